This is an optimization exercise on Yosys and OpenROAD, whose aim is small area, not a production implementation. Where RTL was checked, it was by simulation tests only, not by an equivalence proof against the original. Runs are listed by start time; runs that overlapped did not see each other's results, and the first one shown may already differ from the original design. Some runs may be left out. An edit can pass the tests and still lose a function that they never use. Function not checked in runs 7 and 8: the RTL went through the layout flow alone. The clock cells of runs 10 to 13 come from the design's own scripts or RTL, not from TritonCTS. The clock port is modelled as an ideal driver, which makes a skipped or thinned clock tree look cheaper than it is; a real chip needs a root buffer or a tree.

==> design.v <==
`timescale 1ns / 1ps
module HC_SR04_module (
    input  clk,
    input  reset,
    input  start_trigger,   
    input  data,            
    output start_tick,
    output[15:0] o_data,
    output done
);
    wire w_tick;   
    HC_SR04_cu U_senor_cu (
        .clk(clk),
        .reset(reset),
        .tick(w_tick),
        .start_trigger(start_trigger),
        .data(data),
        .start_tick(start_tick),
        .o_data(o_data),
        .done(done)
    );
    tick_gen_1us U_tick_gen_1us (
        .clk  (clk),
        .reset(reset),
        .tick (w_tick)
    );
endmodule
module HC_SR04_cu (
    input clk,
    input reset,
    input tick,   
    input start_trigger,   
    input data,   
    output start_tick,   
    output [15:0] o_data,   
    output reg done
);
    parameter IDLE = 0, START = 1, WAIT = 2, DATA = 3;
    parameter MAX_DISTANCE = 400;   
    reg [3:0] state, next;
    reg [5:0] tick_count, tick_count_next;
    reg [15:0] data_reg, data_next;
    reg start_tick_reg, start_tick_next;
    reg done_next;
    assign o_data = data_reg / 58;
    assign start_tick = start_tick_reg;
    always @(posedge clk, posedge reset) begin
        if (reset) begin
            state <= 0;
            tick_count <= 0;
            data_reg <= 0;
            start_tick_reg <= 0;
            done <= 0;
        end else begin
            state <= next;
            tick_count <= tick_count_next;
            data_reg <= data_next;
            start_tick_reg <= start_tick_next;
            done <= done_next;
        end
    end
    always @(*) begin
        next = state;
        data_next = data_reg;
        tick_count_next = tick_count;
        start_tick_next = start_tick_reg;
        done_next = 0;
        case (state)
            IDLE:
            if (start_trigger == 1) begin
                next = START;   
            end
            START:
            if (tick == 1) begin
                data_next = 0;   
                start_tick_next = 1;   
                tick_count_next = tick_count + 1;
                if (tick_count_next == 10) begin     
                    next = WAIT;
                    start_tick_next = 0;
                    tick_count_next = 0;
                end
            end
            WAIT:
            if (data == 1) begin
                next = DATA;      
            end else begin
                next = state;
            end
            DATA:
            if (data == 1) begin
                if (tick == 1) begin
                    data_next = data_reg + 1;
                    if (data_next == MAX_DISTANCE * 58) begin
                        next = IDLE;   
                    end
                end
            end else if (data == 0) begin
                done_next = 1;
                next = IDLE;
            end
        endcase
    end
endmodule
module tick_gen_1us (
    input  clk,
    input  reset,
    output tick
);
    localparam BAUD_COUNT = 100;
    reg [$clog2(BAUD_COUNT)-1:0] count_reg, count_next;
    reg tick_reg, tick_next;
    assign tick = tick_reg;
    always @(posedge clk, posedge reset) begin
        if (reset == 1) begin
            count_reg <= 0;
            tick_reg  <= 0;
        end else begin
            count_reg <= count_next;
            tick_reg  <= tick_next;
        end
    end
    always @(*) begin
        count_next = count_reg;
        tick_next  = tick_reg;
        if (count_reg == BAUD_COUNT - 1) begin
            count_next = 0;
            tick_next  = 1;   
        end else begin
            count_next = count_reg + 1;
            tick_next  = 0;
        end
    end
endmodule
==> run.sh <==
#!/bin/bash
# synth_recipe.tcl (not shown) runs the flow's synth.tcl, then flattens the netlist and writes it again
# the make line also repeats each setting of config.mk as NAME=value (left out here)
make -C /OpenROAD-flow-scripts/flow DESIGN_CONFIG=/design/flow/config.mk WORK_HOME=/design/flow/orfs CLKGATE_MAP_FILE= SYNTH_SCRIPT=/design/flow/synth_recipe.tcl finish
==> config.mk <==
export PLATFORM = sky130hd
export DESIGN_NAME = HC_SR04_module
export DESIGN_NICKNAME = HC_SR04_module
export VERILOG_FILES = /design/flow/design.v
export SDC_FILE = /design/flow/constraint.sdc
export NUM_CORES = 4
export LEC_CHECK = 0
export CAP_MARGIN = 20
export CORE_MARGIN = 2
export CORE_UTILIZATION = 40
export SLEW_MARGIN = 20
==> constraint.sdc <==
create_clock -name core_clock -period 12.0 [get_ports {clk}]
set_input_delay 2.4000 -clock core_clock [delete_from_list [all_inputs] [get_ports {clk}]]
set_output_delay 2.4000 -clock core_clock [all_outputs]
set_load 0.01 [all_outputs]
==> results of run 1 <==
worst max-delay path, stage by stage, from the launching register on:
cell,delay [ns]
dfrtp_1,0.63
o211ai_2,0.34
inv_1,0.12
ha_1,0.29
nand2b_1,0.26
o21ai_1,0.18
a221oi_1,0.55
or3_1,0.18
a21oi_1,0.11
o22ai_4,0.31
o2111ai_2,0.20
a211o_1,0.36
o2111a_1,0.31
o311ai_2,0.41
a211o_1,0.17
and3_1,0.40
o31a_1,0.40
o211a_1,0.23
o31a_1,0.49
clkinv_8,0.19
nor2_1,0.29
a2111oi_4,0.12
o31a_4,0.40
o211a_2,0.16
o211ai_1,0.26
o31a_1,0.19
o221a_1,0.17
clkdlybuf4s50_1,0.54
cells by family after synthesis:
logic type                 synth area share
AOI/OAI and AO/OA                     0.356
DFF                                   0.193
xor gates and xnor gates             0.0590
buffers and inverters                0.0811
muxes                                0.0354
and+or+nand+nor                       0.241
adders and majority gates            0.0337
other                              0.000850
per-layer routing:
metal  vias up  GRT usage  part of all wire
met5         -          0                 0
met4         0     0.0458             0.012
met3        17     0.0269             0.046
met2       121      0.322              0.47
met1      2099      0.285              0.47
li1       2153          -                 -
worst max path at each step:
stage,to,slack (ns),start
floorplan,o_data[0],3.13,U_senor_cu.data_reg[11]
global route,o_data[0],0.47,U_senor_cu.data_reg[12]
global placement,o_data[0],1.77,U_senor_cu.data_reg[12]
finish,o_data[0],1.02,U_senor_cu.data_reg[12]
CTS,o_data[0],1.16,U_senor_cu.data_reg[12]
detailed placement,o_data[0],1.51,U_senor_cu.data_reg[12]
area by class of cell:
cell class                      instances  area (µm²)  area share
Multi-Input combinational cell        479        3230       0.688
Sequential cell                        34         851       0.182
Timing Repair Buffer                   19         183      0.0390
Tap cell                              140         175      0.0374
Inverter                               27         114      0.0243
Clock buffer                            5        68.8      0.0147
Clock inverter                          3        68.8      0.0147
layout by cell type, fill, tap and decap left out, types with 12 or more instances in the layout:
cell type and n:
a21oi_1 33, and3_1 13, clkdlybuf4s50_1 16, dfrtp_1 34, inv_1 24, nand2_1 55, nand3_1 24, nor2_1 41
nor3_1 20, o211ai_1 12, o21ai_0 54, xnor2_1 21
Yosys cell counts, types with 9 or more instances:
library cell / n
nor3_1: 20
nor4_1: 9
o21ai_0: 54
inv_1: 24
nor2_1: 41
a21oi_1: 33
ha_1: 11
and2_1: 9
xnor2_1: 21
clkbuf_1: 15
nand4_1: 11
dfrtp_1: 34
a31oi_1: 10
nand2_1: 55
nand3_1: 24
o211ai_1: 12
buf_2: 12
o31ai_1: 9
and3_1: 13
through the flow:
step           instances  utilization
5_1_grt              707        0.434
3_5_place_dp         699        0.421
6_report             707        0.434
4_1_cts              707        0.434
3_3_place_gp         699        0.421
2_1_floorplan        582            -
==> results.cfg, run 1 <==
[run_status]
status = no timing/DRC/antenna violations

[final_layout]
largest_reg_flops = 16
fin_nets = 581
finalInstanceArea_mm2 = 0.00469
drive_gt1_frac = 0.0864
diodes = 0
syn_to_final_growth_pct = 6.18
fillers = 1073

[die]
row_count = 38
io_pins = 22
fp.dieW_um = 109
start_util = 0.409
core-area_mm2 = 0.0108
die_area_mm2 = 0.0119
die_y_um = 109

[clocking]
cts_resized = 0
root_buffer = clkbuf_8
clockBufferDepth = 2
cts-htree-levels = 2
ctsHoldBuffers = 0
cts.clk_slew.worst_paths_ns = 0.08
cts.sinks = 34
cts_setup_buffers = 0
clkLatencyLatePin_ns = 0.30
cts_buffers = 5
tritoncts = done

[job]
maxCapViolations = 0

[timing]
fin_tns_setup_ns = 0
finalSetupViolCount = 0
whs_ns = 0.495
slew_violations = 0
period_minus_slack_ns = 10.98
layout_setup_ws_ns = 1.02
tightestPinTransition_ns = 0.783
finalHoldViolations = 0
finClkSkew_ns = 0.0130
fmax_mhz = 91.1
min_period_over_period = 0.915
slew_headroom = 0.478
rsz0062_at_grt = false

[detailed_routing]
firstDrtPassIters = 7
drtIter0Drc = 289
wl_per_cell_um = 16.2
vias = 4390
vias_per_cell = 6.21
ant_nets = 0
drcViolationCount = 0
routed_wl_um = 11500

[synth]
yosys.area.top_type = dfrtp_1
ys_top_cells_by_area = dfrtp_1, o21ai_0, nand2_1, xnor2_1, a21oi_1
synth.distinct_cells = 92
yosys_warnings = 2
yosysTopAreaCellShare = 0.193
synth-async-reset-ratio = 1.00
synth_seq_cells = 34
seq_area_frac_synth = 0.193
synth_area_mm2 = 0.00441
syn_inst = 578
yosys_most_used_dff = dfrtp_1
synth-edff-count = 0
synth_area_per_cell_um2 = 7.63

[global_route]
antenna_found_initial = 0
grt_max_degree = 35
track_usage = 0.200
grt_pass1_wl_um = 19600
grt_pass1_vias = 3985
grt-ovfl-total = 0

[worst_hold_path]
worst_hold_startpoint = U_tick_gen_1us.count_reg[0]
holdPathEnd = U_tick_gen_1us.count_reg[0]
min_path_cells = 1
hold_class = flop to flop

[place]
gp_congestion = 0.897
dpl_cell_area_mm2 = 0.00454
dp_hpwl_um = 8340
dp_slack_ns = 1.51
portBuffers = 16

[setup_path]
critPathKind = flop to output pin
reg2reg_slack_ns = 8.74
worstReg2RegEnd = U_senor_cu.state[1]
r2r_start = U_senor_cu.data_reg[6]
ff2ff_path_depth = 9
crit_path_max_fanout = 20
crit_arrival_ns = 8.58
crit_required_ns = 9.60
cp-end-kind = output pin
start_kind = flop
Power of run 1 is not shown: the default activity estimate is doubtful for this run.
==> inputs of run 2 (changes only) <==
==> design.v (replaced) <==
`timescale 1ns / 1ps
module HC_SR04_module (
    input  clk,
    input  reset,
    input  start_trigger,
    input  data,
    output start_tick,
    output [15:0] o_data,
    output done
);
    localparam IDLE = 2'd0, START = 2'd1, WAIT = 2'd2, DATA = 2'd3;
    reg [6:0] div;
    wire tick = div[6] & div[5] & div[2];
    reg [1:0] state;
    reg [8:0] q;
    reg [5:0] r;
    reg done_reg;
    wire in_start = (state == START);
    wire in_data  = (state == DATA);
    wire r_last   = r[5] & r[4] & r[3] & r[0];          
    wire r_ninth  = r[3] & r[0];                        
    wire q_last   = q[8] & q[7] & q[3] & q[2] & q[1] & q[0];  
    wire count    = in_data & data & tick;
    assign start_tick = in_start & (r != 6'd0);
    assign o_data = {7'd0, q};
    assign done = done_reg;
    always @(posedge clk, posedge reset) begin
        if (reset) begin
            div <= 7'd0;
        end else begin
            div <= tick ? 7'd1 : div + 7'd1;
        end
    end
    always @(posedge clk, posedge reset) begin
        if (reset) begin
            state <= IDLE;
            q <= 9'd0;
            done_reg <= 1'b0;
        end else begin
            done_reg <= in_data & ~data;
            case (state)
                IDLE:  if (start_trigger) state <= START;
                START: if (tick) begin
                    q <= 9'd0;
                    if (r_ninth) state <= WAIT;
                end
                WAIT:  if (data) state <= DATA;
                DATA:  if (!data) state <= IDLE;
                       else if (tick && r_last) begin
                           q <= q + 9'd1;
                           if (q_last) state <= IDLE;
                       end
            endcase
        end
    end
    always @(posedge clk) begin
        if (!state[0])
            r <= 6'd0;
        else if (tick && (in_start || data))
            r <= r_last ? 6'd0 : r + 6'd1;
    end
endmodule
--- a/config.mk
+++ b/config.mk
@@ -5,7 +5,9 @@
 export SDC_FILE = /design/flow/constraint.sdc
 export NUM_CORES = 4
 export LEC_CHECK = 0
+export ABC_AREA = 1
 export CAP_MARGIN = 20
 export CORE_MARGIN = 2
-export CORE_UTILIZATION = 40
+export CORE_UTILIZATION = 70
+export CTS_BUF_LIST = sky130_fd_sc_hd__clkbuf_8
 export SLEW_MARGIN = 20
==> run 2 against run 1 <==
Count of clock-buffer cells in the layout is 2 lower. Die area fell by 77%. Maximum frequency increased to 2.6 times the previous value. Via count is 69% lower. Highest routed layer unchanged. Clock skew is 0.0092 ns lower. Still clean on timing, DRC and antenna. Design area is 62% lower. Critical path type unchanged. Non-clock buffer count is 5 lower. Critical endpoint is now start_tick.
==> results.cfg, run 2 <==
[place]
dp_hpwl_um = 2290
gp_congestion = 0.867
portBuffers = 14

[clocking]
cts-htree-levels = 1
root_buffer = clkbuf_8
cts_buffers = 3
cts_resized = 0
cts.sinks = 25
tritoncts = done
clkLatencyLatePin_ns = 0.28
cts.clk_slew.worst_paths_ns = 0.09
cts_setup_buffers = 0
clockBufferDepth = 2
ctsHoldBuffers = 0

[timing]
whs_ns = 0.507
fmax_mhz = 238
finClkSkew_ns = 0.00377
rsz0062_at_grt = false
tightestPinTransition_ns = 0.717
slew_headroom = 0.522
finalSetupViolCount = 0
period_minus_slack_ns = 4.20
min_period_over_period = 0.350
slew_violations = 0
fin_tns_setup_ns = 0
finalHoldViolations = 0

[synth]
synth-async-reset-ratio = 0.760
yosysTopAreaCellShare = 0.297
syn_inst = 214
synth_seq_cells = 25
synth_most_common_cell = nand2_1
yosys_warnings = 1
seq_area_frac_synth = 0.372
synth_area_per_cell_um2 = 7.49
synth-edff-count = 0
synth_area_mm2 = 0.00160
ys_top_cells_by_area = dfrtp_1, nand2_1, dfxtp_1, inv_1, nand3_1
yosys.area.top_type = dfrtp_1
synth_common_cells = nand2_1, inv_1, nand3_1, dfrtp_1, nor2_1
synth.distinct_cells = 25
yosys_most_used_dff = dfrtp_1

[run_status]
status = no timing/DRC/antenna violations

[setup_path]
r2r_start = state[0]
crit_path_max_fanout = 5
slowest_delay_ns = 0.52
critPathKind = flop to output pin
reg2reg_slack_ns = 10.09
cpLargestDelayFamily = buffers and inverters
cp-end-kind = output pin
worstReg2RegEnd = q[3]
ff2ff_path_depth = 6
cp_slowest_cell = clkdlybuf4s50_1
path_cells = inv_1 > ha_1 > o31ai_1 > inv_1 > clkdlybuf4s50_1
critical_path_buf_inv_count = 3
crit_arrival_ns = 1.80
crit_required_ns = 9.60
crit_top_cell = inv_1
start_kind = flop

[die]
die_area_mm2 = 0.00269
fp.dieW_um = 51.9
core-area_mm2 = 0.00219
io_pins = 22
row_count = 17
die_y_um = 51.9
start_util = 0.732

[final_layout]
syn_to_final_growth_pct = 10.5
drive_gt1_frac = 0.118
final_cell_mix = nand2_1, inv_1, nand3_1
fin_nets = 243
layout_commonest_cell = nand2_1
diodes = 0
largest_reg_flops = 9

[global_route]
antenna_found_initial = 0
grtUsageMet1 = 0.296
grt_pass1_vias = 1234
grt_util_met3 = 0.0345
track_usage = 0.262
grt-ovfl-total = 0
grt_max_degree = 20
grt_pass1_wl_um = 5180
grtUsageMet2 = 0.477
grt-busiest-layer = met2

[worst_hold_path]
hold_class = flop to flop
holdPathEnd = div[0]
min_path_cells = 1
worst_hold_startpoint = div[0]

[detailed_routing]
drtIter0Drc = 29
firstDrtPassIters = 4
routed_wl_um = 2990
vias_per_cell = 5.30
drcViolationCount = 0
vias = 1361
wl_per_cell_um = 11.6
ant_nets = 0

[job]
maxCapViolations = 0
[run 2: routing by layer]
metal / vias to the layer above / part of all wire / wire [µm]
met4: 0 / 0.022 / 66
met1: 617 / 0.42 / 1260
li1: 693 / - / -
met2: 44 / 0.51 / 1530
met3: 7 / 0.046 / 137
met5: - / 0 / 0
[run 2: area by class of cell]
cell class	count	area [µm²]
clock inverters	1	5.00
well taps	28	35.0
repair buffers	14	140
inverters	33	124
flip-flops and latches	25	596
clock buffers	3	41.3
multi-input cells	153	831
fillers	149	419
[run 2: cell families (layout without fill, tap and decap cells)]
kind of cell	count (synthesis)	count (layout)	share of synthesized area
and+or+nand+nor	110	110	0.327
buffers and inverters	42	51	0.124
AOI/OAI and AO/OA	26	26	0.0991
DFF	25	25	0.372
adders and majority gates	9	9	0.0703
other	1	7	0.00234
xor gates and xnor gates	1	1	0.00547
[run 2: worst max path at each step]
stage,end,cells past startpoint,from
2_1_floorplan,start_tick,4,state[1]
3_3_place_gp,start_tick,5,state[1]
3_5_place_dp,start_tick,5,state[1]
4_1_cts,start_tick,5,state[1]
5_1_grt,start_tick,5,state[1]
6_report,start_tick,5,state[1]
[run 2: per-stage QoR]
stage / cell area, µm² / util / instances / worst slack [ns]
final: 1770 / 0.809 / 257 / 7.80
after global routing: 1770 / 0.809 / 257 / 7.68
after CTS: 1770 / 0.809 / 257 / 7.79
after detailed placement: 1730 / 0.788 / 253 / 8.10
after global placement: 1730 / 0.788 / 253 / 8.15
after floorplan: 1630 / - / 220 / 8.70
Power of run 2 is not shown: the default activity estimate is doubtful for this run.
==> inputs of run 3 (changes only) <==
--- a/config.mk
+++ b/config.mk
@@ -8,6 +8,6 @@
 export ABC_AREA = 1
 export CAP_MARGIN = 20
 export CORE_MARGIN = 2
-export CORE_UTILIZATION = 70
+export CORE_UTILIZATION = 40
 export CTS_BUF_LIST = sky130_fd_sc_hd__clkbuf_8
 export SLEW_MARGIN = 20
==> run 3 against run 2 <==
Critical endpoint unchanged. Via count is 5.4% lower. Synthesized cell count stayed put. Worst setup slack worse by 0.0025 ns. Critical path type unchanged. Design area is 1.6% higher. Count of clock-buffer cells in the layout stayed put. Routed wire length is 7.7% lower. Clock skew hardly changed. Core utilization is 35 points lower. Register-to-register slack hardly changed. Still clean. Hold slack worse by 0.010 ns. Highest routed layer unchanged. Flip-flop and latch count stayed put.
==> results.cfg, run 3 <==
[synth]
yosys_most_used_dff = dfrtp_1
synth_most_common_cell = nand2_1
ys_top_cells_by_area = dfrtp_1, nand2_1, dfxtp_1, inv_1, nand3_1
synth_seq_cells = 25
yosysTopAreaCellShare = 0.297
synth.distinct_cells = 25
syn_inst = 214
yosys.area.top_type = dfrtp_1
synth_area_per_cell_um2 = 7.49
synth_area_mm2 = 0.00160
seq_area_frac_synth = 0.372
synth_common_cells = nand2_1, inv_1, nand3_1, dfrtp_1, nor2_1
yosys_warnings = 1
synth-async-reset-ratio = 0.760
synth-edff-count = 0

[setup_path]
slowest_delay_ns = 0.52
crit_start = state[1]
start_kind = flop
path_cells = inv_1 > ha_1 > o31ai_1 > inv_1 > clkdlybuf4s50_1
crit_path_max_fanout = 5
r2r_start = state[0]
cp_slowest_cell = clkdlybuf4s50_1
crit_arrival_ns = 1.80
crit_top_cell = inv_1
crit_required_ns = 9.60
cp-end-kind = output pin
critPathKind = flop to output pin

[clocking]
ctsHoldBuffers = 0
cts_resized = 0
cts-htree-levels = 1
root_buffer = clkbuf_8
cts.clk_slew.worst_paths_ns = 0.09
cts.sinks = 25
tritoncts = done
cts_setup_buffers = 0
clockBufferDepth = 2
clkLatencyLatePin_ns = 0.28
cts_buffers = 3

[detailed_routing]
drcViolationCount = 0
firstDrtPassIters = 4
routed_wl_um = 2760
vias_per_cell = 4.62
drtIter0Drc = 40
vias = 1288
wl_per_cell_um = 9.90
ant_nets = 0

[timing]
slew_headroom = 0.513
slew_violations = 0
period_minus_slack_ns = 4.20
layout_setup_ws_ns = 7.80
fin_tns_setup_ns = 0
finalHoldViolations = 0
tightestPinTransition_ns = 0.729
finalSetupViolCount = 0
min_period_over_period = 0.350
rsz0062_at_grt = false
finClkSkew_ns = 0.00328
fmax_mhz = 238

[place]
gp_congestion = 0.857
dp_slack_ns = 8.09
portBuffers = 14
dp_hpwl_um = 2130

[die]
die_y_um = 67.3
core-area_mm2 = 0.00391
die_area_mm2 = 0.00453
row_count = 23
io_pins = 22
fp.dieW_um = 67.3
start_util = 0.410

[final_layout]
syn_to_final_growth_pct = 12.3
final_cell_mix = nand2_1, inv_1, nand3_1
drive_gt1_frac = 0.118
fin_nets = 243
fillers = 426
diodes = 0
layout_commonest_cell = nand2_1
largest_reg_flops = 9

[worst_hold_path]
worst_hold_startpoint = div[0]
hold_class = flop to flop

[global_route]
track_usage = 0.148
antenna_found_initial = 0
grt_pass1_vias = 1181
grt_max_degree = 20
grt_pass1_wl_um = 5090
grt-ovfl-total = 0

[run_status]
status = no timing/DRC/antenna violations

[job]
maxCapViolations = 0
[run 3: routing by layer]
layer | track usage | part of all wire | vias up
li1 | - | - | 698
met5 | 0 | 0 | -
met2 | 0.229 | 0.42 | 15
met3 | 0.0250 | 0.027 | 5
met1 | 0.203 | 0.53 | 570
met4 | 0.0663 | 0.020 | 0
[run 3: final timing paths]
check                           slack (ns)  cells after the start         end
worst min register to register        0.50                      1      div[0]
max in group asynchronous             9.00                      2        q[7]
worst max-delay path                  7.80                      5  start_tick
worst max register to register       10.10                      5        q[6]
min in group asynchronous             2.54                      2      div[5]
worst min-delay path                  0.50                      1      div[0]
[run 3: kinds of logic (layout without fill, tap and decap cells)]
group | after synthesis | count (layout) | share of synthesized area
compound gates | 26 | 26 | 0.0991
xor+xnor | 1 | 1 | 0.00547
fa+ha+maj | 9 | 9 | 0.0703
buf+inv | 42 | 51 | 0.124
flops | 25 | 25 | 0.372
other cells | 1 | 7 | 0.00234
simple gates | 110 | 110 | 0.327
[run 3: layout make-up]
cell class / instances / area, µm² / area share
multi-input cells: 153 / 831 / 0.462
well taps: 50 / 62.6 / 0.0348
clock buffers: 3 / 41.3 / 0.0229
flip-flops and latches: 25 / 596 / 0.331
inverters: 33 / 124 / 0.0688
repair buffers: 14 / 140 / 0.0779
clock inverters: 1 / 5.00 / 0.00278
[run 3: critical path, delay by kind of cell, from the launching register on]
kind                       cells  cell delay [ns]
DFF                            1             0.42
adders and majority gates      1             0.29
AOI/OAI and AO/OA              1             0.11
buffers and inverters          3             0.70
[run 3: per-stage QoR]
step / instances / hold slack (ns) / instance area [µm²] / util
2_1_floorplan: 220 / 0.458 / 1630 / -
5_1_grt: 279 / 0.513 / 1800 / 0.460
6_report: 279 / 0.497 / 1800 / 0.460
3_3_place_gp: 275 / 0.485 / 1750 / 0.448
4_1_cts: 279 / 0.503 / 1800 / 0.460
3_5_place_dp: 275 / 0.488 / 1750 / 0.448
Power of run 3 is not shown: the default activity estimate is doubtful for this run.
==> inputs of run 4 (changes only) <==
--- a/config.mk
+++ b/config.mk
@@ -6,8 +6,9 @@
 export NUM_CORES = 4
 export LEC_CHECK = 0
 export ABC_AREA = 1
+export ABC_CLOCK_PERIOD_IN_PS = 100000
 export CAP_MARGIN = 20
 export CORE_MARGIN = 2
-export CORE_UTILIZATION = 40
+export CORE_UTILIZATION = 70
 export CTS_BUF_LIST = sky130_fd_sc_hd__clkbuf_8
 export SLEW_MARGIN = 20
==> run 4 against run 3 <==
Still clean on timing, DRC and antenna. Synthesized area is the same. Flip-flop and latch count is the same. Synthesized cell count is the same. Hold slack gained 0.010 ns. Register-to-register slack is essentially flat. Critical path depth is the same. Non-clock buffer count is the same. Global-route usage grew 11 points. Sequential share of layout area grew 0.51 points. Core utilization grew 35 points. Critical endpoint unchanged. Highest routed layer unchanged.
==> results.cfg, run 4 <==
[run_status]
status = no timing/DRC/antenna violations

[die]
fp.dieW_um = 51.9
die_area_mm2 = 0.00269
io_pins = 22
start_util = 0.732
row_count = 17
core-area_mm2 = 0.00219
die_y_um = 51.9

[final_layout]
largest_reg_flops = 9
final_cell_mix = nand2_1, inv_1, nand3_1
fin_nets = 243
drive_gt1_frac = 0.118
layout_commonest_cell = nand2_1
diodes = 0
syn_to_final_growth_pct = 10.5

[synth]
synthMuxAreaShare = 0
synth_compound_area_frac = 0.0991
yosys_most_used_dff = dfrtp_1
yosys.area.top_type = dfrtp_1
yosys.area_share.xor_xnor = 0.00546
synth_common_cells = nand2_1, inv_1, nand3_1, dfrtp_1, nor2_1
yosys_warnings = 1
yosysTopAreaCellShare = 0.297
synth-async-reset-ratio = 0.760
synth_seq_cells = 25
synth-adder-area-share = 0.0703
synth_top_family_by_area = simple AND/OR/NAND/NOR gates
synth_area_per_cell_um2 = 7.49
synth-simple-area-share = 0.327
synth.distinct_cells = 25
ys_top_cells_by_area = dfrtp_1, nand2_1, dfxtp_1, inv_1, nand3_1
synth-edff-count = 0
synth_most_common_cell = nand2_1
seq_area_frac_synth = 0.372
syn_inst = 214
synth_area_mm2 = 0.00160

[timing]
finalSetupViolCount = 0
finalHoldViolations = 0
fin_tns_setup_ns = 0
rsz0062_at_grt = false
finClkSkew_ns = 0.00377
period_minus_slack_ns = 4.20
min_period_over_period = 0.350
slew_violations = 0
slew_headroom = 0.522
tightestPinTransition_ns = 0.717
fmax_mhz = 238

[clocking]
ctsHoldBuffers = 0
cts-htree-levels = 1
tritoncts = done
cts_setup_buffers = 0
cts.clk_slew.worst_paths_ns = 0.09
cts.sinks = 25
clkLatencyLatePin_ns = 0.28
clockBufferDepth = 2
cts_resized = 0
cts_buffers = 3
root_buffer = clkbuf_8

[setup_path]
cpLargestDelayFamily = buffers and inverters
critPathKind = flop to output pin
slowest_delay_ns = 0.52
cp_slowest_cell = clkdlybuf4s50_1
crit_path_max_fanout = 5
start_kind = flop
path_cells = inv_1 > ha_1 > o31ai_1 > inv_1 > clkdlybuf4s50_1
crit_arrival_ns = 1.80
critical_path_buf_inv_count = 3
cp-end-kind = output pin
crit_required_ns = 9.60
crit_top_cell = inv_1

[detailed_routing]
vias_per_cell = 5.30
vias = 1361
drcViolationCount = 0
wl_per_cell_um = 11.6
ant_nets = 0
routed_wl_um = 2990
drtIter0Drc = 29
firstDrtPassIters = 4

[global_route]
grt-ovfl-total = 0
grt_pass1_vias = 1234
grt_pass1_wl_um = 5180
track_usage = 0.262
antenna_found_initial = 0
grt_max_degree = 20

[place]
dp_hpwl_um = 2290
portBuffers = 14
gp_congestion = 0.867

[job]
maxCapViolations = 0

[worst_hold_path]
hold_class = flop to flop
run 4: cells by family after synthesis:
kind of cell,after synthesis
buf+inv,42
other cells,1
flops,25
simple gates,110
compound gates,26
fa+ha+maj,9
xor+xnor,1
run 4: area by class of cell:
class	instances	area, µm²
Clock buffer	3	41.3
Clock inverter	1	5.00
Fill cell	149	419
Inverter	33	124
Multi-Input combinational cell	153	831
Sequential cell	25	596
Tap cell	28	35.0
Timing Repair Buffer	14	140
run 4: per-stage QoR:
step / cell area [µm²] / util / std cells / hold WS [ns] / worst slack [ns]
floorplan: 1630 / - / 220 / 0.458 / 8.70
global placement: 1730 / 0.788 / 253 / 0.474 / 8.15
detailed placement: 1730 / 0.788 / 253 / 0.492 / 8.10
CTS: 1770 / 0.809 / 257 / 0.508 / 7.79
global route: 1770 / 0.809 / 257 / 0.529 / 7.68
finish: 1770 / 0.809 / 257 / 0.507 / 7.80
run 4: worst paths after layout:
| path | slack [ns] | depth (start not counted) | endpoint | startpoint |
|---|---|---|---|---|
| setup reg to reg | 10.09 | 6 | q[3] | state[0] |
| hold / removal | 0.51 | 1 | div[0] | div[0] |
| max in group asynchronous | 8.98 | 2 | q[8] | reset |
| setup / recovery | 7.80 | 5 | start_tick | state[1] |
| min in group asynchronous | 2.57 | 2 | q[5] | reset |
| hold reg to reg | 0.51 | 1 | div[0] | div[0] |
run 4: per-layer routing:
| layer | routed length (µm) | global-route usage | share of wire |
|---|---|---|---|
| met1 | 1260 | 0.296 | 0.42 |
| met2 | 1530 | 0.477 | 0.51 |
| met3 | 137 | 0.0345 | 0.046 |
| met4 | 66 | 0.127 | 0.022 |
| met5 | 0 | 0 | 0 |
Power of run 4 is not shown: the default activity estimate is doubtful for this run.
==> inputs of run 5 (changes only) <==
--- a/config.mk
+++ b/config.mk
@@ -5,7 +5,7 @@
 export SDC_FILE = /design/flow/constraint.sdc
 export NUM_CORES = 4
 export LEC_CHECK = 0
-export ABC_AREA = 1
+export ABC_AREA = 0
 export ABC_CLOCK_PERIOD_IN_PS = 100000
 export CAP_MARGIN = 20
 export CORE_MARGIN = 2
==> run 5 against run 4 <==
Design area is 9.8% lower. Count of clock-buffer cells in the layout stayed put. Global-route usage is 0.14 points lower. Final cell count is 25% lower. Critical path depth is 1 lower. Via count is 13% lower. Core utilization is 0.57 points higher. Sequential share of layout area is 3.7 points higher. Largest cell class unchanged. Routed wire length is 3.5% lower. Highest routed layer unchanged.
==> results.cfg, run 5 <==
[run_status]
status = no timing/DRC/antenna violations

[synth]
yosys_most_used_dff = dfrtp_1
synth-edff-count = 0
synth_most_common_cell = dfrtp_1
ys_top_cells_by_area = dfrtp_1, dfxtp_1, ha_1, buf_4, o31ai_1
synth_seq_cells = 25
synth_area_mm2 = 0.00145
yosysTopAreaCellShare = 0.328
synth_common_cells = dfrtp_1, nand2_1, buf_4
yosys.area.top_type = dfrtp_1
seq_area_frac_synth = 0.411
yosys_warnings = 1
synth_area_per_cell_um2 = 9.35
synth.distinct_cells = 37
syn_inst = 155
synth-async-reset-ratio = 0.760

[timing]
fmax_mhz = 236
layout_setup_ws_ns = 7.76
finalHoldViolations = 0
tightestPinTransition_ns = 0.707
slew_violations = 0
slew_headroom = 0.528
min_period_over_period = 0.353
finalSetupViolCount = 0
period_minus_slack_ns = 4.24
fin_tns_setup_ns = 0
rsz0062_at_grt = false
finClkSkew_ns = 0.00283

[die]
row_count = 16
die_y_um = 49.5
start_util = 0.739
fp.dieW_um = 49.5
die_area_mm2 = 0.00245
core-area_mm2 = 0.00196
io_pins = 22

[worst_hold_path]
hold_class = flop to flop
holdPathEnd = div[0]
worst_hold_startpoint = div[0]
min_path_cells = 1

[detailed_routing]
vias = 1184
drtIter0Drc = 51
vias_per_cell = 6.17
firstDrtPassIters = 4
wl_met3_um = 202
route.met2.wl_um = 1400
ant_nets = 0
wl_per_cell_um = 15.0
drcViolationCount = 0
routed_wl_um = 2890
top_layer = met4
met1Wirelength_um = 1250

[final_layout]
drive_gt1_frac = 0.0545
largest_reg_flops = 9
fin_util = 0.814
layout_commonest_cell = dfrtp_1
fin_nets = 179
syn_to_final_growth_pct = 10.3
diodes = 0
finalInstanceArea_mm2 = 0.00160
fillers = 144
final_cell_mix = dfrtp_1, clkdlybuf4s50_1, nand2_1

[setup_path]
critPathKind = flop to output pin
crit_required_ns = 9.60
cp_slowest_cell = clkdlybuf4s50_1
crit_path_max_fanout = 6
reg2reg_slack_ns = 10.04
r2r_start = state[1]
crit_arrival_ns = 1.84
slowest_delay_ns = 0.56
ff2ff_path_depth = 6
start_kind = flop
path_cells = inv_1 > ha_1 > a21boi_0 > clkdlybuf4s50_1
worstReg2RegEnd = q[7]
cp-end-kind = output pin

[clocking]
cts_buffers = 3
cts.sinks = 25
root_buffer = clkbuf_8
clkLatencyLatePin_ns = 0.26
cts-htree-levels = 1
ctsHoldBuffers = 0
cts.clk_slew.worst_paths_ns = 0.08
tritoncts = done
cts_setup_buffers = 0
cts_resized = 0
clockBufferDepth = 2

[place]
gp_congestion = 0.835
dpl_cell_area_mm2 = 0.00155
dp_hpwl_um = 2090
dp_slack_ns = 7.90
portBuffers = 14

[global_route]
grt_max_degree = 20
grt-ovfl-total = 0
track_usage = 0.260
antenna_found_initial = 0
grt_pass1_wl_um = 5000
grt_pass1_vias = 1105

[job]
maxCapViolations = 0
==> run 5: final cells by class <==
class,instances,area (µm²),share of cell area
Timing Repair Buffer,14,140,0.0877
Tap cell,27,33.8,0.0211
Clock inverter,1,5.00,0.00313
Clock buffer,3,41.3,0.0258
Inverter,9,33.8,0.0211
Sequential cell,25,596,0.373
Multi-Input combinational cell,113,748,0.468
==> run 5: through the flow <==
step / hold slack, ns / instances
global route: 0.521 / 192
CTS: 0.498 / 192
detailed placement: 0.487 / 188
floorplan: 0.456 / 161
global placement: 0.474 / 188
finish: 0.496 / 192
==> run 5: worst max path at each step <==
stage / from / to / cells past startpoint
2_1_floorplan: state[1] / start_tick / 3
6_report: state[1] / start_tick / 4
3_5_place_dp: data / state[1] / 5
4_1_cts: state[1] / start_tick / 4
5_1_grt: state[1] / start_tick / 4
3_3_place_gp: data / state[1] / 5
==> run 5: logic make-up (layout without fill, tap and decap cells) <==
logic type / count (synthesis) / after routing / share of synthesized area
XOR/XNOR: 7 / 7 / 0.0423
buffers and inverters: 23 / 27 / 0.0881
AND/OR/NAND/NOR: 56 / 56 / 0.213
other: 1 / 7 / 0.00259
AO/OA/AOI/OAI: 32 / 32 / 0.150
flip-flops: 25 / 25 / 0.411
adder cells (fa/ha/maj): 9 / 9 / 0.0777
multiplexers: 2 / 2 / 0.0147
==> run 5: layer usage <==
metal | GRT usage | vias up
met2 | 0.428 | 56
met5 | 0 | -
met4 | 0.0926 | 0
met3 | 0.0364 | 5
met1 | 0.353 | 557
li1 | - | 566
==> run 5: critical path, delay by kind of cell, from the launching register on <==
kind | cells | cell delay [ns]
adder cells (fa/ha/maj) | 1 | 0.26
flip-flops | 1 | 0.43
buffers and inverters | 2 | 0.67
AO/OA/AOI/OAI | 1 | 0.22
Power of run 5 is not shown: the default activity estimate is doubtful for this run.
==> inputs of run 6 (changes only) <==
==> flow/run.sh (new file) <==
#!/bin/bash
# Own layout flow: standard synthesis, then an area re-mapping of its combinational logic
# (registers untouched), then the standard ORFS layout with small port buffers.
set -euo pipefail
W=$PWD
R=$W/orfs/results/$FLOW_PLATFORM/HC_SR04_module/base
F=$W/flow
bash standard.sh synth > $W/log_1_standard_synth.txt 2>&1
cp $R/1_2_yosys.v $W/std_1_2_yosys.v
LIB=$FLOW_HOME/platforms/sky130hd/lib/sky130_fd_sc_hd__tt_025C_1v80.lib \
DONT="sky130_fd_sc_hd__probe_p_8 sky130_fd_sc_hd__probec_p_8 sky130_fd_sc_hd__lpflow_*" \
IN=$W/std_1_2_yosys.v OUT=$W/resyn.v TOP=$FLOW_TOP ABC_SCRIPT=$F/area.abc \
  yosys -c $F/resyn.tcl > $W/log_2_resyn.txt 2>&1
cp $W/resyn.v $R/1_2_yosys.v
rm -f $R/1_synth.odb $R/1_synth.sdc
bash standard.sh BUFFER_PORTS_ARGS="-buffer_cell sky130_fd_sc_hd__buf_1" SKIP_REPAIR_TIE_FANOUT=1 finish > $W/log_3_layout.txt 2>&1
==> flow/area.abc (new file) <==
strash
&get -n
&deepsyn -T 20
&put
dch -f
&get -n
&nf -a
&put
==> flow/resyn.tcl (new file) <==
# Re-map the combinational logic of the standard synthesis netlist for area.
# Flip-flops (and tie cells) are kept as the very same instances, names and cell types.
yosys -import
set lib $::env(LIB)
read_liberty -ignore_miss_func $lib
read_verilog $::env(IN)
hierarchy -top $::env(TOP)
set keep {}
foreach c [split [tee -q -s result.string select -list t:sky130_fd_sc_hd__df* t:sky130_fd_sc_hd__conb_*] "\n"] {}
foreach t [lsort -unique [regexp -all -inline {sky130_fd_sc_hd__(?:df|conb_)\w+} [tee -q -s result.string ls]]] {}
set used [lsort -unique [regexp -all -inline {sky130_fd_sc_hd__\w+} [read [open $::env(IN)]]]]
foreach t $used {
  if {[regexp {^sky130_fd_sc_hd__(df|conb_)} $t]} {
    setattr -mod -set keep_hierarchy 1 $t
    lappend keep $t
  }
}
flatten
hierarchy -top $::env(TOP)
foreach t $keep { blackbox $t }
opt_clean -purge
set dont {}
foreach c $::env(DONT) { lappend dont -dont_use $c }
abc -liberty $lib {*}$dont -script $::env(ABC_SCRIPT)
opt_clean -purge
stat -liberty $lib
write_verilog -noattr -nohex -nodec $::env(OUT)
==> standard.sh (new file) <==
#!/bin/bash
# synth_recipe.tcl (not shown) runs the flow's synth.tcl, then flattens the netlist and writes it again
# the make line also repeats each setting of config.mk as NAME=value (left out here)
make -C /OpenROAD-flow-scripts/flow DESIGN_CONFIG=/design/flow/config.mk WORK_HOME=/design/flow/orfs CLKGATE_MAP_FILE= SYNTH_SCRIPT=/design/flow/synth_recipe.tcl "${@:-finish}"
removed: run.sh
==> run 6 against run 5 <==
Highest routed layer unchanged. Via count is 28% lower. Synthesized area is 29% lower. Worst setup slack better by 0.26 ns. First-iteration DRC count is 67% lower. Still clean.
==> results.cfg, run 6 <==
[place]
gp_congestion = 0.795
dp_hpwl_um = 1420
portBuffers = 14

[die]
die_area_mm2 = 0.00179
core-area_mm2 = 0.00133
row_count = 13
start_util = 0.771
die_y_um = 42.3
fp.dieW_um = 42.3
io_pins = 22

[global_route]
grt_max_degree = 20
antenna_found_initial = 0
grt-ovfl-total = 0
track_usage = 0.260
grt_pass1_vias = 772
grt_pass1_wl_um = 3480

[clocking]
root_buffer = clkbuf_8
ctsHoldBuffers = 0
tritoncts = done
cts_setup_buffers = 0
clkLatencyLatePin_ns = 0.27
cts.sinks = 25
cts_resized = 0
clockBufferDepth = 2
cts.clk_slew.worst_paths_ns = 0.09
cts_buffers = 3
cts-htree-levels = 1

[detailed_routing]
vias = 857
drcViolationCount = 0
firstDrtPassIters = 5
wl_per_cell_um = 15.0
drtIter0Drc = 17
vias_per_cell = 6.21
ant_nets = 0
routed_wl_um = 2070

[timing]
period_minus_slack_ns = 3.98
rsz0062_at_grt = false
slew_violations = 0
slew_headroom = 0.560
fin_tns_setup_ns = 0
fmax_mhz = 251
finClkSkew_ns = 0.00724
tightestPinTransition_ns = 0.656
finalSetupViolCount = 0
finalHoldViolations = 0
min_period_over_period = 0.332

[worst_hold_path]
worst_hold_startpoint = div[0]
hold_class = flop to flop

[setup_path]
crit_top_cell = and4_1
crit_required_ns = 12.20
slowest_delay_ns = 0.57
crit_arrival_ns = 4.18
cpLargestDelayFamily = simple AND/OR/NAND/NOR gates
ff2ff_path_depth = 6
reg2reg_slack_ns = 9.73
critPathKind = input port to flop
start_kind = input port
cp-end-kind = flop
crit_start = data
crit_end = q[8]
cp.depth = 7
cp_slowest_cell = nor4_1
path_cells = buf_1 > clkinv_1 > nor4_1 > and4_1 > and4_1 > and3_1 > a2bb2oi_1
worstReg2RegEnd = q[8]
crit_path_max_fanout = 5
r2r_start = div[5]
critical_path_buf_inv_count = 2

[final_layout]
drive_gt1_frac = 0.0325
syn_to_final_growth_pct = 11.4
largest_reg_flops = 9
fin_nets = 128
final_cell_mix = dfrtp_1, nor2_1, a21oi_1, buf_1, nor3_1
diodes = 0
layout_commonest_cell = dfrtp_1

[synth]
synth_area_per_cell_um2 = 9.80
syn_inst = 105
synth_area_mm2 = 0.00103
yosys_warnings = 1

[run_status]
status = no timing/DRC/antenna violations

[job]
maxCapViolations = 0
## run 6: final cells by class
cell class / count / area, µm²
Clock buffer: 3 / 41.3
Clock inverter: 1 / 5.00
Fill cell: 73 / 188
Inverter: 3 / 11.3
Multi-Input combinational cell: 77 / 422
Sequential cell: 25 / 596
Tap cell: 15 / 18.8
Timing Repair Buffer: 14 / 52.6
## run 6: worst min path at each step
stage                     cells past startpoint      to  slack (ns)
after floorplan                               1  div[0]        0.46
after global placement                        2    r[5]        0.48
after detailed placement                      2    r[5]        0.49
after CTS                                     2    r[5]        0.50
after global routing                          2    r[5]        0.53
final                                         1  div[0]        0.50
## run 6: worst register-to-register path, delay by kind of cell (launching register included)
kind / cells / cell delay [ns]
DFF: 1 / 0.40
AOI/OAI and AO/OA: 1 / 0.15
and+or+nand+nor: 5 / 1.65
## run 6: per-stage QoR
step	cell area, µm²	hold WS, ns	instances	util	setup WS [ns]
detailed placement	1100	0.485	134	0.825	7.89
global route	1150	0.527	138	0.859	7.92
floorplan	1030	0.460	105	-	8.23
CTS	1150	0.504	138	0.859	8.07
finish	1150	0.503	138	0.859	8.02
global placement	1100	0.484	134	0.825	8.00
## run 6: routing by layer
layer / wire (µm) / track usage / vias up
met5: 0 / 0 / -
met4: 57 / 0.125 / 0
li1: - / - / 412
met3: 92 / 0.0259 / 8
met1: 910 / 0.354 / 403
met2: 1000 / 0.415 / 34
Power of run 6 is not shown: the default activity estimate is doubtful for this run.
==> inputs of run 7 (changes only) <==
--- a/design.v
+++ b/design.v
@@ -10,7 +10,7 @@
 );
     localparam IDLE = 2'd0, START = 2'd1, WAIT = 2'd2, DATA = 2'd3;
     reg [6:0] div;
-    wire tick = div[6] & div[5] & div[2];
+    wire tick = div[6] & div[5] & ~div[4] & ~div[2] & div[1] & div[0];
     reg [1:0] state;
     reg [8:0] q;
     reg [5:0] r;
@@ -26,9 +26,9 @@
     assign done = done_reg;
     always @(posedge clk, posedge reset) begin
         if (reset) begin
-            div <= 7'd0;
+            div <= 7'h23;
         end else begin
-            div <= tick ? 7'd1 : div + 7'd1;
+            div <= {div[5:0], div[6] ^ div[0] ^ tick};
         end
     end
     always @(posedge clk, posedge reset) begin
--- a/flow/resyn.tcl
+++ b/flow/resyn.tcl
@@ -6,8 +6,6 @@
 read_verilog $::env(IN)
 hierarchy -top $::env(TOP)
 set keep {}
-foreach c [split [tee -q -s result.string select -list t:sky130_fd_sc_hd__df* t:sky130_fd_sc_hd__conb_*] "\n"] {}
-foreach t [lsort -unique [regexp -all -inline {sky130_fd_sc_hd__(?:df|conb_)\w+} [tee -q -s result.string ls]]] {}
 set used [lsort -unique [regexp -all -inline {sky130_fd_sc_hd__\w+} [read [open $::env(IN)]]]]
 foreach t $used {
   if {[regexp {^sky130_fd_sc_hd__(df|conb_)} $t]} {
--- a/config.mk
+++ b/config.mk
@@ -11,4 +11,5 @@
 export CORE_MARGIN = 2
 export CORE_UTILIZATION = 70
 export CTS_BUF_LIST = sky130_fd_sc_hd__clkbuf_8
+export CTS_CLUSTER_SIZE = 30
 export SLEW_MARGIN = 20
==> run 7 against run 6 <==
Routed wire length grew 9.1%. Flip-flop and latch count is the same. Worst setup slack better by 0.066 ns. Highest routed layer unchanged. Critical endpoint unchanged.
==> results.cfg, run 7 <==
[final_layout]
layout_commonest_cell = dfrtp_1
syn_to_final_growth_pct = 12.7
fin_nets = 119
final_cell_mix = dfrtp_1, buf_1, nor2_1, nor3_1
largest_reg_flops = 9
fillers = 70
diodes = 0
drive_gt1_frac = 0.0702

[worst_hold_path]
min_path_cells = 0
worst_hold_startpoint = div[3]
holdPathEnd = div[4]
hold_class = flop to flop

[place]
dp_hpwl_um = 1490
portBuffers = 14
gp_congestion = 0.766
dp_slack_ns = 7.86

[global_route]
antenna_found_initial = 0
grt_pass1_vias = 791
track_usage = 0.296
grt_max_degree = 20
grt_pass1_wl_um = 3760
grt-ovfl-total = 0

[die]
start_util = 0.758
die_area_mm2 = 0.00172
die_y_um = 41.5
io_pins = 22
row_count = 13
fp.dieW_um = 41.5
core-area_mm2 = 0.00130

[detailed_routing]
firstDrtPassIters = 4
vias = 826
vias_per_cell = 6.40
route.met2.wl_um = 1070
drtIter0Drc = 35
routed_wl_um = 2250
top_layer = met4
ant_nets = 0
drcViolationCount = 0
wl_met3_um = 134
wl_per_cell_um = 17.5
met1Wirelength_um = 943

[clocking]
ctsHoldBuffers = 0
clkLatencyLatePin_ns = 0.27
root_buffer = clkbuf_8
cts_buffers = 3
tritoncts = done
cts.clk_slew.worst_paths_ns = 0.09
cts_resized = 0
clockBufferDepth = 2
cts-htree-levels = 1
cts_setup_buffers = 0
cts.sinks = 25

[timing]
slew_violations = 0
min_period_over_period = 0.326
finalHoldViolations = 0
layout_setup_ws_ns = 8.09
slew_headroom = 0.561
rsz0062_at_grt = false
fmax_mhz = 256
period_minus_slack_ns = 3.91
finClkSkew_ns = 0.00526
finalSetupViolCount = 0
fin_tns_setup_ns = 0
tightestPinTransition_ns = 0.655

[run_status]
status = no timing/DRC/antenna violations

[setup_path]
ff2ff_path_depth = 6
crit_path_max_fanout = 5
worstReg2RegEnd = q[8]
reg2reg_slack_ns = 9.42
r2r_start = div[1]
crit_arrival_ns = 4.11
start_kind = input port
critPathKind = input port to flop
cp-end-kind = flop
crit_required_ns = 12.20

[synth]
yosys_warnings = 1
synth_area_um2 = 986
synth_area_per_cell_um2 = 10.3
syn_inst = 96

[job]
maxCapViolations = 0
==> run 7: layout make-up <==
cell class                      instances  area [µm²]  area share
Clock inverter                          1        7.51     0.00676
Multi-Input combinational cell         69         384       0.346
Clock buffer                            3        41.3      0.0372
Timing Repair Buffer                   14        52.6      0.0473
Inverter                                2        7.51     0.00676
Tap cell                               15        18.8      0.0169
Sequential cell                        25         599       0.539
==> run 7: routing by layer <==
layer	vias to the layer above	GRT usage
met4	0	0.174
met2	42	0.484
met1	392	0.365
met3	14	0.0522
li1	378	-
met5	-	0
==> run 7: worst max-delay path, stage by stage <==
cell,delay [ns]
buf_1,0.07
nor2b_1,0.08
and2_0,0.24
nor4_1,0.61
nand4_1,0.22
or3_1,0.35
a21oi_1,0.15
==> run 7: metrics by stage <==
stage | hold slack [ns] | cells | util | area (µm²)
after global placement | 0.345 | 125 | 0.813 | 1060
final | 0.367 | 129 | 0.854 | 1110
after global routing | 0.387 | 129 | 0.854 | 1110
after detailed placement | 0.339 | 125 | 0.813 | 1060
after floorplan | 0.331 | 96 | - | 986
after CTS | 0.367 | 129 | 0.850 | 1110
==> run 7: how the worst max path moves through the flow <==
stage                     endpoint  cells after the start  slack [ns]  startpoint
after global routing          q[8]                      7        7.99        data
after detailed placement      q[8]                      7        7.86        data
after CTS                     q[8]                      7        8.14        data
final                         q[8]                      7        8.09        data
after global placement        q[6]                      7        8.02        data
after floorplan               q[8]                      6        8.23        data
Power of run 7 is not shown: the default activity estimate is doubtful for this run.
==> inputs of run 8 (changes only) <==
--- a/flow/run.sh
+++ b/flow/run.sh
@@ -1,6 +1,7 @@
 #!/bin/bash
 # Own layout flow: standard synthesis, then an area re-mapping of its combinational logic
-# (registers untouched), then the standard ORFS layout with small port buffers.
+# (registers untouched), then the standard ORFS layout with small port buffers and one clock buffer
+# (flow/pre_cts.tcl) in place of a clock tree.
 set -euo pipefail
 W=$PWD
 R=$W/orfs/results/$FLOW_PLATFORM/HC_SR04_module/base
@@ -13,4 +14,6 @@
   yosys -c $F/resyn.tcl > $W/log_2_resyn.txt 2>&1
 cp $W/resyn.v $R/1_2_yosys.v
 rm -f $R/1_synth.odb $R/1_synth.sdc
-bash standard.sh BUFFER_PORTS_ARGS="-buffer_cell sky130_fd_sc_hd__buf_1" SKIP_REPAIR_TIE_FANOUT=1 finish > $W/log_3_layout.txt 2>&1
+bash standard.sh BUFFER_PORTS_ARGS="-buffer_cell sky130_fd_sc_hd__buf_1" SKIP_REPAIR_TIE_FANOUT=1 \
+  PRE_CTS_TCL=$F/pre_cts.tcl CTS_ARGS="-sink_clustering_enable -repair_clock_nets -clk_nets clk -buf_list sky130_fd_sc_hd__clkbuf_16" \
+  finish > $W/log_3_layout.txt 2>&1
==> flow/pre_cts.tcl (new file) <==
# Drive the flip-flops' clock pins from one clock buffer placed at their centroid.
set sx 0; set sy 0; set n 0
foreach p [get_pins -hierarchical */CLK] {
  set inst [[sta::sta_to_db_pin $p] getInst]
  set bb [$inst getBBox]
  set sx [expr {$sx + ([$bb xMin] + [$bb xMax]) / 2.0}]
  set sy [expr {$sy + ([$bb yMin] + [$bb yMax]) / 2.0}]
  incr n
}
set dbu [[ord::get_db_tech] getDbUnitsPerMicron]
set x [expr {$sx / $n / $dbu}]
set y [expr {$sy / $n / $dbu}]
puts "clock buffer at $x $y for $n sinks"
insert_buffer -buffer_cell sky130_fd_sc_hd__clkbuf_16 -net clk -buffer_name clkbuf_root -location [list $x $y]
--- a/config.mk
+++ b/config.mk
@@ -11,5 +11,4 @@
 export CORE_MARGIN = 2
 export CORE_UTILIZATION = 70
 export CTS_BUF_LIST = sky130_fd_sc_hd__clkbuf_8
-export CTS_CLUSTER_SIZE = 30
 export SLEW_MARGIN = 20
==> run 8 against run 7 <==
Flip-flop and latch count is the same. Sequential share of layout area grew 1.2 points. Still clean. Worst setup slack lost 0.010 ns.
==> results.cfg, run 8 <==
[run_status]
status = no timing/DRC/antenna violations

[die]
die_area_mm2 = 0.00172
start_util = 0.758
core-area_mm2 = 0.00130
row_count = 13
die_y_um = 41.5
io_pins = 22
fp.dieW_um = 41.5

[setup_path]
crit_arrival_ns = 4.01
start_kind = input port
cp-end-kind = flop
critPathKind = input port to flop
slowest_delay_ns = 0.53
cp_slowest_cell = nor4_1
crit_required_ns = 12.09
path_cells = buf_1 > nor2b_1 > and2_0 > nor4_1 > nand4_1 > or3_1 > a21oi_1
crit_path_max_fanout = 5

[place]
dpl_cell_area_mm2 = 0.00106
dp_slack_ns = 7.86
gp_congestion = 0.766
dp_hpwl_um = 1490
portBuffers = 14

[timing]
period_minus_slack_ns = 3.92
rsz0062_at_grt = false
slew_violations = 0
finalSetupViolCount = 0
finClkSkew_ns = 0.00793
finalHoldViolations = 0
fin_tns_setup_ns = 0
slew_headroom = 0.566
min_period_over_period = 0.327
fmax_mhz = 255
tightestPinTransition_ns = 0.648
layout_setup_ws_ns = 8.08

[clocking]
cts.clk_slew.worst_paths_ns = 0.09
ctsHoldBuffers = 0
cts_setup_buffers = 0
cts_resized = 0
clkLatencyLatePin_ns = 0.16

[final_layout]
largest_reg_flops = 9
diodes = 0
syn_to_final_growth_pct = 10.3
final_cell_mix = dfrtp_1, buf_1, nor2_1, nor3_1
fin_util = 0.836
drive_gt1_frac = 0.0450
finalInstanceArea_mm2 = 0.00109
layout_commonest_cell = dfrtp_1
fin_nets = 117

[detailed_routing]
firstDrtPassIters = 4
top_layer = met4
ant_nets = 0
routed_wl_um = 1930
wl_met3_um = 87
route.met2.wl_um = 944
vias_per_cell = 6.28
met1Wirelength_um = 828
drcViolationCount = 0
wl_per_cell_um = 15.3
drtIter0Drc = 8
vias = 791

[synth]
yosys_warnings = 1
syn_inst = 96
synth_area_um2 = 986
synth_area_per_cell_um2 = 10.3

[global_route]
grt_pass1_vias = 756
grt_pass1_wl_um = 3240
grt_max_degree = 26
grt-ovfl-total = 0
antenna_found_initial = 0
track_usage = 0.234

[job]
maxCapViolations = 0

[worst_hold_path]
hold_class = flop to flop
-- run 8: path summary, 6_finish.rpt --
path / from / endpoint / slack (ns) / depth (start not counted)
worst max-delay path: data / q[8] / 8.08 / 7
worst min-delay path: div[3] / div[4] / 0.37 / 0
worst max register to register: div[1] / q[8] / 9.53 / 6
worst min register to register: div[3] / div[4] / 0.37 / 0
max in group asynchronous: reset / div[5] / 9.44 / 2
min in group asynchronous: reset / state[0] / 2.21 / 2
-- run 8: cell type report, clock buffers not listed --
| class | instances | area [µm²] |
|---|---|---|
| multi-input combinational | 69 | 384 |
| timing repair buffer | 14 | 52.6 |
| inverter | 2 | 7.51 |
| tap | 15 | 18.8 |
| sequential | 25 | 599 |
| fill | 71 | 214 |
-- run 8: per-stage QoR --
stage / std cells / hold WS (ns)
4_1_cts: 126 / 0.347
6_report: 126 / 0.366
2_1_floorplan: 96 / 0.331
3_3_place_gp: 125 / 0.345
5_1_grt: 126 / 0.386
3_5_place_dp: 125 / 0.339
-- run 8: worst max-delay path, delay by kind of cell --
family / cells / cell delay, ns
buf+inv: 1 / 0.07
compound gates: 1 / 0.15
simple gates: 5 / 1.40
-- run 8: routing by layer --
metal	track usage	vias to the layer above
met5	0	-
met4	0.0774	0
met3	0.00870	8
met2	0.419	27
met1	0.305	381
li1	-	375
Power of run 8 is not shown: the default activity estimate is doubtful for this run.
==> inputs of run 9 (changes only) <==
--- a/design.v
+++ b/design.v
@@ -17,11 +17,11 @@
     reg done_reg;
     wire in_start = (state == START);
     wire in_data  = (state == DATA);
-    wire r_last   = r[5] & r[4] & r[3] & r[0];          
-    wire r_ninth  = r[3] & r[0];                        
+    wire r_last   = r[4] & ~r[3] & ~r[2] & ~r[1] & ~r[0];  
+    wire r_ninth  = r[3] & ~r[2];                         
     wire q_last   = q[8] & q[7] & q[3] & q[2] & q[1] & q[0];  
     wire count    = in_data & data & tick;
-    assign start_tick = in_start & (r != 6'd0);
+    assign start_tick = in_start & (r[1] | r[0]);       
     assign o_data = {7'd0, q};
     assign done = done_reg;
     always @(posedge clk, posedge reset) begin
@@ -55,8 +55,8 @@
     end
     always @(posedge clk) begin
         if (!state[0])
-            r <= 6'd0;
+            r <= 6'h20;
         else if (tick && (in_start || data))
-            r <= r_last ? 6'd0 : r + 6'd1;
+            r <= {r[4:0], r[5] ^ r[0] ^ r_last};
     end
 endmodule
==> flow/pre_cts.tcl (replaced) <==
# Drive the flip-flops' clock pins from a few clock buffers, each placed at the centroid
# of the group of flip-flops it drives (groups split along the longer side).
set bufcell sky130_fd_sc_hd__buf_4
set ngroups 2
set dbu [[ord::get_db_tech] getDbUnitsPerMicron]
set sinks {}
foreach p [get_pins -hierarchical */CLK] {
  set bb [[[sta::sta_to_db_pin $p] getInst] getBBox]
  lappend sinks [list [expr {([$bb xMin] + [$bb xMax]) / 2.0}] [expr {([$bb yMin] + [$bb yMax]) / 2.0}] $p]
}
set xs [lmap s $sinks {lindex $s 0}]; set ys [lmap s $sinks {lindex $s 1}]
set w [expr {[tcl::mathfunc::max {*}$xs] - [tcl::mathfunc::min {*}$xs]}]
set h [expr {[tcl::mathfunc::max {*}$ys] - [tcl::mathfunc::min {*}$ys]}]
set key [expr {$w >= $h ? 0 : 1}]
set sinks [lsort -real -index $key $sinks]
set n [llength $sinks]
for {set g 0} {$g < $ngroups} {incr g} {
  set lo [expr {$g * $n / $ngroups}]
  set hi [expr {($g + 1) * $n / $ngroups - 1}]
  set grp [lrange $sinks $lo $hi]
  set sx 0; set sy 0; set pins {}
  foreach s $grp { set sx [expr {$sx + [lindex $s 0]}]; set sy [expr {$sy + [lindex $s 1]}]; lappend pins [lindex $s 2] }
  set k [llength $grp]
  set x [expr {$sx / $k / $dbu}]; set y [expr {$sy / $k / $dbu}]
  puts "clock buffer $g at $x $y for $k sinks"
  insert_buffer -buffer_cell $bufcell -net clk -load_pins $pins -buffer_name clkbuf_$g -location [list $x $y]
}
==> run 9 against run 8 <==
Still clean. Via count down 9.6%. Final cell count fell by 5.6%. Global-route usage grew 8.1 points. Critical path depth grew 2. Die area down 3.2%. Register-to-register slack got worse by 0.03 ns. Clock skew fell by 0.0050 ns. Routed wire length grew 8.5%. Synthesized area fell by 3.6%. Synthesized cell count is 13% lower. Maximum frequency down 0.19%. Core utilization rose by 3.6 points.
==> results.cfg, run 9 <==
[setup_path]
cpLargestDelayFamily = simple AND/OR/NAND/NOR gates
worstReg2RegEnd = q[7]
crit_top_cell = and4_1
crit_required_ns = 12.25
slowest_delay_ns = 0.33
start_kind = input port
cp-end-kind = flop
crit_path_max_fanout = 9
reg2reg_slack_ns = 9.50
critPathKind = input port to flop
ff2ff_path_depth = 8
crit_arrival_ns = 4.18
cp_slowest_cell = nor4b_1
crit_start = data
critical_path_buf_inv_count = 2
path_cells = buf_1 > nor2b_1 > nor4b_1 > buf_4 > and4_1 > and4_1 > and2_0 > and3_1 > nor3_1
r2r_start = div[5]

[place]
portBuffers = 14
gp_congestion = 0.688
dp_hpwl_um = 1260

[clocking]
cts_resized = 0
ctsHoldBuffers = 0
cts.clk_slew.worst_paths_ns = 0.11
tritoncts = done
clkLatencyLatePin_ns = 0.38
cts_buffers = 3
cts_setup_buffers = 0

[worst_hold_path]
hold_class = flop to flop
holdPathEnd = div[4]
worst_hold_startpoint = div[3]
min_path_cells = 0

[timing]
tightestPinTransition_ns = 0.644
fmax_mhz = 254
finClkSkew_ns = 0.00295
min_period_over_period = 0.327
period_minus_slack_ns = 3.93
finalSetupViolCount = 0
fin_tns_setup_ns = 0
slew_headroom = 0.568
finalHoldViolations = 0
rsz0062_at_grt = false
slew_violations = 0

[final_layout]
diodes = 0
syn_to_final_growth_pct = 17.8
multi_input_area_um2 = 340
final_cell_mix = dfrtp_1, buf_1, nor2_1
layout_commonest_cell = dfrtp_1
largest_reg_flops = 9
drive_gt1_frac = 0.0865
fillers = 59
fin_nets = 110
final-seq-area_um2 = 599
fin_util = 0.871

[global_route]
grt-ovfl-total = 0
grt_pass1_wl_um = 3210
grt_pass1_vias = 724
grt_max_degree = 20
track_usage = 0.315
antenna_found_initial = 0

[detailed_routing]
vias = 715
drcViolationCount = 0
drtIter0Drc = 15
wl_per_cell_um = 17.6
routed_wl_um = 2090
firstDrtPassIters = 4
ant_nets = 0
vias_per_cell = 6.01

[die]
core-area_mm2 = 0.00128
die_area_mm2 = 0.00167
fp.dieW_um = 40.9
row_count = 13
die_y_um = 40.9
start_util = 0.740
io_pins = 22

[synth]
synth_area_per_cell_um2 = 11.3
yosys_warnings = 1
synth_area_um2 = 951
syn_inst = 84

[run_status]
status = no timing/DRC/antenna violations

[job]
maxCapViolations = 0
-- run 9: area by class of cell, clock buffers not listed --
| cell class | count | share of cell area |
|---|---|---|
| Sequential cell | 25 | 0.535 |
| Multi-Input combinational cell | 56 | 0.304 |
| Tap cell | 15 | 0.0168 |
| Inverter | 3 | 0.0101 |
| Timing Repair Buffer | 15 | 0.0536 |
-- run 9: worst max path at each step --
stage / endpoint / slack [ns] / depth (start not counted)
after global routing: q[7] / 7.94 / 9
after detailed placement: q[7] / 7.71 / 9
after global placement: q[7] / 7.84 / 9
after floorplan: q[7] / 7.60 / 7
after CTS: q[7] / 8.09 / 9
final: q[7] / 8.07 / 9
-- run 9: metal layers --
| layer | global-route usage | up-vias | routed length [µm] | part of all wire |
|---|---|---|---|---|
| li1 | - | 342 | - | - |
| met4 | 0.192 | 0 | 61 | 0.029 |
| met3 | 0.0815 | 7 | 119 | 0.057 |
| met1 | 0.344 | 337 | 898 | 0.43 |
| met2 | 0.539 | 29 | 1010 | 0.48 |
| met5 | 0 | - | 0 | 0 |
-- run 9: stage by stage --
stage                     setup slack, ns  instances  hold slack [ns]  instance area [µm²]
after detailed placement             7.71        114            0.345                 1030
after CTS                            8.09        119            0.375                 1120
after global placement               7.84        114            0.333                 1030
final                                8.07        119            0.372                 1120
after floorplan                      7.60         84            0.331                  951
after global routing                 7.94        119            0.393                 1120
Power of run 9 is not shown: the default activity estimate is doubtful for this run.
==> inputs of run 10 (changes only) <==
--- a/flow/run.sh
+++ b/flow/run.sh
@@ -15,5 +15,5 @@
 cp $W/resyn.v $R/1_2_yosys.v
 rm -f $R/1_synth.odb $R/1_synth.sdc
 bash standard.sh BUFFER_PORTS_ARGS="-buffer_cell sky130_fd_sc_hd__buf_1" SKIP_REPAIR_TIE_FANOUT=1 \
-  PRE_CTS_TCL=$F/pre_cts.tcl CTS_ARGS="-sink_clustering_enable -repair_clock_nets -clk_nets clk -buf_list sky130_fd_sc_hd__clkbuf_16" \
+  PRE_CTS_TCL=$F/pre_cts.tcl \
   finish > $W/log_3_layout.txt 2>&1
==> flow/pre_cts.tcl (replaced) <==
# Clock distribution for this small design: instead of a clock tree, the flip-flops'
# clock pins are split into 2 groups along the longer side of their spread, and
# each group is driven by one buf_4 placed at the group's centroid, fed by the clock port.
set bufcell sky130_fd_sc_hd__buf_4
set ngroups 2
set dbu [[ord::get_db_tech] getDbUnitsPerMicron]
set sinks {}
foreach p [get_pins -hierarchical */CLK] {
  set bb [[[sta::sta_to_db_pin $p] getInst] getBBox]
  lappend sinks [list [expr {([$bb xMin] + [$bb xMax]) / 2.0}] [expr {([$bb yMin] + [$bb yMax]) / 2.0}] $p]
}
set xs [lmap s $sinks {lindex $s 0}]
set ys [lmap s $sinks {lindex $s 1}]
set w [expr {[tcl::mathfunc::max {*}$xs] - [tcl::mathfunc::min {*}$xs]}]
set h [expr {[tcl::mathfunc::max {*}$ys] - [tcl::mathfunc::min {*}$ys]}]
set sinks [lsort -real -index [expr {$w >= $h ? 0 : 1}] $sinks]
set n [llength $sinks]
for {set g 0} {$g < $ngroups} {incr g} {
  set grp [lrange $sinks [expr {$g * $n / $ngroups}] [expr {($g + 1) * $n / $ngroups - 1}]]
  set sx 0
  set sy 0
  set pins {}
  foreach s $grp {
    set sx [expr {$sx + [lindex $s 0]}]
    set sy [expr {$sy + [lindex $s 1]}]
    lappend pins [lindex $s 2]
  }
  set k [llength $grp]
  set x [expr {$sx / $k / $dbu}]
  set y [expr {$sy / $k / $dbu}]
  puts "clock buffer $g ($bufcell) at $x $y for $k sinks"
  insert_buffer -buffer_cell $bufcell -net clk -load_pins $pins -buffer_name clkbuf_$g -location [list $x $y]
}

# The clock is distributed; the CTS step's clock_tree_synthesis call has nothing left to do.
rename clock_tree_synthesis orfs_clock_tree_synthesis
proc clock_tree_synthesis {args} {
  puts "clock_tree_synthesis skipped: clock buffers inserted by pre_cts.tcl"
}
==> run 10 against run 9 <==
Still clean. Die area unchanged. Clock skew is 0.0069 ns higher. Sequential share of layout area up 3.8 points. Routed wire length shrank 21%. Hold slack worse by 0.012 ns. Via count down 6.0%. Global-route usage fell by 9.4 points. Core utilization is 5.8 points lower. Register-to-register slack about the same. Synthesized cell count did not move. Worst setup slack got worse by 0.23 ns. Critical endpoint unchanged.
==> results.cfg, run 10 <==
[run_status]
status = no timing/DRC/antenna violations

[global_route]
grt_pass1_vias = 589
grt_pass1_wl_um = 2490
track_usage = 0.222
grt-ovfl-total = 0
antenna_found_initial = 0
grt_max_degree = 20

[setup_path]
crit_arrival_ns = 4.17
path_cells = buf_1 > nor2b_1 > nor4b_1 > buf_4 > and4_1 > and4_1 > and2_0 > and3_1 > nor3_1
crit_required_ns = 12.01
crit_top_cell = and4_1
reg2reg_slack_ns = 9.50
r2r_start = div[5]
cp-end-kind = flop
slowest_delay_ns = 0.35
start_kind = input port
critPathKind = input port to flop
worstReg2RegEnd = q[7]
critical_path_buf_inv_count = 2
cp_slowest_cell = nor4b_1
cpLargestDelayFamily = simple AND/OR/NAND/NOR gates
ff2ff_path_depth = 8
crit_path_max_fanout = 9

[detailed_routing]
drtIter0Drc = 7
routed_wl_um = 1650
vias_per_cell = 5.79
vias = 672
wl_per_cell_um = 14.2
firstDrtPassIters = 4
ant_nets = 0
drcViolationCount = 0

[final_layout]
stdcell_count = 116
multi_input_area_um2 = 340
fillers = 79
syn_to_final_growth_pct = 9.87
diodes = 0
largest_reg_flops = 9
final-seq-area_um2 = 599
drive_gt1_frac = 0.0594
fin_nets = 107
layout_commonest_cell = dfrtp_1
final_cell_mix = dfrtp_1, buf_1, nor2_1
finalInstanceArea_mm2 = 0.00104

[die]
row_count = 13
io_pins = 22
start_util = 0.740
die_area_mm2 = 0.00167
fp.dieW_um = 40.9
die_y_um = 40.9
core-area_mm2 = 0.00128

[clocking]
clkLatencyLatePin_ns = 0.15
cts.clk_slew.worst_paths_ns = 0.10
cts_resized = 0
cts_setup_buffers = 0
ctsHoldBuffers = 0

[timing]
finClkSkew_ns = 0.00990
rsz0062_at_grt = false
slew_violations = 0
slew_headroom = 0.569
period_minus_slack_ns = 4.16
finalHoldViolations = 0
tightestPinTransition_ns = 0.642
finalSetupViolCount = 0
min_period_over_period = 0.347
fin_tns_setup_ns = 0
fmax_mhz = 240
whs_ns = 0.360

[place]
dp_hpwl_um = 1260
dp.cells = 114
gp_congestion = 0.688
portBuffers = 14
dpl_cell_area_mm2 = 0.00103

[synth]
yosys_warnings = 1
synth_area_um2 = 951
syn_inst = 84
synth_area_per_cell_um2 = 11.3

[job]
maxCapViolations = 0

[worst_hold_path]
holdPathEnd = div[4]
hold_class = flop to flop
min_path_cells = 0
worst_hold_startpoint = div[3]
-- run 10: final cells by class, clock buffers not listed --
class	count	area share
inverters	3	0.0108
multi-input cells	56	0.326
well taps	15	0.0180
repair buffers	15	0.0575
flip-flops and latches	25	0.574
-- run 10: worst max-delay path by stage --
stage | end | from | depth (start not counted) | slack [ns]
2_1_floorplan | q[7] | data | 7 | 7.60
3_3_place_gp | q[7] | data | 9 | 7.84
3_5_place_dp | q[7] | data | 9 | 7.71
6_report | q[7] | data | 9 | 7.84
4_1_cts | q[7] | data | 9 | 7.70
5_1_grt | q[7] | data | 9 | 7.69
-- run 10: routing by layer --
metal / vias up / track usage / part of all wire
li1: 342 / - / -
met1: 315 / 0.277 / 0.47
met2: 13 / 0.418 / 0.48
met3: 2 / 0.0163 / 0.034
met4: 0 / 0.0333 / 0.013
met5: - / 0 / 0
-- run 10: metrics by stage --
stage,setup WS [ns],utilization
4_1_cts,7.70,0.813
6_report,7.84,0.813
2_1_floorplan,7.60,-
3_5_place_dp,7.71,0.801
5_1_grt,7.69,0.813
3_3_place_gp,7.84,0.801
Power of run 10 is not shown: the default activity estimate is doubtful for this run.
==> inputs of run 11 (changes only) <==
--- a/flow/pre_cts.tcl
+++ b/flow/pre_cts.tcl
@@ -1,8 +1,8 @@
 # Clock distribution for this small design: instead of a clock tree, the flip-flops'
-# clock pins are split into 2 groups along the longer side of their spread, and
-# each group is driven by one buf_4 placed at the group's centroid, fed by the clock port.
-set bufcell sky130_fd_sc_hd__buf_4
-set ngroups 2
+# clock pins are split into 1 groups along the longer side of their spread, and
+# each group is driven by one buf_12 placed at the group's centroid, fed by the clock port.
+set bufcell sky130_fd_sc_hd__buf_12
+set ngroups 1
 set dbu [[ord::get_db_tech] getDbUnitsPerMicron]
 set sinks {}
 foreach p [get_pins -hierarchical */CLK] {
==> run 11 against run 10 <==
Global-route usage is 0.10 points lower. Hold slack worse by 0.0027 ns. Synthesized cell count stayed put. Routed wire length is 2.1% higher. Critical path depth stayed put. Still clean. Die area stayed put. Register-to-register slack hardly changed. Sequential share of layout area is 0.27 points lower. Flip-flop and latch count stayed put.
==> results.cfg, run 11 <==
[run_status]
status = no timing/DRC/antenna violations

[worst_hold_path]
hold_class = flop to flop
min_path_cells = 0
worst_hold_startpoint = div[3]

[final_layout]
final_cell_mix = dfrtp_1, buf_1, nor2_1
drive_gt1_frac = 0.0500
fillers = 76
stdcell_count = 115
largest_reg_flops = 9
fin_nets = 106
diodes = 0
syn_to_final_growth_pct = 10.4
layout_commonest_cell = dfrtp_1

[detailed_routing]
routed_wl_um = 1680
drcViolationCount = 0
wl_per_cell_um = 14.6
drtIter0Drc = 4
ant_nets = 0
vias = 667
firstDrtPassIters = 4
vias_per_cell = 5.80

[place]
portBuffers = 14
dp.cells = 114
dp_slack_ns = 7.71
gp_congestion = 0.688
dp_hpwl_um = 1260

[job]
maxCapViolations = 0

[timing]
finClkSkew_ns = 0.00354
fmax_mhz = 239
fin_tns_setup_ns = 0
min_period_over_period = 0.349
period_minus_slack_ns = 4.18
finalSetupViolCount = 0
tightestPinTransition_ns = 0.660
slew_violations = 0
finalHoldViolations = 0
layout_setup_ws_ns = 7.82
rsz0062_at_grt = false
slew_headroom = 0.557

[clocking]
cts_resized = 0
clkLatencyLatePin_ns = 0.13
ctsHoldBuffers = 0
cts_setup_buffers = 0
cts.clk_slew.worst_paths_ns = 0.09

[global_route]
grt_pass1_vias = 564
track_usage = 0.221
grt_pass1_wl_um = 2490
antenna_found_initial = 0
grt-ovfl-total = 0
grt_max_degree = 26

[die]
row_count = 13
io_pins = 22
start_util = 0.740
die_area_mm2 = 0.00167
fp.dieW_um = 40.9
die_y_um = 40.9
core-area_mm2 = 0.00128

[setup_path]
crit_path_max_fanout = 9
r2r_start = div[5]
crit_start = data
crit_arrival_ns = 4.17
critPathKind = input port to flop
start_kind = input port
cp-end-kind = flop
crit_required_ns = 11.99
ff2ff_path_depth = 8

[synth]
yosys_warnings = 1
synth_area_per_cell_um2 = 11.3
syn_inst = 84
synth_area_um2 = 951
==> run 11: path summary, 6_finish.rpt <==
path                          end  slack, ns
max                          q[7]       7.82
min                        div[4]       0.36
max reg2reg                  q[7]       9.49
min reg2reg                div[4]       0.36
max in group asynchronous  div[5]       9.40
min in group asynchronous    q[6]       2.25
==> run 11: critical path, cell delays in order <==
cell     delay (ns)
buf_1          0.08
nor2b_1        0.08
nor4b_1        0.36
buf_4          0.23
and4_1         0.27
and4_1         0.28
and2_0         0.26
and3_1         0.18
nor3_1         0.05
==> run 11: layer usage <==
metal | vias to the layer above | GRT usage | part of all wire
met1 | 318 | 0.294 | 0.46
met4 | 0 | 0.0167 | 0
li1 | 337 | - | -
met3 | 0 | 0.0163 | 0.033
met2 | 12 | 0.402 | 0.51
met5 | - | 0 | 0
==> run 11: cell type report, clock buffers not listed <==
type | instances | area, µm² | area share
sequential | 25 | 599 | 0.571
multi-input combinational | 56 | 340 | 0.324
timing repair buffer | 15 | 60.1 | 0.0572
tap | 15 | 18.8 | 0.0179
inverter | 3 | 11.3 | 0.0107
==> run 11: through the flow <==
step / hold slack, ns / utilization / area [µm²]
final: 0.357 / 0.817 / 1050
after global routing: 0.365 / 0.817 / 1050
after CTS: 0.341 / 0.817 / 1050
after detailed placement: 0.345 / 0.801 / 1030
after global placement: 0.333 / 0.801 / 1030
after floorplan: 0.331 / - / 951
Power of run 11 is not shown: the default activity estimate is doubtful for this run.
==> inputs of run 12 (changes only) <==
==> flow/area.abc (replaced) <==
strash
dc2
&get -n
&deepsyn -T 20
&put
dch -f
&get -n
&nf -a -R 1000
&put
mfs2 -a
strash
dch -f
amap
--- a/config.mk
+++ b/config.mk
@@ -8,7 +8,7 @@
 export ABC_AREA = 0
 export ABC_CLOCK_PERIOD_IN_PS = 100000
 export CAP_MARGIN = 20
-export CORE_MARGIN = 2
-export CORE_UTILIZATION = 70
-export CTS_BUF_LIST = sky130_fd_sc_hd__clkbuf_8
+export CORE_AREA = 2 2 62 62
+export DIE_AREA = 0 0 64 64
+export PLACE_DENSITY = 0.9
 export SLEW_MARGIN = 20
==> run 12 against run 11 <==
Still clean. Final cell count rose by 33%. Global-route usage decreased by 14 points. Clock skew barely moved. Critical path depth increased by 4. Routed wire length decreased by 3.9%. Register-to-register slack worse by 0.42 ns. Via count fell by 0.15%. Design area is 0.12% higher. Flip-flop and latch count stayed put. Synthesized cell count up 9.5%. Core utilization down 51 points. Critical path type unchanged. Critical endpoint is now q[8].
==> results.cfg, run 12 <==
[run_status]
status = no timing/DRC/antenna violations

[die]
fp.dieW_um = 64
start_util = 0.272
die_area_mm2 = 0.00410
row_count = 21
die_y_um = 64
io_pins = 22
core-area_mm2 = 0.00339

[final_layout]
fin_util = 0.310
largest_reg_flops = 9
final_cell_mix = dfrtp_1, buf_1, nor2_1
layout_commonest_cell = dfrtp_1
diodes = 0
drive_gt1_frac = 0.0374
syn_to_final_growth_pct = 14.1
fin_nets = 113

[setup_path]
path_cells = buf_1 > nor2_1 > nor2_1 > nand2_1 > nor2_1 > and2_0 > and3_1 > nand2_1 > nor2_1 > nand2_1 > nor2_1 > nor2_1 > a211oi_1
cpLargestDelayFamily = simple AND/OR/NAND/NOR gates
start_kind = input port
crit_required_ns = 12.04
crit_arrival_ns = 4.43
slowest_delay_ns = 0.27
cp-end-kind = flop
cp_slowest_cell = and2_0
crit_top_cell = nor2_1
critical_path_buf_inv_count = 1
critPathKind = input port to flop
crit_path_max_fanout = 6

[detailed_routing]
drcViolationCount = 0
firstDrtPassIters = 4
drtIter0Drc = 15
wl_per_cell_um = 10.6
routed_wl_um = 1620
vias_per_cell = 4.35
vias = 666
ant_nets = 0

[global_route]
grt-ovfl-total = 0
grt_max_degree = 26
grt_pass1_wl_um = 2740
grt_pass1_vias = 602
track_usage = 0.0798
antenna_found_initial = 0

[timing]
tightestPinTransition_ns = 0.806
fmax_mhz = 228
slew_headroom = 0.459
rsz0062_at_grt = false
finalHoldViolations = 0
layout_setup_ws_ns = 7.61
min_period_over_period = 0.366
slew_violations = 0
period_minus_slack_ns = 4.39
fin_tns_setup_ns = 0
finalSetupViolCount = 0
finClkSkew_ns = 0.00308

[place]
dp_slack_ns = 7.47
gp_congestion = 0.852
portBuffers = 14
dp_hpwl_um = 1290

[clocking]
ctsHoldBuffers = 0
cts_setup_buffers = 0
cts.clk_slew.worst_paths_ns = 0.09
cts_resized = 0
clkLatencyLatePin_ns = 0.13

[job]
maxCapViolations = 0

[synth]
synth_area_um2 = 921
syn_inst = 92
yosys_warnings = 1
synth_area_per_cell_um2 = 10.0

[worst_hold_path]
hold_class = flop to flop
[run 12: path summary, 6_finish.rpt]
kind / depth (start not counted) / end / from / slack (ns)
max: 13 / q[8] / data / 7.61
max in group asynchronous: 2 / div[1] / reset / 9.42
min: 0 / div[4] / div[3] / 0.36
max reg2reg: 14 / q[8] / div[5] / 9.07
min in group asynchronous: 2 / q[7] / reset / 2.25
min reg2reg: 0 / div[4] / div[3] / 0.36
[run 12: metal layers]
layer	global-route usage	part of all wire
met5	0	0
met3	0.00880	0.066
met4	0.0109	0.012
met1	0.123	0.49
met2	0.122	0.43
[run 12: stage by stage]
step	area, µm²	instances	hold slack (ns)
2_1_floorplan	921	92	0.331
3_3_place_gp	1030	152	0.338
3_5_place_dp	1030	152	0.338
4_1_cts	1050	153	0.344
5_1_grt	1050	153	0.368
6_report	1050	153	0.361
[run 12: final cells by class, clock buffers not listed]
type,count,area (µm²)
inverters,11,41.3
repair buffers,14,52.6
well taps,46,57.6
flip-flops and latches,25,599
fillers,349,2340
multi-input cells,56,280
Power of run 12 is not shown: the default activity estimate is doubtful for this run.
==> inputs of run 13 (changes only) <==
==> flow/run.sh (replaced) <==
#!/bin/bash
# Own layout flow: standard synthesis, then an area re-mapping of its combinational logic
# (registers untouched; several ABC scripts tried in parallel, the smallest result kept),
# then the standard ORFS layout with small port buffers and, in place of a clock tree,
# the clock buffers that flow/pre_cts.tcl inserts.
set -euo pipefail
W=$PWD
R=$W/orfs/results/$FLOW_PLATFORM/HC_SR04_module/base
F=$W/flow
bash standard.sh synth > $W/log_1_standard_synth.txt 2>&1
cp $R/1_2_yosys.v $W/std_1_2_yosys.v
export LIB=$FLOW_HOME/platforms/sky130hd/lib/sky130_fd_sc_hd__tt_025C_1v80.lib
export DONT="sky130_fd_sc_hd__probe_p_8 sky130_fd_sc_hd__probec_p_8 sky130_fd_sc_hd__lpflow_*"
export IN=$W/std_1_2_yosys.v TOP=$FLOW_TOP
mkdir -p $W/resyn
ls $F/abc_*.abc | xargs -P ${NUM_CORES:-4} -I{} bash -c \
  'b=$(basename {} .abc); OUT=$0/resyn/$b.v ABC_SCRIPTS={} yosys -c $1/resyn.tcl > $0/log_2_resyn_$b.txt 2>&1 || true' $W $F
best=""; best_area=""
for l in $W/log_2_resyn_abc_*.txt; do
  b=$(basename $l .txt); b=${b#log_2_resyn_}
  a=$(grep -m1 "RESYN best" $l | awk '{print $NF}') || true
  [[ -n "$a" && -f $W/resyn/$b.v ]] || continue
  if [[ -z "$best" ]] || awk -v a=$a -v b=$best_area 'BEGIN{exit !(a<b)}'; then best=$b; best_area=$a; fi
done
echo "resynthesis: $best area $best_area" > $W/log_2_resyn_choice.txt
if [[ -n "$best" ]]; then
  cp $W/resyn/$best.v $R/1_2_yosys.v
  rm -f $R/1_synth.odb $R/1_synth.sdc
fi
bash standard.sh BUFFER_PORTS_ARGS="-buffer_cell sky130_fd_sc_hd__buf_1" SKIP_REPAIR_TIE_FANOUT=1 \
  PRE_CTS_TCL=$F/pre_cts.tcl \
  finish > $W/log_3_layout.txt 2>&1
==> flow/abc_p1_0.abc (new file) <==
strash
dc2
&get -n
&deepsyn -J 1000 -S 0
&put
dch -f
&get -n
&nf -a -R 1000
&put
mfs2 -a
strash
dch -f
amap
==> flow/abc_p1_12.abc (new file) <==
strash
dc2
&get -n
&deepsyn -J 1000 -S 12
&put
dch -f
&get -n
&nf -a -R 1000
&put
mfs2 -a
strash
dch -f
amap
==> flow/abc_p1_3.abc (new file) <==
strash
dc2
&get -n
&deepsyn -J 1000 -S 3
&put
dch -f
&get -n
&nf -a -R 1000
&put
mfs2 -a
strash
dch -f
amap
==> flow/abc_p1_6.abc (new file) <==
strash
dc2
&get -n
&deepsyn -J 1000 -S 6
&put
dch -f
&get -n
&nf -a -R 1000
&put
mfs2 -a
strash
dch -f
amap
==> flow/abc_p1_9.abc (new file) <==
strash
dc2
&get -n
&deepsyn -J 1000 -S 9
&put
dch -f
&get -n
&nf -a -R 1000
&put
mfs2 -a
strash
dch -f
amap
==> flow/abc_p3_3.abc (new file) <==
strash
&get -n
&syn2
&put
&get -n
&deepsyn -J 1000 -S 3
&put
dch -f
&get -n
&nf -a -R 1000
&put
mfs2 -a
strash
dch -f
amap
==> flow/abc_p3_6.abc (new file) <==
strash
&get -n
&syn2
&put
&get -n
&deepsyn -J 1000 -S 6
&put
dch -f
&get -n
&nf -a -R 1000
&put
mfs2 -a
strash
dch -f
amap
==> flow/abc_p5_0.abc (new file) <==
strash
&get -n
&synch2
&put
dc2
&get -n
&deepsyn -J 1000 -S 0
&put
dch -f
&get -n
&nf -a -R 1000
&put
mfs2 -a
strash
dch -f
amap
--- a/flow/pre_cts.tcl
+++ b/flow/pre_cts.tcl
@@ -1,8 +1,8 @@
 # Clock distribution for this small design: instead of a clock tree, the flip-flops'
-# clock pins are split into 1 groups along the longer side of their spread, and
-# each group is driven by one buf_12 placed at the group's centroid, fed by the clock port.
-set bufcell sky130_fd_sc_hd__buf_12
-set ngroups 1
+# clock pins are split into 2 groups along the longer side of their spread, and
+# each group is driven by one buf_4 placed at the group's centroid, fed by the clock port.
+set bufcell sky130_fd_sc_hd__buf_4
+set ngroups 2
 set dbu [[ord::get_db_tech] getDbUnitsPerMicron]
 set sinks {}
 foreach p [get_pins -hierarchical */CLK] {
--- a/flow/resyn.tcl
+++ b/flow/resyn.tcl
@@ -1,5 +1,6 @@
 # Re-map the combinational logic of the standard synthesis netlist for area.
 # Flip-flops (and tie cells) are kept as the very same instances, names and cell types.
+# Each ABC script in $ABC_SCRIPTS is tried; the smallest result is written.
 yosys -import
 set lib $::env(LIB)
 read_liberty -ignore_miss_func $lib
@@ -19,7 +20,26 @@
 opt_clean -purge
 set dont {}
 foreach c $::env(DONT) { lappend dont -dont_use $c }
-abc -liberty $lib {*}$dont -script $::env(ABC_SCRIPT)
-opt_clean -purge
+design -save pre
+set best_area 1e12
+set best_script {}
+foreach sc $::env(ABC_SCRIPTS) {
+  design -load pre
+  if {[catch {abc -liberty $lib {*}$dont -script $sc} err]} {
+    puts "RESYN $sc failed: $err"
+    continue
+  }
+  opt_clean -purge
+  set st [tee -q -s result.string stat -liberty $lib]
+  if {![regexp {Chip area for module '[^']*': ([0-9.]+)} $st -> area]} { continue }
+  puts "RESYN $sc area $area"
+  if {$area < $best_area} {
+    set best_area $area
+    set best_script $sc
+    design -save best
+  }
+}
+puts "RESYN best $best_script area $best_area"
+design -load best
 stat -liberty $lib
 write_verilog -noattr -nohex -nodec $::env(OUT)
removed: flow/area.abc
==> run 13 against run 12 <==
Critical path type unchanged. Still clean on timing, DRC and antenna. Synthesized cell count unchanged. Routed wire length down 0.37%. Flip-flop and latch count unchanged. Clock skew up 0.00056 ns.
==> results.cfg, run 13 <==
[run_status]
status = no timing/DRC/antenna violations

[job]
maxCapViolations = 0

[timing]
fmax_mhz = 228
fin_tns_setup_ns = 0
finalHoldViolations = 0
rsz0062_at_grt = false
slew_headroom = 0.462
min_period_over_period = 0.365
finalSetupViolCount = 0
period_minus_slack_ns = 4.39
slew_violations = 0
finClkSkew_ns = 0.00363
tightestPinTransition_ns = 0.801
layout_setup_ws_ns = 7.61

[final_layout]
final_cell_mix = dfrtp_1, buf_1, nor2_1
stdcell_count = 154
syn_to_final_growth_pct = 13.6
layout_commonest_cell = dfrtp_1
fin_nets = 114
diodes = 0
largest_reg_flops = 9
drive_gt1_frac = 0.0463
fin_util = 0.309

[synth]
synth_area_um2 = 921
syn_inst = 92
synth_area_per_cell_um2 = 10.0
yosys_warnings = 1

[detailed_routing]
routed_wl_um = 1610
firstDrtPassIters = 4
vias = 662
vias_per_cell = 4.30
wl_per_cell_um = 10.5
drcViolationCount = 0
drtIter0Drc = 19
ant_nets = 0

[worst_hold_path]
worst_hold_startpoint = div[3]
min_path_cells = 0
holdPathEnd = div[4]
hold_class = flop to flop

[place]
dp.cells = 152
gp_congestion = 0.852
portBuffers = 14
dp_hpwl_um = 1290
dp_slack_ns = 7.47

[global_route]
track_usage = 0.0795
grt_pass1_wl_um = 2740
grt_max_degree = 20
grt_pass1_vias = 614
antenna_found_initial = 0
grt-ovfl-total = 0

[setup_path]
cp_slowest_cell = and2_0
critPathKind = input port to flop
crit_arrival_ns = 4.44
reg2reg_slack_ns = 9.07
ff2ff_path_depth = 14
crit_top_cell = nor2_1
slowest_delay_ns = 0.27
crit_required_ns = 12.05
cp-end-kind = flop
path_cells = buf_1 > nor2_1 > nor2_1 > nand2_1 > nor2_1 > and2_0 > and3_1 > nand2_1 > nor2_1 > nand2_1 > nor2_1 > nor2_1 > a211oi_1
r2r_start = div[5]
crit_path_max_fanout = 6
worstReg2RegEnd = q[8]
start_kind = input port

[clocking]
ctsHoldBuffers = 0
cts.clk_slew.worst_paths_ns = 0.10
cts_setup_buffers = 0
cts_resized = 0
clkLatencyLatePin_ns = 0.14

[die]
start_util = 0.272
fp.dieW_um = 64
die_y_um = 64
die_area_mm2 = 0.00410
io_pins = 22
row_count = 21
core-area_mm2 = 0.00339
## run 13: worst max-delay path by stage
stage / from / end
2_1_floorplan: data / q[8]
3_3_place_gp: data / q[8]
3_5_place_dp: data / q[8]
4_1_cts: data / q[8]
5_1_grt: data / q[8]
6_report: data / q[8]
## run 13: layout make-up, clock buffers not listed
class                      instances  area [µm²]
fill                             352        2340
sequential                        25         599
timing repair buffer              14        52.6
inverter                          11        41.3
multi-input combinational         56         280
tap                               46        57.6
## run 13: layer usage
layer,GRT usage,vias to the layer above,part of all wire
met4,0.0109,0,0.012
li1,-,347,-
met3,0.00704,2,0.056
met1,0.123,295,0.50
met5,0,-,0
met2,0.122,18,0.43
## run 13: per-stage QoR
step	hold WS, ns	instance area [µm²]
detailed placement	0.338	1030
global route	0.372	1050
CTS	0.344	1050
finish	0.364	1050
global placement	0.338	1030
floorplan	0.331	921
## run 13: critical path, delay by kind of cell
family                 cells  cell delay [ns]
and+or+nand+nor           11             1.74
AOI/OAI and AO/OA          1             0.18
buffers and inverters      1             0.11
Power of run 13 is not shown: the default activity estimate is doubtful for this run.

[re-timing with driven ports]
How much do the figures lean on ideal ports? The routed layouts below were timed once more, with nothing changed but the port constraints. Step 1 sets driving cells, clkbuf_16 on the clock port and buf_2 on the other inputs (assumed; they add their load-dependent delay and slew). Step 2 adds t to the input delays and takes it off the output delays; t is the mean of the earliest and latest rising clock arrival at the registers after step 1. Input paths then give back, and output paths get back, about the clock's delay inside the block. Three values: no drivers, after step 1, after step 2; two values: the first two.
| run | t, ns | setup slack, ns | hold WS [ns] | pins driven straight from the clock port |
|---|---|---|---|---|
| run 1 | 0.321 | 1.024 / 0.996 / 1.317 | 0.495 / 0.495 / 0.495 | 1 |
| run 2 | 0.297 | 7.804 / 7.781 / 8.078 | 0.507 / 0.507 / 0.507 | 1 |
| run 3 | 0.301 | 7.801 / 7.776 / 8.078 | 0.497 / 0.497 / 0.497 | 1 |
| run 4 | 0.297 | 7.804 / 7.781 / 8.078 | 0.507 / 0.507 / 0.507 | 1 |
| run 5 | 0.285 | 7.758 / 7.735 / 7.868 | 0.496 / 0.496 / 0.496 | 1 |
| run 6 | 0.292 | 8.022 / 8.026 / 7.734 | 0.503 / 0.503 / 0.503 | 1 |
| run 7 | 0.294 | 8.088 / 8.083 / 7.789 | 0.367 / 0.367 / 0.367 | 1 |
| run 8 | 0.180 | 8.078 / 8.076 / 7.896 | 0.366 / 0.366 / 0.366 | 1 |
| run 9 | 0.415 | 8.070 / 8.078 / 7.663 | 0.372 / 0.372 / 0.372 | 1 |
| run 10 | 0.171 | 7.842 / 7.844 / 7.673 | 0.360 / 0.360 / 0.360 | 2 |
| run 11 | 0.153 | 7.817 / 7.821 / 7.668 | 0.357 / 0.357 / 0.357 | 1 |
| run 12 | 0.157 | 7.607 / 7.607 / 7.450 | 0.361 / 0.361 / 0.361 | 1 |
| run 13 | 0.169 | 7.614 / 7.610 / 7.441 | 0.364 / 0.364 / 0.364 | 2 |
After both steps every run listed still meets setup and hold. The setup slack of run 9, which loses most, moves by +0.008 ns with the drivers and by -0.407 ns with both steps.
